What follows belongs to an exercise in optimizing a design on an open flow for small area, a short achievable clock period and few clock cycles; a production flow would make more cautious choices.
Function was checked by simulation only, so behaviour that the tests miss may differ from the original.
Runs are listed by start time; runs that overlapped did not see each other's results, and the first one shown may already differ from the original design.
Not every run is shown, and edits may drop behaviour that the tests do not exercise.

File: flow/config.mk
export PLATFORM = sky130hd
export DESIGN_NAME = zipcore
export DESIGN_NICKNAME = zipcore
export VERILOG_FILES = /design/flow/design.v
export SDC_FILE = /design/flow/constraint.sdc
export NUM_CORES = 4
export LEC_CHECK = 0
export CAP_MARGIN = 20
export CORE_MARGIN = 2
export CORE_UTILIZATION = 40
export SLEW_MARGIN = 20
File: flow/constraint.sdc
create_clock -name core_clock -period 12.0 [get_ports {i_clk}]
set_input_delay 2.4000 -clock core_clock [delete_from_list [all_inputs] [get_ports {i_clk}]]
set_output_delay 2.4000 -clock core_clock [all_outputs]
set_load 0.01 [all_outputs]
File: flow/design.v
`default_nettype	none
module	wbdblpriarb(i_clk, i_rst,
	i_a_cyc_a,i_a_cyc_b,i_a_stb_a,i_a_stb_b,i_a_we,i_a_adr, i_a_dat, i_a_sel, o_a_ack, o_a_stall, o_a_err,
	i_b_cyc_a,i_b_cyc_b,i_b_stb_a,i_b_stb_b,i_b_we,i_b_adr, i_b_dat, i_b_sel, o_b_ack, o_b_stall, o_b_err,
	o_cyc_a, o_cyc_b, o_stb_a, o_stb_b, o_we, o_adr, o_dat, o_sel,
		i_ack, i_stall, i_err);
	parameter			DW=32, AW=32;
	input	wire			i_clk, i_rst;
	input	wire			i_a_cyc_a, i_a_cyc_b, i_a_stb_a, i_a_stb_b, i_a_we;
	input	wire	[(AW-1):0]	i_a_adr;
	input	wire	[(DW-1):0]	i_a_dat;
	input	wire	[(DW/8-1):0]	i_a_sel;
	output	wire			o_a_ack, o_a_stall, o_a_err;
	input	wire			i_b_cyc_a, i_b_cyc_b, i_b_stb_a, i_b_stb_b, i_b_we;
	input	wire	[(AW-1):0]	i_b_adr;
	input	wire	[(DW-1):0]	i_b_dat;
	input	wire	[(DW/8-1):0]	i_b_sel;
	output	wire			o_b_ack, o_b_stall, o_b_err;
	output	wire			o_cyc_a,o_cyc_b, o_stb_a, o_stb_b, o_we;
	output	wire	[(AW-1):0]	o_adr;
	output	wire	[(DW-1):0]	o_dat;
	output	wire	[(DW/8-1):0]	o_sel;
	input	wire			i_ack, i_stall, i_err;
	reg	r_a_owner;
	assign o_cyc_a = ((r_a_owner) ? i_a_cyc_a : i_b_cyc_a);
	assign o_cyc_b = ((r_a_owner) ? i_a_cyc_b : i_b_cyc_b);
	always @(posedge i_clk)
		if (i_rst)
			r_a_owner <= 1'b1;
		else if ((!o_cyc_a)&&(!o_cyc_b))
			r_a_owner <= ((i_b_stb_a)||(i_b_stb_b))? 1'b0:1'b1;
	assign o_we    = (r_a_owner) ? i_a_we    : i_b_we;
	assign o_stb_a = (r_a_owner) ? i_a_stb_a : i_b_stb_a;
	assign o_stb_b = (r_a_owner) ? i_a_stb_b : i_b_stb_b;
	assign o_adr   = (r_a_owner) ? i_a_adr   : i_b_adr;
	assign o_dat   = (r_a_owner) ? i_a_dat   : i_b_dat;
	assign o_sel   = (r_a_owner) ? i_a_sel   : i_b_sel;
	assign	o_a_ack   = ( r_a_owner) ? i_ack   : 1'b0;
	assign	o_b_ack   = (!r_a_owner) ? i_ack   : 1'b0;
	assign	o_a_stall = ( r_a_owner) ? i_stall : 1'b1;
	assign	o_b_stall = (!r_a_owner) ? i_stall : 1'b1;
	assign	o_a_err = ( r_a_owner) ? i_err : 1'b0;
	assign	o_b_err = (!r_a_owner) ? i_err : 1'b0;
endmodule
`default_nettype	none
module	dblfetch(i_clk, i_reset, i_new_pc, i_clear_cache,
			i_stall_n, i_pc, o_insn, o_pc, o_valid,
		o_wb_cyc, o_wb_stb, o_wb_we, o_wb_addr, o_wb_data,
			i_wb_ack, i_wb_stall, i_wb_err, i_wb_data,
		o_illegal);
	parameter		ADDRESS_WIDTH=32, AUX_WIDTH = 1;
	parameter	[0:0]	F_OPT_CLK2FFLOGIC=1'b0;
	localparam		AW=ADDRESS_WIDTH, DW = 32;
	input	wire			i_clk, i_reset, i_new_pc, i_clear_cache,
						i_stall_n;
	input	wire	[(AW-1):0]	i_pc;
	output	reg	[(DW-1):0]	o_insn;
	output	reg	[(AW-1):0]	o_pc;
	output	wire			o_valid;
	output	reg			o_wb_cyc, o_wb_stb;
	output	wire			o_wb_we;
	output	reg	[(AW-1):0]	o_wb_addr;
	output	wire	[(DW-1):0]	o_wb_data;
	input	wire			i_wb_ack, i_wb_stall, i_wb_err;
	input	wire	[(DW-1):0]	i_wb_data;
	output	reg		o_illegal;
	assign	o_wb_we = 1'b0;
	assign	o_wb_data = 32'h0000;
	reg	last_ack, last_stb, invalid_bus_cycle;
	reg	[(DW-1):0]	cache	[0:1];
	reg			cache_read_addr, cache_write_addr;
	reg	[1:0]		cache_valid;
	always @(posedge i_clk)
		if ((i_reset)||((o_wb_cyc)&&(i_wb_err)))
		begin
			o_wb_cyc <= 1'b0;
			o_wb_stb <= 1'b0;
		end else if (o_wb_cyc)
		begin
			if ((o_wb_stb)&&(!i_wb_stall))
				o_wb_stb <= (!last_stb);
			if (((i_wb_ack)&&(last_ack))
				||((i_new_pc)||(i_clear_cache)))
			begin
				o_wb_cyc <= 1'b0;
				o_wb_stb <= 1'b0;
			end
		end else if ((invalid_bus_cycle)||(i_new_pc)
			||((o_valid)&&(i_stall_n)&&(cache_read_addr)))
		begin
			o_wb_cyc <= 1'b1;
			o_wb_stb <= 1'b1;
		end
	always @(posedge i_clk)
		if (o_wb_stb)
		begin
			if (!i_wb_stall)
				last_stb <= 1'b1;
		end else
			last_stb <= 1'b0;
	always @(posedge i_clk)
		if (!o_wb_cyc)
			last_ack <= 1'b0;
		else if (i_wb_ack)
			last_ack <= 1'b1;
	always @(posedge i_clk)
		if (i_reset)
			invalid_bus_cycle <= 1'b0;
		else if ((i_new_pc)||(i_clear_cache))
			invalid_bus_cycle <= 1'b1;
		else if (!o_wb_cyc)
			invalid_bus_cycle <= 1'b0;
	always @(posedge i_clk)
		if (i_new_pc)
			o_wb_addr <= i_pc;
		else if (o_wb_stb)
		begin
			if ((!i_wb_stall)&&(!invalid_bus_cycle))
				o_wb_addr <= o_wb_addr + 1'b1;
		end
	always @(posedge i_clk)
		if (!o_wb_cyc)
			cache_write_addr <= 1'b0;
		else if ((o_wb_cyc)&&(i_wb_ack))
			cache_write_addr <= cache_write_addr + 1'b1;
	always @(posedge i_clk)
		if (i_reset)
		begin
			cache[0] <= 32'h0;
			cache[1] <= 32'h0;
		end else if ((o_wb_cyc)&&(i_wb_ack))
			cache[cache_write_addr] <= i_wb_data;
	always @(posedge i_clk)
		if ((i_new_pc)||(invalid_bus_cycle)
				||((o_valid)&&(cache_read_addr)&&(i_stall_n)))
			cache_read_addr <= 1'b0;
		else if ((o_valid)&&(i_stall_n))
			cache_read_addr <= 1'b1;
	always @(posedge i_clk)
		if ((i_reset)||(i_new_pc)||(invalid_bus_cycle))
			cache_valid <= 2'b00;
		else begin
			if ((o_valid)&&(i_stall_n))
				cache_valid[cache_read_addr] <= 1'b0;
			if ((o_wb_cyc)&&(i_wb_ack))
				cache_valid[cache_write_addr] <= 1'b1;
		end
	always @(posedge i_clk)
		if (i_reset)
			o_insn <= 32'h0;
		else if (((i_stall_n)||(!o_valid))&&(o_wb_cyc)&&(i_wb_ack))
			o_insn <= i_wb_data;
		else if (!o_valid)
			o_insn <= cache[cache_read_addr];
		else if (i_stall_n)
			o_insn <= cache[cache_read_addr^1];
	always @(posedge i_clk)
		if (i_new_pc)
			o_pc <= i_pc;
		else if ((o_valid)&&(i_stall_n))
			o_pc <= o_pc + 1'b1;
	assign	o_valid = cache_valid[cache_read_addr];
	always @(posedge i_clk)
		if ((o_wb_cyc)&&(i_wb_err))
			o_illegal <= 1'b1;
		else if ((!o_wb_cyc)&&((i_new_pc)||(invalid_bus_cycle)))
			o_illegal <= 1'b0;
endmodule
`default_nettype	none
module	memops(i_clk, i_reset, i_stb, i_lock,
		i_op, i_addr, i_data, i_oreg,
			o_busy, o_valid, o_err, o_wreg, o_result,
		o_wb_cyc_gbl, o_wb_cyc_lcl,
			o_wb_stb_gbl, o_wb_stb_lcl,
			o_wb_we, o_wb_addr, o_wb_data, o_wb_sel,
		i_wb_ack, i_wb_stall, i_wb_err, i_wb_data);
	parameter	ADDRESS_WIDTH=30;
	parameter [0:0]	IMPLEMENT_LOCK=1'b1,
			WITH_LOCAL_BUS=1'b1,
			OPT_ALIGNMENT_ERR=1'b0,
			OPT_ZERO_ON_IDLE=1'b0;
	parameter [0:0]	F_OPT_CLK2FFLOGIC = 1'b0;
	localparam	AW=ADDRESS_WIDTH;
	input	wire		i_clk, i_reset;
	input	wire		i_stb, i_lock;
	input	wire	[2:0]	i_op;
	input	wire	[31:0]	i_addr;
	input	wire	[31:0]	i_data;
	input	wire	[4:0]	i_oreg;
	output	wire		o_busy;
	output	reg		o_valid;
	output	reg		o_err;
	output	reg	[4:0]	o_wreg;
	output	reg	[31:0]	o_result;
	output	wire		o_wb_cyc_gbl;
	output	reg		o_wb_stb_gbl;
	output	wire		o_wb_cyc_lcl;
	output	reg		o_wb_stb_lcl;
	output	reg		o_wb_we;
	output	reg	[(AW-1):0]	o_wb_addr;
	output	reg	[31:0]	o_wb_data;
	output	reg	[3:0]	o_wb_sel;
	input	wire		i_wb_ack, i_wb_stall, i_wb_err;
	input	wire	[31:0]	i_wb_data;
	reg	misaligned;
	generate if (OPT_ALIGNMENT_ERR)
	begin : GENERATE_ALIGNMENT_ERR
		always @(*)
		casez({ i_op[2:1], i_addr[1:0] })
		4'b01?1: misaligned <= 1'b1;  
		4'b0110: misaligned <= 1'b1;  
		4'b10?1: misaligned <= 1'b1;  
		default: misaligned <= 1'b0;
		endcase
	end else begin : NO_ALIGNMENT_ERR
		always @(*) misaligned = (i_op[0])&&(!i_op[0]);
	end
	endgenerate
	reg	r_wb_cyc_gbl, r_wb_cyc_lcl;
	wire	gbl_stb, lcl_stb;
	assign	lcl_stb = (i_stb)&&(WITH_LOCAL_BUS!=0)&&(i_addr[31:24]==8'hff)
				&&(!misaligned);
	assign	gbl_stb = (i_stb)&&((WITH_LOCAL_BUS==0)||(i_addr[31:24]!=8'hff))
				&&(!misaligned);
	always @(posedge i_clk)
		if (i_reset)
		begin
			r_wb_cyc_gbl <= 1'b0;
			r_wb_cyc_lcl <= 1'b0;
		end else if ((r_wb_cyc_gbl)||(r_wb_cyc_lcl))
		begin
			if ((i_wb_ack)||(i_wb_err))
			begin
				r_wb_cyc_gbl <= 1'b0;
				r_wb_cyc_lcl <= 1'b0;
			end
		end else if (i_stb)  
		begin  
			r_wb_cyc_lcl <= lcl_stb;
			r_wb_cyc_gbl <= gbl_stb;
		end
	always @(posedge i_clk)
		if ((i_reset)||((i_wb_err)&&(r_wb_cyc_gbl)))
			o_wb_stb_gbl <= 1'b0;
		else if (o_wb_cyc_gbl)
			o_wb_stb_gbl <= (o_wb_stb_gbl)&&(i_wb_stall);
		else
			o_wb_stb_gbl <= gbl_stb;
	always @(posedge i_clk)
		if ((i_reset)||((i_wb_err)&&(r_wb_cyc_lcl)))
			o_wb_stb_lcl <= 1'b0;
		else if (o_wb_cyc_lcl)
			o_wb_stb_lcl <= (o_wb_stb_lcl)&&(i_wb_stall);
		else
			o_wb_stb_lcl  <= lcl_stb;
	reg	[3:0]	r_op;
	always @(posedge i_clk)
	if (i_stb)
	begin
		o_wb_we   <= i_op[0];
		if (OPT_ZERO_ON_IDLE)
		begin
			casez({ i_op[2:1], i_addr[1:0] })
			4'b100?: o_wb_data <= { i_data[15:0], 16'h00 };
			4'b101?: o_wb_data <= { 16'h00, i_data[15:0] };
			4'b1100: o_wb_data <= {         i_data[7:0], 24'h00 };
			4'b1101: o_wb_data <= {  8'h00, i_data[7:0], 16'h00 };
			4'b1110: o_wb_data <= { 16'h00, i_data[7:0],  8'h00 };
			4'b1111: o_wb_data <= { 24'h00, i_data[7:0] };
			default: o_wb_data <= i_data;
			endcase
		end else
			casez({ i_op[2:1], i_addr[1:0] })
			4'b10??: o_wb_data <= { (2){ i_data[15:0] } };
			4'b11??: o_wb_data <= { (4){ i_data[7:0] } };
			default: o_wb_data <= i_data;
			endcase
		o_wb_addr <= i_addr[(AW+1):2];
		casez({ i_op[2:1], i_addr[1:0] })
		4'b01??: o_wb_sel <= 4'b1111;
		4'b100?: o_wb_sel <= 4'b1100;
		4'b101?: o_wb_sel <= 4'b0011;
		4'b1100: o_wb_sel <= 4'b1000;
		4'b1101: o_wb_sel <= 4'b0100;
		4'b1110: o_wb_sel <= 4'b0010;
		4'b1111: o_wb_sel <= 4'b0001;
		default: o_wb_sel <= 4'b1111;
		endcase
		r_op <= { i_op[2:1] , i_addr[1:0] };
	end else if ((OPT_ZERO_ON_IDLE)&&(!o_wb_cyc_gbl)&&(!o_wb_cyc_lcl))
	begin
		o_wb_we   <= 1'b0;
		o_wb_addr <= 0;
		o_wb_data <= 32'h0;
		o_wb_sel  <= 4'h0;
	end
	always @(posedge i_clk)
		o_valid <= (!i_reset)&&((o_wb_cyc_gbl)||(o_wb_cyc_lcl))
				&&(i_wb_ack)&&(!o_wb_we);
	always @(posedge i_clk)
		if (i_reset)
			o_err <= 1'b0;
		else if ((o_wb_cyc_gbl)||(o_wb_cyc_lcl))
			o_err <= i_wb_err;
		else
			o_err <= ((i_stb)&&(misaligned));
	assign	o_busy = (r_wb_cyc_gbl)||(r_wb_cyc_lcl);
	always @(posedge i_clk)
		if (i_stb)
			o_wreg    <= i_oreg;
	always @(posedge i_clk)
	if ((OPT_ZERO_ON_IDLE)&&(!i_wb_ack))
		o_result <= 32'h0;
	else begin
		casez(r_op)
		4'b01??: o_result <= i_wb_data;
		4'b100?: o_result <= { 16'h00, i_wb_data[31:16] };
		4'b101?: o_result <= { 16'h00, i_wb_data[15: 0] };
		4'b1100: o_result <= { 24'h00, i_wb_data[31:24] };
		4'b1101: o_result <= { 24'h00, i_wb_data[23:16] };
		4'b1110: o_result <= { 24'h00, i_wb_data[15: 8] };
		4'b1111: o_result <= { 24'h00, i_wb_data[ 7: 0] };
		default: o_result <= i_wb_data;
		endcase
	end
	generate
	if (IMPLEMENT_LOCK != 0)
	begin
		reg	lock_gbl, lock_lcl;
		always @(posedge i_clk)
		begin
			if ((i_reset)||((i_wb_err)&&
					((r_wb_cyc_gbl)||(r_wb_cyc_lcl))))
			begin
				lock_gbl <= 1'b0;
				lock_lcl <= 1'b0;
			end else begin
				lock_gbl <= (i_lock)&&((r_wb_cyc_gbl)||(lock_gbl));
				lock_lcl <= (i_lock)&&((r_wb_cyc_lcl)||(lock_lcl));
			end
		end
		assign	o_wb_cyc_gbl = (r_wb_cyc_gbl)||(lock_gbl);
		assign	o_wb_cyc_lcl = (r_wb_cyc_lcl)||(lock_lcl);
	end else begin
		assign	o_wb_cyc_gbl = (r_wb_cyc_gbl);
		assign	o_wb_cyc_lcl = (r_wb_cyc_lcl);
	end endgenerate
	/*verilator lint_off UNUSED*/
	wire	unused;
	assign	unused = i_lock;
	/*verilator lint_on UNUSED*/
endmodule
`default_nettype	none
module	idecode(i_clk, i_rst, i_ce, i_stalled,
		i_instruction, i_gie, i_pc, i_pf_valid,
			i_illegal,
		o_valid,
		o_phase, o_illegal,
		o_pc, o_gie,
		o_dcdR, o_dcdA, o_dcdB, o_I, o_zI,
		o_cond, o_wF,
		o_op, o_ALU, o_M, o_DV, o_FP, o_break, o_lock,
		o_wR, o_rA, o_rB,
		o_early_branch, o_early_branch_stb, o_branch_pc, o_ljmp,
		o_pipe,
		o_sim, o_sim_immv
		);
	parameter	ADDRESS_WIDTH=24, IMPLEMENT_MPY=1, EARLY_BRANCHING=1,
			IMPLEMENT_DIVIDE=1, IMPLEMENT_FPU=0, AW = ADDRESS_WIDTH;
	input	wire		i_clk, i_rst, i_ce, i_stalled;
	input	wire [31:0]	i_instruction;
	input	wire		i_gie;
	input	wire [(AW-1):0]	i_pc;
	input	wire		i_pf_valid, i_illegal;
	output	wire		o_valid, o_phase;
	output	reg		o_illegal;
	output	reg	[AW:0]	o_pc;
	output	reg		o_gie;
	output	reg	[6:0]	o_dcdR, o_dcdA, o_dcdB;
	output	wire	[31:0]	o_I;
	output	reg		o_zI;
	output	reg	[3:0]	o_cond;
	output	reg		o_wF;
	output	reg	[3:0]	o_op;
	output	reg		o_ALU, o_M, o_DV, o_FP, o_break;
	output	wire		o_lock;
	output	reg		o_wR, o_rA, o_rB;
	output	wire		o_early_branch, o_early_branch_stb;
	output	wire	[(AW-1):0]	o_branch_pc;
	output	wire		o_ljmp;
	output	wire		o_pipe;
	output	reg		o_sim		;
	output	reg	[22:0]	o_sim_immv	;
	wire	[4:0]	w_op;
	wire		w_ldi, w_mov, w_cmptst, w_ldilo, w_ALU, w_brev,
			w_noop, w_lock;
	wire	[4:0]	w_dcdR, w_dcdB, w_dcdA;
	wire		w_dcdR_pc, w_dcdR_cc;
	wire		w_dcdA_pc, w_dcdA_cc;
	wire		w_dcdB_pc, w_dcdB_cc;
	wire	[3:0]	w_cond;
	wire		w_wF, w_mem, w_sto, w_div, w_fpu;
	wire		w_wR, w_rA, w_rB, w_wR_n;
	wire		w_ljmp, w_ljmp_dly, w_cis_ljmp;
	wire	[31:0]	iword;
	reg	[15:0]	r_nxt_half;
	assign	iword = (o_phase)
			? { r_nxt_half[15:0], i_instruction[15:0] }
			: i_instruction;
	generate
	if (EARLY_BRANCHING != 0)
	begin
		reg	r_pre_ljmp;
		always @(posedge i_clk)
		if ((i_rst)||(o_early_branch))
			r_pre_ljmp <= 1'b0;
		else if ((i_ce)&&(i_pf_valid))
			r_pre_ljmp <= (!o_phase)&&(i_instruction[31])
				&&(i_instruction[14:0] == 15'h7cf8);
		else if (i_ce)
			r_pre_ljmp <= 1'b0;
		assign	w_cis_ljmp = r_pre_ljmp;
		assign	w_ljmp = (iword == 32'h7c87c000);
	end else begin
		assign	w_cis_ljmp = 1'b0;
		assign	w_ljmp = 1'b0;
	end
	endgenerate
	reg	[4:0]	w_cis_op;
	always @(*)
		if (!iword[31])
			w_cis_op = w_op;
		else case(iword[26:24])
		3'h0: w_cis_op = 5'h00;
		3'h1: w_cis_op = 5'h01;
		3'h2: w_cis_op = 5'h02;
		3'h3: w_cis_op = 5'h10;
		3'h4: w_cis_op = 5'h12;
		3'h5: w_cis_op = 5'h13;
		3'h6: w_cis_op = 5'h18;
		3'h7: w_cis_op = 5'h0d;
		endcase
	assign	w_op= iword[26:22];
	assign	w_mov    = (w_cis_op      == 5'h0d);
	assign	w_ldi    = (w_cis_op[4:1] == 4'hc);
	assign	w_brev   = (w_cis_op      == 5'h8);
	assign	w_cmptst = (w_cis_op[4:1] == 4'h8);
	assign	w_ldilo  = (w_cis_op[4:0] == 5'h9);
	assign	w_ALU    = (!w_cis_op[4])  
				&&(w_cis_op[3:1] != 3'h7);  
	assign	w_dcdR = { ((!iword[31])&&(w_mov)&&(~i_gie))?iword[18]:i_gie,
				iword[30:27] };
	assign	w_lock   = (!iword[31])&&(w_op[4:0]==5'h1d)&&(
				((IMPLEMENT_FPU>0)&&(w_dcdR[3:1]==3'h7))
				||(IMPLEMENT_FPU==0));
	assign	w_noop   = (!iword[31])&&(w_op[4:0] == 5'h1f)&&(
			((IMPLEMENT_FPU>0)&&(w_dcdR[3:1] == 3'h7))
			||(IMPLEMENT_FPU==0));
	assign w_dcdB[4] = ((!iword[31])&&(w_mov)&&(~i_gie))?iword[13]:i_gie;
	assign w_dcdB[3:0]= (iword[31])
				? (((!iword[23])&&(iword[26:25]==2'b10))
					? 4'hd : iword[22:19])
				: iword[17:14];
	assign	w_dcdA = w_dcdR;	 
	assign	w_dcdR_pc = (w_dcdR == {i_gie, 4'hf});
	assign	w_dcdR_cc = (w_dcdR == {i_gie, 4'he});
	assign	w_dcdA_pc = w_dcdR_pc;
	assign	w_dcdA_cc = w_dcdR_cc;
	assign	w_dcdB_pc = (w_rB)&&(w_dcdB[3:0] == 4'hf);
	assign	w_dcdB_cc = (w_rB)&&(w_dcdB[3:0] == 4'he);
	assign	w_cond = ((w_ldi)||(iword[31])) ? 4'h8 :
			{ (iword[21:19]==3'h0), iword[21:19] };
	assign	w_mem    = (w_cis_op[4:3] == 2'b10)&&(w_cis_op[2:1] !=2'b00);
	assign	w_sto     = (w_mem)&&( w_cis_op[0]);
	assign	w_div     = (!iword[31])&&(w_op[4:1] == 4'h7);
	assign	w_fpu   = (!iword[31])&&(w_op[4:3] == 2'b11)
				&&(w_dcdR[3:1] != 3'h7)&&(w_op[2:1] != 2'b00);
	assign	w_rA =  
			((w_fpu)&&(w_cis_op[4:1] != 4'hf))
			||(w_div)
			||((w_ALU)&&(!w_brev)&&(!w_mov))
			||(w_sto)
			||(w_cmptst);
	assign	w_rB     = (w_mov)
				||((!iword[31])&&(iword[18])&&(!w_ldi))
				||(( iword[31])&&(iword[23])&&(!w_ldi))
				||(( iword[31])&&(w_mem));
	assign	w_wR_n   = (w_sto)
				||((!iword[31])&&(w_cis_op[4:3]==2'b11)
					&&(w_cis_op[2:1]!=2'b00)
					&&(w_dcdR[3:1]==3'h7))
				||(w_cmptst);
	assign	w_wR     = ~w_wR_n;
	assign	w_wF     = (w_cmptst)
			||((w_cond[3])&&((w_fpu)||(w_div)
				||((w_ALU)&&(!w_mov)&&(!w_ldilo)&&(!w_brev)
					&&(w_dcdR[3:1] != 3'h7))));
	reg	[22:0]	r_I;
	wire	[22:0]	w_I, w_fullI;
	wire		w_Iz;
	assign	w_fullI = (w_ldi) ? { iword[22:0] }  
			:((w_mov) ?{ {(23-13){iword[12]}}, iword[12:0] }
			:((~iword[18]) ? { {(23-18){iword[17]}}, iword[17:0] }
			: { {(23-14){iword[13]}}, iword[13:0] }
			));
	wire	[7:0]	w_halfbits;
	assign	w_halfbits = iword[23:16];
	wire	[7:0]	w_halfI;
	assign	w_halfI = (iword[26:24]==3'h6) ? w_halfbits[7:0]
			:(w_halfbits[7])?
				{ {(6){w_halfbits[2]}}, w_halfbits[1:0]}
				:{ w_halfbits[6], w_halfbits[6:0] };
	assign	w_I  = (iword[31])?{{(23-8){w_halfI[7]}}, w_halfI }:w_fullI;
	assign	w_Iz = (w_I == 0);
	reg	r_phase;
	always @(posedge i_clk)
		if ((i_rst)  
			||(o_early_branch)||(w_ljmp_dly))
			r_phase <= 1'b0;
		else if ((i_ce)&&(i_pf_valid))
			r_phase <= (o_phase)? 1'b0
				: ((i_instruction[31])&&(i_pf_valid));
		else if (i_ce)
			r_phase <= 1'b0;
	assign	o_phase = r_phase;
	always @(posedge i_clk)
		if (i_rst)
			o_illegal <= 1'b0;
		else if (i_ce)
		begin
			o_illegal <= (i_illegal);
			if ((IMPLEMENT_MPY==0)&&((w_cis_op[4:1]==4'h5)||(w_cis_op[4:0]==5'h0c)))
				o_illegal <= 1'b1;
			if ((IMPLEMENT_DIVIDE==0)&&(w_div))
				o_illegal <= 1'b1;
			else if ((IMPLEMENT_DIVIDE!=0)&&(w_div)&&(w_dcdR[3:1]==3'h7))
				o_illegal <= 1'b1;
			if ((IMPLEMENT_FPU==0)&&(w_fpu))
				o_illegal <= 1'b1;
			if ((w_cis_op[4:3]==2'b11)&&(w_cis_op[2:1]!=2'b00)
				&&(w_dcdR[3:1]==3'h7)
				&&(
					(w_cis_op[2:0] != 3'h4)	 
					&&(w_cis_op[2:0] != 3'h7)))	 
				o_illegal <= 1'b1;
		end
	always @(posedge i_clk)
		if (i_ce)
		begin
			if (!o_phase)
				o_gie<= i_gie;
			if (iword[31])
			begin
				if (o_phase)
					o_pc <= o_pc + 1'b1;
				else if (i_pf_valid)
					o_pc <= { i_pc, 1'b1 };
			end else begin
				o_pc <= { i_pc + 1'b1, 1'b0 };
			end
			o_cond <= w_cond;
			o_wF <= w_wF;
			o_op <= ((w_ldi)||(w_noop))? 4'hd : w_cis_op[3:0];
			o_dcdR <= { w_dcdR_cc, w_dcdR_pc, w_dcdR};
			o_dcdA <= { w_dcdA_cc, w_dcdA_pc, w_dcdA};
			o_dcdB <= { w_dcdB_cc, w_dcdB_pc, w_dcdB};
			o_wR  <= w_wR;
			o_rA  <= w_rA;
			o_rB  <= w_rB;
			r_I    <= w_I;
			o_zI   <= w_Iz;
			o_ALU  <=  (w_ALU)||(w_ldi)||(w_cmptst)||(w_noop);
			o_M    <=  w_mem;
			o_DV   <=  w_div;
			o_FP   <=  w_fpu;
			o_break <= (!iword[31])&&(w_op[4:0]==5'h1c)&&(
				((IMPLEMENT_FPU>0)&&(w_dcdR[3:1]==3'h7))
				||(IMPLEMENT_FPU==0));
			r_nxt_half <= { iword[31], iword[14:0] };
			o_sim <= 1'b0;
			o_sim_immv <= iword[22:0];
		end
	assign	o_lock = 1'b0;
	generate
	if (EARLY_BRANCHING!=0)
	begin
		reg			r_early_branch,
					r_early_branch_stb,
					r_ljmp;
		reg	[(AW-1):0]	r_branch_pc;
		always @(posedge i_clk)
			if (i_rst)
				r_ljmp <= 1'b0;
			else if ((i_ce)&&(o_phase))
				r_ljmp <= w_cis_ljmp;
			else if ((i_ce)&&(i_pf_valid))
				r_ljmp <= (w_ljmp);
		assign	o_ljmp = r_ljmp;
		always @(posedge i_clk)
		if (i_rst)
		begin
			r_early_branch     <= 1'b0;
			r_early_branch_stb <= 1'b0;
		end else if ((i_ce)&&(i_pf_valid))
		begin
			if (r_ljmp)
			begin
				r_early_branch     <= 1'b1;
				r_early_branch_stb <= 1'b1;
			end else if ((!iword[31])&&(iword[30:27]==4'hf)
					&&(w_cond[3]))
			begin
				if ((w_op[4:0]==5'h02)&&(!iword[18]))
				begin
					r_early_branch     <= 1'b1;
					r_early_branch_stb  <= 1'b1;
				end else begin
					r_early_branch     <= 1'b0;
					r_early_branch_stb  <= 1'b0;
				end
			end else begin
				r_early_branch <= 1'b0;
				r_early_branch_stb <= 1'b0;
			end
		end else if (i_ce)
		begin
			r_early_branch     <= 1'b0;
			r_early_branch_stb <= 1'b0;
		end else
			r_early_branch_stb <= 1'b0;
		always @(posedge i_clk)
			if (i_ce)
			begin
				if (r_ljmp)
					r_branch_pc <= iword[(AW+1):2];
				else  
				r_branch_pc <= i_pc
					+ {{(AW-15){iword[17]}},iword[16:2]}
					+ {{(AW-1){1'b0}},1'b1};
			end
		assign	w_ljmp_dly         = r_ljmp;
		assign	o_early_branch     = r_early_branch;
		assign	o_early_branch_stb = r_early_branch_stb;
		assign	o_branch_pc        = r_branch_pc;
	end else begin
		assign	w_ljmp_dly         = 1'b0;
		assign	o_early_branch     = 1'b0;
		assign	o_early_branch_stb = 1'b0;
		assign	o_branch_pc = {(AW){1'b0}};
		assign	o_ljmp = 1'b0;
	end endgenerate
	reg	r_valid;
	assign o_pipe = 1'b0;
	always @(posedge i_clk)
		if (i_rst)
			r_valid <= 1'b0;
		else if (i_ce)
			r_valid <= ((i_pf_valid)||(o_phase)||(i_illegal))
					&&(!o_ljmp)&&(!o_early_branch);
		else if (!i_stalled)
			r_valid <= 1'b0;
	assign	o_valid = r_valid;
	assign	o_I = { {(32-22){r_I[22]}}, r_I[21:0] };
	/*verilator lint_off UNUSED*/
	wire	[3:0] possibly_unused;
	assign	possibly_unused = { w_lock, w_ljmp, w_ljmp_dly, w_cis_ljmp };
	/*verilator lint_on UNUSED*/
endmodule
`default_nettype	none
module	div(i_clk, i_rst, i_wr, i_signed, i_numerator, i_denominator,
		o_busy, o_valid, o_err, o_quotient, o_flags);
	parameter		BW=32, LGBW = 5;
	input	wire		i_clk, i_rst;
	input	wire		i_wr, i_signed;
	input	wire [(BW-1):0]	i_numerator, i_denominator;
	output	reg		o_busy, o_valid, o_err;
	output	reg [(BW-1):0]	o_quotient;
	output	wire	[3:0]	o_flags;
	reg			r_busy;
	reg	[(2*BW-2):0]	r_divisor;
	reg	[(BW-1):0]	r_dividend;
	wire	[(BW):0]	diff;  
	assign	diff = r_dividend - r_divisor[(BW-1):0];
	reg		r_sign, pre_sign, r_z, r_c, last_bit;
	reg	[(LGBW-1):0]	r_bit;
	reg	zero_divisor;
	always @(posedge i_clk)
		if (i_rst)
			r_busy <= 1'b0;
		else if (i_wr)
			r_busy <= 1'b1;
		else if ((last_bit)||(zero_divisor))
			r_busy <= 1'b0;
	always @(posedge i_clk)
		if (i_rst)
			o_busy <= 1'b0;
		else if (i_wr)
			o_busy <= 1'b1;
		else if (((last_bit)&&(!r_sign))||(zero_divisor))
			o_busy <= 1'b0;
		else if (!r_busy)
			o_busy <= 1'b0;
	always @(posedge i_clk)
		if (i_rst)
			zero_divisor <= 1'b0;
		else if (i_wr)
			zero_divisor <= (i_denominator == 0);
		else if (!r_busy)
			zero_divisor <= 1'b0;
	always @(posedge i_clk)
		if (i_rst)
			o_valid <= 1'b0;
		else if (r_busy)
		begin
			if ((last_bit)||(zero_divisor))
				o_valid <= (zero_divisor)||(!r_sign);
		end else if (r_sign)
		begin
			o_valid <= (!zero_divisor);  
		end else
			o_valid <= 1'b0;
	always @(posedge i_clk)
		if((i_rst)||(o_valid))
			o_err <= 1'b0;
		else if (((r_busy)||(r_sign))&&(zero_divisor))
			o_err <= 1'b1;
		else
			o_err <= 1'b0;
	always @(posedge i_clk)
		if ((r_busy)&&(!pre_sign))
			r_bit <= r_bit + {(LGBW){1'b1}};
		else
			r_bit <= {(LGBW){1'b1}};
	always @(posedge i_clk)
		if (r_busy)
			last_bit <= (r_bit == {{(LGBW-1){1'b0}},1'b1});
		else
			last_bit <= 1'b0;
	always @(posedge i_clk)
		if (i_wr)
			pre_sign <= i_signed;
		else
			pre_sign <= 1'b0;
	always @(posedge i_clk)
		if((r_busy)&&(r_divisor[(2*BW-2):(BW)] == 0)&&(!diff[BW]))
			r_z <= 1'b0;
		else if ((!r_busy)&&(!r_sign))
			r_z <= 1'b1;
	always @(posedge i_clk)
		if (pre_sign)
		begin
			if (r_dividend[BW-1])
				r_dividend <= -r_dividend;
		end else if((r_busy)&&(r_divisor[(2*BW-2):(BW)]==0)&&(!diff[BW]))
			r_dividend <= diff[(BW-1):0];
		else if (!r_busy)
			r_dividend <=  i_numerator;
	always @(posedge i_clk)
		if (pre_sign)
		begin
			if (r_divisor[(2*BW-2)])
				r_divisor[(2*BW-2):(BW-1)]
					<= -r_divisor[(2*BW-2):(BW-1)];
		end else if (r_busy)
			r_divisor <= { 1'b0, r_divisor[(2*BW-2):1] };
		else
			r_divisor <= {  i_denominator, {(BW-1){1'b0}} };
	always @(posedge i_clk)
		if (pre_sign)
			r_sign <= ((r_divisor[(2*BW-2)])^(r_dividend[(BW-1)]));
		else if (r_busy)
			r_sign <= (r_sign)&&(!zero_divisor);
		else
			r_sign <= 1'b0;
	always @(posedge i_clk)
		if (r_busy)
		begin
			o_quotient <= { o_quotient[(BW-2):0], 1'b0 };
			if ((r_divisor[(2*BW-2):(BW)] == 0)&&(!diff[BW]))
			begin
				o_quotient[0] <= 1'b1;
			end
		end else if (r_sign)
			o_quotient <= -o_quotient;
		else
			o_quotient <= 0;
	always @(posedge i_clk)
		r_c <= (r_busy)&&((diff == 0)||(r_dividend == 0));
	wire	w_n;
	assign w_n = o_quotient[(BW-1)];
	assign o_flags = { 1'b0, w_n, r_c, r_z };
endmodule
`default_nettype	none
module	cpuops(i_clk,i_rst, i_ce, i_op, i_a, i_b, o_c, o_f, o_valid,
			o_busy);
	parameter	IMPLEMENT_MPY = 4;
	input	wire	i_clk, i_rst, i_ce;
	input	wire	[3:0]	i_op;
	input	wire	[31:0]	i_a, i_b;
	output	reg	[31:0]	o_c;
	output	wire	[3:0]	o_f;
	output	reg		o_valid;
	output	wire		o_busy;
	wire	[32:0]		w_lsr_result, w_asr_result, w_lsl_result;
	wire	signed	[32:0]	w_pre_asr_input, w_pre_asr_shifted;
	assign	w_pre_asr_input = { i_a, 1'b0 };
	assign	w_pre_asr_shifted = w_pre_asr_input >>> i_b[4:0];
	assign	w_asr_result = (|i_b[31:5])? {(33){i_a[31]}}
				: w_pre_asr_shifted; 
	assign	w_lsr_result = ((|i_b[31:6])||(i_b[5]&&(i_b[4:0]!=0)))? 33'h00
				:((i_b[5])?{32'h0,i_a[31]}
				: ( { i_a, 1'b0 } >> (i_b[4:0]) )); 
	assign	w_lsl_result = ((|i_b[31:6])||(i_b[5]&&(i_b[4:0]!=0)))? 33'h00
				:((i_b[5])?{i_a[0], 32'h0}
				: ({1'b0, i_a } << i_b[4:0]));	 
	wire	[31:0]	w_brev_result;
	genvar	k;
	generate
	for(k=0; k<32; k=k+1)
	begin : bit_reversal_cpuop
		assign w_brev_result[k] = i_b[31-k];
	end endgenerate
	wire	z, n, v;
	reg	c, pre_sign, set_ovfl, keep_sgn_on_ovfl;
	always @(posedge i_clk)
		if (i_ce)  
			set_ovfl<=(((i_op==4'h0)&&(i_a[31] != i_b[31])) 
				||((i_op==4'h2)&&(i_a[31] == i_b[31]))  
				||(i_op == 4'h6)  
				||(i_op == 4'h5));  
	always @(posedge i_clk)
		if (i_ce)  
			keep_sgn_on_ovfl<=
				(((i_op==4'h0)&&(i_a[31] != i_b[31])) 
				||((i_op==4'h2)&&(i_a[31] == i_b[31])));  
	wire	[63:0]	mpy_result;  
	reg	mpyhi;		 
	wire	mpybusy;	 
	wire	mpydone;	 
	wire	this_is_a_multiply_op;
	assign	this_is_a_multiply_op = (i_ce)&&((i_op[3:1]==3'h5)||(i_op[3:0]==4'hc));
	generate
	if (IMPLEMENT_MPY == 0)
	begin  
		assign	mpy_result = 64'h00;
		assign	mpybusy    = 1'b0;
		assign	mpydone    = 1'b1;
		always @(*) mpyhi = 1'b0;  
	end else if (IMPLEMENT_MPY == 1)
	begin  
		wire	signed	[63:0]	w_mpy_a_input, w_mpy_b_input;
		assign	w_mpy_a_input = {{(32){(i_a[31])&(i_op[0])}},i_a[31:0]};
		assign	w_mpy_b_input = {{(32){(i_b[31])&(i_op[0])}},i_b[31:0]};
		assign	mpy_result = w_mpy_a_input * w_mpy_b_input;
		assign	mpybusy = 1'b0;
		assign	mpydone = 1'b0;
		always @(*) mpyhi = 1'b0;  
	end else if (IMPLEMENT_MPY == 2)
	begin  
		reg	signed	[63:0]	r_mpy_a_input, r_mpy_b_input;
		always @(posedge i_clk)
		begin
			r_mpy_a_input <={{(32){(i_a[31])&(i_op[0])}},i_a[31:0]};
			r_mpy_b_input <={{(32){(i_b[31])&(i_op[0])}},i_b[31:0]};
		end
		assign	mpy_result = r_mpy_a_input * r_mpy_b_input;
		assign	mpybusy = 1'b0;
		reg	mpypipe;
		always @(posedge i_clk)
			if (i_rst)
				mpypipe <= 1'b0;
			else
				mpypipe <= (this_is_a_multiply_op);
		assign	mpydone = mpypipe;  
		always @(posedge i_clk)
			if (this_is_a_multiply_op)
				mpyhi  = i_op[1];
	end else if (IMPLEMENT_MPY == 3)
	begin  
		reg	signed	[63:0]	r_smpy_result;
		reg		[63:0]	r_umpy_result;
		reg	signed	[31:0]	r_mpy_a_input, r_mpy_b_input;
		reg		[1:0]	mpypipe;
		reg		[1:0]	r_sgn;
		always @(posedge i_clk)
			if (i_rst)
				mpypipe <= 2'b0;
			else
			mpypipe <= { mpypipe[0], this_is_a_multiply_op };
		always @(posedge i_clk)
		begin
			r_mpy_a_input <= i_a[31:0];
			r_mpy_b_input <= i_b[31:0];
			r_sgn <= { r_sgn[0], i_op[0] };
		end
		wire		[31:0]	u_mpy_a_input, u_mpy_b_input;
		assign	u_mpy_a_input = r_mpy_a_input;
		assign	u_mpy_b_input = r_mpy_b_input;
		always @(posedge i_clk)
			r_smpy_result <= r_mpy_a_input * r_mpy_b_input;
		always @(posedge i_clk)
			r_umpy_result <= u_mpy_a_input * u_mpy_b_input;
		always @(posedge i_clk)
			if (this_is_a_multiply_op)
				mpyhi  <= i_op[1];
		assign	mpybusy = mpypipe[0];
		assign	mpy_result = (r_sgn[1])?r_smpy_result:r_umpy_result;
		assign	mpydone = mpypipe[1];
	end else  
	begin  
		reg	[63:0]	r_mpy_result;
		reg	[31:0]	r_mpy_a_input, r_mpy_b_input;
		reg		r_mpy_signed;
		reg	[2:0]	mpypipe;
		always @(posedge i_clk)
		begin
			if (i_rst)
				mpypipe <= 3'h0;
			else begin
				mpypipe[0] <= this_is_a_multiply_op;
				mpypipe[1] <= mpypipe[0];
				mpypipe[2] <= mpypipe[1];
			end
			if (i_op[0])  
			begin
				r_mpy_a_input <= {(~i_a[31]),i_a[30:0]};
				r_mpy_b_input <= {(~i_b[31]),i_b[30:0]};
			end else begin
				r_mpy_a_input <= i_a[31:0];
				r_mpy_b_input <= i_b[31:0];
			end
			r_mpy_signed  <= i_op[0];
			if (this_is_a_multiply_op)
				mpyhi  <= i_op[1];
		end
		assign	mpybusy = |mpypipe[1:0];
		assign	mpydone = mpypipe[2];
		reg	[31:0]	pp_f, pp_l;  
		reg	[32:0]	pp_oi;  
		reg	[32:0]	pp_s;
		always @(posedge i_clk)
		begin
			pp_f<=r_mpy_a_input[31:16]*r_mpy_b_input[31:16];
			pp_oi<=r_mpy_a_input[31:16]*r_mpy_b_input[15: 0]
				+ r_mpy_a_input[15: 0]*r_mpy_b_input[31:16];
			pp_l<=r_mpy_a_input[15: 0]*r_mpy_b_input[15: 0];
			if (r_mpy_signed)
				pp_s <= 32'h8000_0000-(
				  	r_mpy_a_input[31:0]
					+ r_mpy_b_input[31:0]);
			else
				pp_s <= 33'h0;
		end
		always @(posedge i_clk)
		begin
			r_mpy_result[15:0] <= pp_l[15:0];
			r_mpy_result[63:16] <=
			  	{ 32'h00, pp_l[31:16] }
				+ { 15'h00, pp_oi }
				+ { pp_s, 15'h00 }
				+ { pp_f, 16'h00 };
		end
		assign	mpy_result = r_mpy_result;
	end
	endgenerate  
	always @(posedge i_clk)
	if (i_ce)
	begin
		pre_sign <= (i_a[31]);
		c <= 1'b0;
		casez(i_op)
		4'b0000:{c,o_c } <= {1'b0,i_a}-{1'b0,i_b}; 
		4'b0001:   o_c   <= i_a & i_b;		 
		4'b0010:{c,o_c } <= i_a + i_b;		 
		4'b0011:   o_c   <= i_a | i_b;		 
		4'b0100:   o_c   <= i_a ^ i_b;		 
		4'b0101:{o_c,c } <= w_lsr_result[32:0];	 
		4'b0110:{c,o_c } <= w_lsl_result[32:0];  
		4'b0111:{o_c,c } <= w_asr_result[32:0];	 
		4'b1000:   o_c   <= w_brev_result;	 
		4'b1001:   o_c   <= { i_a[31:16], i_b[15:0] };  
		4'b1010:   o_c   <= mpy_result[63:32];	 
		4'b1011:   o_c   <= mpy_result[63:32];	 
		4'b1100:   o_c   <= mpy_result[31:0];	 
		default:   o_c   <= i_b;		 
		endcase
	end else  
		o_c <= (mpyhi)?mpy_result[63:32]:mpy_result[31:0];
	reg	r_busy;
	always @(posedge i_clk)
		if (i_rst)
			r_busy <= 1'b0;
		else
			r_busy <= ((IMPLEMENT_MPY > 1)
					&&(this_is_a_multiply_op))||mpybusy;
	assign	o_busy = (r_busy);  
	assign	z = (o_c == 32'h0000);
	assign	n = (o_c[31]);
	assign	v = (set_ovfl)&&(pre_sign != o_c[31]);
	wire	vx = (keep_sgn_on_ovfl)&&(pre_sign != o_c[31]);
	assign	o_f = { v, n^vx, c, z };
	always @(posedge i_clk)
		if (i_rst)
			o_valid <= 1'b0;
		else if (IMPLEMENT_MPY <= 1)
			o_valid <= (i_ce);
		else
			o_valid <=((i_ce)&&(!this_is_a_multiply_op))||(mpydone);
endmodule
`default_nettype	none
module	zipcpu(i_clk, i_rst, i_interrupt,
		i_halt, i_clear_pf_cache, i_dbg_reg, i_dbg_we, i_dbg_data,
			o_dbg_stall, o_dbg_reg, o_dbg_cc,
			o_break,
		o_wb_gbl_cyc, o_wb_gbl_stb,
			o_wb_lcl_cyc, o_wb_lcl_stb,
			o_wb_we, o_wb_addr, o_wb_data, o_wb_sel,
			i_wb_ack, i_wb_stall, i_wb_data,
			i_wb_err,
		o_op_stall, o_pf_stall, o_i_count
		);
	parameter [31:0] RESET_ADDRESS=32'h0100000;
	parameter	ADDRESS_WIDTH=30,
			LGICACHE=8;
	parameter	IMPLEMENT_MPY = 4;
	parameter	IMPLEMENT_DIVIDE = 1;
	parameter	IMPLEMENT_FPU = 0,
			IMPLEMENT_LOCK=1;
	parameter	EARLY_BRANCHING = 0;
	parameter	WITH_LOCAL_BUS = 1;
	localparam	AW=ADDRESS_WIDTH;
	localparam	[(AW-1):0]	RESET_BUS_ADDRESS = RESET_ADDRESS[(AW+1):2];
	input	wire		i_clk, i_rst, i_interrupt;
	input	wire		i_halt, i_clear_pf_cache;
	input	wire	[4:0]	i_dbg_reg;
	input	wire		i_dbg_we;
	input	wire	[31:0]	i_dbg_data;
	output	wire		o_dbg_stall;
	output	reg	[31:0]	o_dbg_reg;
	output	reg	[3:0]	o_dbg_cc;
	output	wire		o_break;
	output	wire		o_wb_gbl_cyc, o_wb_gbl_stb;
	output	wire		o_wb_lcl_cyc, o_wb_lcl_stb, o_wb_we;
	output	wire	[(AW-1):0]	o_wb_addr;
	output	wire	[31:0]	o_wb_data;
	output	wire	[3:0]	o_wb_sel;
	input	wire		i_wb_ack, i_wb_stall;
	input	wire	[31:0]	i_wb_data;
	input	wire		i_wb_err;
	output	wire		o_op_stall;
	output	wire		o_pf_stall;
	output	wire		o_i_count;
	(* ram_style = "distributed" *)
	reg	[31:0]	regset [0:31];
	reg	[3:0]	flags, iflags;
	wire	[14:0]	w_uflags, w_iflags;
	reg		break_en, step, sleep, r_halted;
	wire		break_pending, trap, gie, ubreak;
	wire		w_clear_icache, ill_err_u;
	reg		ill_err_i;
	reg		ibus_err_flag;
	wire		ubus_err_flag;
	wire		idiv_err_flag, udiv_err_flag;
	wire		ifpu_err_flag, ufpu_err_flag;
	wire		ihalt_phase, uhalt_phase;
	wire		master_ce;
	reg	[(AW+1):0]	pf_pc;
	reg	new_pc;
	wire	clear_pipeline;
	assign	clear_pipeline = new_pc;
	wire		dcd_stalled;
	wire		pf_cyc, pf_stb, pf_we, pf_ack, pf_stall, pf_err;
	wire	[(AW-1):0]	pf_addr;
	wire	[31:0]		pf_data;
	wire	[31:0]		pf_instruction;
	wire	[(AW-1):0]	pf_instruction_pc;
	wire	pf_valid, pf_gie, pf_illegal;
	reg		op_valid ,
			op_valid_mem, op_valid_alu;
	reg		op_valid_div, op_valid_fpu;
	wire		op_stall, dcd_ce, dcd_phase;
	wire	[3:0]	dcd_opn;
	wire	[4:0]	dcd_A, dcd_B, dcd_R;
	wire		dcd_Acc, dcd_Bcc, dcd_Apc, dcd_Bpc, dcd_Rcc, dcd_Rpc;
	wire	[3:0]	dcd_F;
	wire		dcd_wR, dcd_rA, dcd_rB,
				dcd_ALU, dcd_M, dcd_DIV, dcd_FP,
				dcd_wF, dcd_gie, dcd_break, dcd_lock,
				dcd_pipe, dcd_ljmp;
	wire		dcd_valid;
	wire	[AW:0]	dcd_pc ;
	wire	[31:0]	dcd_I;
	wire		dcd_zI;	 
	wire	dcd_A_stall, dcd_B_stall, dcd_F_stall;
	wire	dcd_illegal;
	wire			dcd_early_branch, dcd_early_branch_stb;
	wire	[(AW-1):0]	dcd_branch_pc;
	wire		dcd_sim;
	wire	[22:0]	dcd_sim_immv;
	reg	[4:0]	alu_reg;
	wire	[3:0]	op_opn;
	wire	[4:0]	op_R;
	reg	[31:0]	r_op_Av, r_op_Bv;
	reg	[(AW-1):0]	op_pc;
	wire	[31:0]	w_op_Av, w_op_Bv;
	wire	[31:0]	op_Av, op_Bv;
	reg		op_wR, op_wF;
	wire		op_gie, op_Rcc;
	wire	[3:0]	op_Fl;
	reg	[6:0]	r_op_F;
	wire	[7:0]	op_F;
	wire		op_ce, op_phase, op_pipe, op_change_data_ce;
	reg	op_illegal;
	wire	op_break;
	wire	op_lock;
	wire	[(AW-1):0]	alu_pc;
	reg		r_alu_pc_valid, mem_pc_valid;
	wire		alu_pc_valid;
	wire		alu_phase;
	wire		alu_ce , alu_stall;
	wire	[31:0]	alu_result;
	wire	[3:0]	alu_flags;
	wire		alu_valid, alu_busy;
	wire		set_cond;
	reg		alu_wR, alu_wF;
	wire		alu_gie, alu_illegal;
	wire	mem_ce, mem_stalled;
	wire	mem_pipe_stalled;
	wire	mem_valid, mem_ack, mem_stall, mem_err, bus_err,
		mem_cyc_gbl, mem_cyc_lcl, mem_stb_gbl, mem_stb_lcl, mem_we;
	wire	[4:0]		mem_wreg;
	wire			mem_busy, mem_rdbusy;
	wire	[(AW-1):0]	mem_addr;
	wire	[31:0]		mem_data, mem_result;
	wire	[3:0]		mem_sel;
	wire	div_ce, div_error, div_busy, div_valid;
	wire	[31:0]	div_result;
	wire	[3:0]	div_flags;
	wire		fpu_ce, fpu_error, fpu_busy, fpu_valid;
	wire	[31:0]	fpu_result;
	wire	[3:0]	fpu_flags;
	assign	div_ce = (master_ce)&&(!clear_pipeline)&&(op_valid_div)
				&&(!mem_rdbusy)&&(!div_busy)&&(!fpu_busy)
				&&(set_cond);
	assign	fpu_ce = (master_ce)&&(!clear_pipeline)&&(op_valid_fpu)
				&&(!mem_rdbusy)&&(!div_busy)&&(!fpu_busy)
				&&(set_cond);
	wire	adf_ce_unconditional;
	wire		wr_reg_ce, wr_flags_ce, wr_write_pc, wr_write_cc,
			wr_write_scc, wr_write_ucc;
	wire	[4:0]	wr_reg_id;
	wire	[31:0]	wr_gpreg_vl, wr_spreg_vl;
	wire	w_switch_to_interrupt, w_release_from_interrupt;
	reg	[(AW+1):0]	ipc;
	wire	[(AW+1):0]	upc;
	assign	master_ce = ((!i_halt)||(alu_phase))&&(!o_break)&&(!sleep);
	assign		dcd_stalled = (dcd_valid)&&(op_stall);
	wire	prelock_stall;
	assign	op_stall = (alu_busy)||(div_busy)||(fpu_busy)||(wr_reg_ce)
			||(mem_busy)||(op_valid)||(wr_flags_ce);
	assign	op_ce = ((dcd_valid)||(dcd_illegal)||(dcd_early_branch))&&(!op_stall);
	assign	op_change_data_ce = (!op_stall);
	assign	alu_stall = (op_valid_alu)&&((!master_ce)||(op_break));
	assign	alu_ce = (master_ce)&&(op_valid_alu)&&(!alu_stall)&&(!clear_pipeline);
	assign	mem_ce = (master_ce)&&(op_valid_mem)&&(!mem_stalled)
			&&(!clear_pipeline);
	assign	mem_stalled = (op_valid_mem)&&(!master_ce);
	assign	adf_ce_unconditional = (master_ce)&&(!clear_pipeline)&&(op_valid)
				&&(!op_valid_mem)&&(!mem_rdbusy)
				&&((!op_valid_alu)||(!alu_stall))&&(!op_break)
				&&(!div_busy)&&(!fpu_busy)&&(!clear_pipeline);
	wire	pf_stalled;
	assign	pf_stalled = (dcd_stalled)||(dcd_phase);
	wire	pf_new_pc;
	assign	pf_new_pc = (new_pc)||((dcd_early_branch_stb)&&(!clear_pipeline));
	wire	[(AW-1):0]	pf_request_address;
	assign	pf_request_address = ((dcd_early_branch)&&(!clear_pipeline))
				? dcd_branch_pc:pf_pc[(AW+1):2];
	assign	pf_gie = gie;
	dblfetch #(ADDRESS_WIDTH)
		pf(i_clk, i_rst, pf_new_pc, w_clear_icache,
				(!pf_stalled),
				pf_request_address,
				pf_instruction, pf_instruction_pc,
					pf_valid,
				pf_cyc, pf_stb, pf_we, pf_addr, pf_data,
					pf_ack, pf_stall, pf_err, i_wb_data,
				pf_illegal);
	assign		dcd_ce = (!dcd_valid)||(!dcd_stalled);
	idecode #(AW, IMPLEMENT_MPY, EARLY_BRANCHING, IMPLEMENT_DIVIDE,
			IMPLEMENT_FPU)
		instruction_decoder(i_clk, 
			(clear_pipeline)||(w_clear_icache),
			dcd_ce,
			dcd_stalled, pf_instruction, pf_gie,
			pf_instruction_pc, pf_valid, pf_illegal, 
			dcd_valid, dcd_phase,
			dcd_illegal, dcd_pc, dcd_gie,
			{ dcd_Rcc, dcd_Rpc, dcd_R },
			{ dcd_Acc, dcd_Apc, dcd_A },
			{ dcd_Bcc, dcd_Bpc, dcd_B },
			dcd_I, dcd_zI, dcd_F, dcd_wF, dcd_opn,
			dcd_ALU, dcd_M, dcd_DIV, dcd_FP, dcd_break, dcd_lock,
			dcd_wR,dcd_rA, dcd_rB,
			dcd_early_branch, dcd_early_branch_stb,
			dcd_branch_pc, dcd_ljmp,
			dcd_pipe,
			dcd_sim, dcd_sim_immv);
	assign	op_pipe = 1'b0;
	assign	w_op_Av = regset[dcd_A];
	assign	w_op_Bv = regset[dcd_B];
	wire	[8:0]	w_cpu_info;
	assign	w_cpu_info = {
	1'b1,
	(IMPLEMENT_MPY    >0)? 1'b1:1'b0,
	(IMPLEMENT_DIVIDE >0)? 1'b1:1'b0,
	(IMPLEMENT_FPU    >0)? 1'b1:1'b0,
	1'b0,
	1'b0,
	1'b0,
	1'b0,
	1'b1
	};
	wire	[31:0]	w_pcA_v;
	assign	w_pcA_v[(AW+1):0] = { (dcd_A[4] == dcd_gie)
				? { dcd_pc[AW:1], 2'b00 }
				: { upc[(AW+1):2], uhalt_phase, 1'b0 } };
	generate
	if (AW < 30)
		assign	w_pcA_v[31:(AW+2)] = 0;
	endgenerate
	always @(posedge i_clk)
		if (op_ce)
		begin
			if (dcd_Apc)
				r_op_Av <= w_pcA_v;
			else if (dcd_Acc)
				r_op_Av <= { w_cpu_info, w_op_Av[22:16], 1'b0, (dcd_A[4])?w_uflags:w_iflags };
			else
				r_op_Av <= w_op_Av;
		end
	wire	[31:0]	w_op_BnI, w_pcB_v;
	assign	w_pcB_v[(AW+1):0] = { (dcd_B[4] == dcd_gie)
					? { dcd_pc[AW:1], 2'b00 }
					: { upc[(AW+1):2], uhalt_phase, 1'b0 } };
	generate
	if (AW < 30)
		assign	w_pcB_v[31:(AW+2)] = 0;
	endgenerate
	assign	w_op_BnI = (!dcd_rB) ? 32'h00
		: ((dcd_Bcc) ? { w_cpu_info, w_op_Bv[22:16],  
			1'b0, (dcd_B[4])?w_uflags:w_iflags}
		: w_op_Bv);
	always @(posedge i_clk)
		if(op_ce)
		begin
			if ((dcd_Bpc)&&(dcd_rB))
				r_op_Bv <= w_pcB_v + { dcd_I[29:0], 2'b00 };
			else
				r_op_Bv <= w_op_BnI + dcd_I;
		end
	always @(posedge i_clk)
		if (op_ce)  
		begin  
			case(dcd_F[2:0])
			3'h0:	r_op_F <= 7'h00;	 
			3'h1:	r_op_F <= 7'h11;	 
			3'h2:	r_op_F <= 7'h44;	 
			3'h3:	r_op_F <= 7'h22;	 
			3'h4:	r_op_F <= 7'h08;	 
			3'h5:	r_op_F <= 7'h10;	 
			3'h6:	r_op_F <= 7'h40;	 
			3'h7:	r_op_F <= 7'h20;	 
			endcase
		end  
	assign	op_F = { r_op_F[3], r_op_F[6:0] };
	wire	w_op_valid;
	assign	w_op_valid = (!clear_pipeline)&&(dcd_valid)&&(!dcd_ljmp)&&(!dcd_early_branch);
	always @(posedge i_clk)
		if (clear_pipeline)
		begin
			op_valid     <= 1'b0;
			op_valid_alu <= 1'b0;
			op_valid_mem <= 1'b0;
			op_valid_div <= 1'b0;
			op_valid_fpu <= 1'b0;
		end else if (op_ce)
		begin
			op_valid<= (w_op_valid)||(dcd_illegal)&&(dcd_valid)||(dcd_early_branch);
			op_valid_alu <= (w_op_valid)&&((dcd_ALU)||(dcd_illegal)
					||(dcd_early_branch));
			op_valid_mem <= (dcd_M)&&(!dcd_illegal)&&(w_op_valid);
			op_valid_div <= (dcd_DIV)&&(!dcd_illegal)&&(w_op_valid);
			op_valid_fpu <= (dcd_FP)&&(!dcd_illegal)&&(w_op_valid);
		end else if ((adf_ce_unconditional)||(mem_ce))
		begin
			op_valid     <= 1'b0;
			op_valid_alu <= 1'b0;
			op_valid_mem <= 1'b0;
			op_valid_div <= 1'b0;
			op_valid_fpu <= 1'b0;
		end
	reg	r_op_break;
	always @(posedge i_clk)
		if ((i_rst)||(clear_pipeline))	r_op_break <= 1'b0;
		else if (op_ce)
			r_op_break <= (dcd_break);
		else if (!op_valid)
			r_op_break <= 1'b0;
	assign	op_break = r_op_break;
	assign op_lock       = 1'b0;
	always @(posedge i_clk)
		if (clear_pipeline)
			op_illegal <= 1'b0;
		else if(op_ce)
			op_illegal <= (dcd_valid)&&((dcd_illegal)||(dcd_lock));
		else if(alu_ce)
			op_illegal <= 1'b0;
	always @(posedge i_clk)
		if (op_ce)
		begin
			op_wF <= (dcd_wF)&&((!dcd_Rcc)||(!dcd_wR))
				&&(!dcd_early_branch)&&(!dcd_illegal);
			op_wR <= (dcd_wR)&&(!dcd_early_branch)&&(!dcd_illegal);
		end
	reg	[3:0]	r_op_opn;
	reg	[4:0]	r_op_R;
	reg		r_op_Rcc;
	reg		r_op_gie;
	always @(posedge i_clk)
		if (op_change_data_ce)
		begin
			r_op_opn    <= (dcd_early_branch) ? 4'hf : dcd_opn;
			r_op_R    <= dcd_R;
			r_op_Rcc <= (dcd_Rcc)&&(dcd_wR)&&(dcd_R[4]==dcd_gie);
			r_op_gie <= dcd_gie;
			op_pc  <= (dcd_early_branch)?dcd_branch_pc:dcd_pc[AW:1];
		end
	assign	op_opn = r_op_opn;
	assign	op_R = r_op_R;
	assign	op_gie = r_op_gie;
	assign	op_Rcc = r_op_Rcc;
	assign	op_Fl = (op_gie)?(w_uflags[3:0]):(w_iflags[3:0]);
	reg	r_op_phase;
	always @(posedge i_clk)
		if (clear_pipeline)
			r_op_phase <= 1'b0;
		else if (op_change_data_ce)
			r_op_phase <= (dcd_phase)&&((!dcd_wR)||(!dcd_Rpc));
	assign	op_phase = r_op_phase;
	assign	op_Av = r_op_Av;
	assign	dcd_A_stall = 1'b0;
	assign	op_Bv = r_op_Bv;
	assign	dcd_B_stall = 1'b0;
	assign	dcd_F_stall = 1'b0;
	cpuops	#(IMPLEMENT_MPY) doalu(i_clk, (clear_pipeline),
			alu_ce, op_opn, op_Av, op_Bv,
			alu_result, alu_flags, alu_valid, alu_busy);
	generate
	if (IMPLEMENT_DIVIDE != 0)
	begin
		div thedivide(i_clk, (clear_pipeline), div_ce, op_opn[0],
			op_Av, op_Bv, div_busy, div_valid, div_error, div_result,
			div_flags);
	end else begin
		assign	div_error = 1'b0;  
		assign	div_busy  = 1'b0;
		assign	div_valid = 1'b0;
		assign	div_result= 32'h00;
		assign	div_flags = 4'h0;
	end endgenerate
	generate
	if (IMPLEMENT_FPU != 0)
	begin
		assign	fpu_error = 1'b0;  
		assign	fpu_busy  = 1'b0;
		assign	fpu_valid = 1'b0;
		assign	fpu_result= 32'h00;
		assign	fpu_flags = 4'h0;
	end else begin
		assign	fpu_error = 1'b0;
		assign	fpu_busy  = 1'b0;
		assign	fpu_valid = 1'b0;
		assign	fpu_result= 32'h00;
		assign	fpu_flags = 4'h0;
	end endgenerate
	assign	set_cond = ((op_F[7:4]&op_Fl[3:0])==op_F[3:0]);
	always @(posedge i_clk)
		if (i_rst)
		begin
			alu_wR   <= 1'b0;
			alu_wF   <= 1'b0;
		end else if (alu_ce)
		begin
			alu_wR  <= (op_wR)&&(set_cond);
			alu_wF  <= (op_wF)&&(set_cond);
		end else if (!alu_busy) begin
			alu_wR <= (i_halt)&&(i_dbg_we);
			alu_wF <= 1'b0;
		end
	reg	r_alu_phase;
	always @(posedge i_clk)
		if (i_rst)
			r_alu_phase <= 1'b0;
		else if ((adf_ce_unconditional)||(mem_ce))
			r_alu_phase <= op_phase;
	assign	alu_phase = r_alu_phase;
	always @(posedge i_clk)
		if ((i_halt)&&(i_dbg_we))
			alu_reg <= i_dbg_reg;
		else
			alu_reg <= op_R;
	reg		dbgv;
	always @(posedge i_clk)
		dbgv <= (!i_rst)&&(i_halt)&&(i_dbg_we)&&(r_halted);
	reg	[31:0]	dbg_val;
	always @(posedge i_clk)
		dbg_val <= i_dbg_data;
	assign	alu_gie = op_gie;
	assign	alu_pc = op_pc;
	reg	r_alu_illegal;
	always @(posedge i_clk)
		if (clear_pipeline)
			r_alu_illegal <= 1'b0;
		else if (alu_ce)
			r_alu_illegal <= op_illegal;
		else
			r_alu_illegal <= 1'b0;
	assign	alu_illegal = (r_alu_illegal);
	always @(posedge i_clk)
		if (clear_pipeline)
			r_alu_pc_valid <= 1'b0;
		else if ((adf_ce_unconditional)&&(!op_phase))
			r_alu_pc_valid <= 1'b1;
		else if (((!alu_busy)&&(!div_busy)&&(!fpu_busy))||(clear_pipeline))
			r_alu_pc_valid <= 1'b0;
	assign	alu_pc_valid = (r_alu_pc_valid)&&((!alu_busy)&&(!div_busy)&&(!fpu_busy));
	always @(posedge i_clk)
		if (i_rst)
			mem_pc_valid <= 1'b0;
		else
			mem_pc_valid <= (mem_ce);
	wire	bus_lock;
	assign	prelock_stall = 1'b0;
	assign	bus_lock = 1'b0;
	memops	#(AW,IMPLEMENT_LOCK,WITH_LOCAL_BUS) domem(i_clk, i_rst,
			(mem_ce)&&(set_cond), bus_lock,
				(op_opn[2:0]), op_Bv, op_Av, op_R,
				mem_busy,
				mem_valid, bus_err, mem_wreg, mem_result,
			mem_cyc_gbl, mem_cyc_lcl,
				mem_stb_gbl, mem_stb_lcl,
				mem_we, mem_addr, mem_data, mem_sel,
				mem_ack, mem_stall, mem_err, i_wb_data);
	assign	mem_pipe_stalled = 1'b0;
	assign	mem_rdbusy = ((mem_busy)&&(!mem_we));
	wbdblpriarb	#(32,AW) pformem(i_clk, i_rst,
		mem_cyc_gbl, mem_cyc_lcl, mem_stb_gbl, mem_stb_lcl,
			mem_we, mem_addr, mem_data, mem_sel,
			mem_ack, mem_stall, mem_err,
		pf_cyc,1'b0,pf_stb, 1'b0, pf_we, pf_addr, mem_data, mem_sel,
			pf_ack, pf_stall, pf_err,
		o_wb_gbl_cyc, o_wb_lcl_cyc, o_wb_gbl_stb, o_wb_lcl_stb,
			o_wb_we, o_wb_addr, o_wb_data, o_wb_sel,
			i_wb_ack, i_wb_stall, i_wb_err);
	assign	wr_reg_ce = (dbgv)||(mem_valid)
				||((!clear_pipeline)&&(!alu_illegal)
					&&(((alu_wR)&&(alu_valid))
						||(div_valid)||(fpu_valid)));
	assign	wr_reg_id = (alu_wR|div_valid|fpu_valid)?alu_reg:mem_wreg;
	assign	wr_write_cc = (wr_reg_id[3:0] == 4'he);
	assign	wr_write_scc = (wr_reg_id[4:0] == {1'b0, 4'he});
	assign	wr_write_ucc = (wr_reg_id[4:0] == {1'b1, 4'he});
	assign	wr_write_pc = (wr_reg_id[3:0] == 4'hf);
	assign	wr_gpreg_vl = ((mem_valid) ? mem_result
				:((div_valid|fpu_valid))
					? ((div_valid) ? div_result:fpu_result)
				:((dbgv) ? dbg_val : alu_result));
	assign	wr_spreg_vl = ((mem_valid) ? mem_result
				:((dbgv) ? dbg_val : alu_result));
	always @(posedge i_clk)
		if (wr_reg_ce)
			regset[wr_reg_id] <= wr_gpreg_vl;
	assign	wr_flags_ce = ((alu_wF)||(div_valid)||(fpu_valid))&&(!clear_pipeline)&&(!alu_illegal);
	assign	w_uflags = { 1'b0, uhalt_phase, ufpu_err_flag,
			udiv_err_flag, ubus_err_flag, trap, ill_err_u,
			ubreak, step, 1'b1, sleep,
			((wr_flags_ce)&&(alu_gie))?alu_flags:flags };
	assign	w_iflags = { 1'b0, ihalt_phase, ifpu_err_flag,
			idiv_err_flag, ibus_err_flag, trap, ill_err_i,
			break_en, 1'b0, 1'b0, sleep,
			((wr_flags_ce)&&(!alu_gie))?alu_flags:iflags };
	always @(posedge i_clk)
		if ((wr_reg_ce)&&(wr_write_ucc))
			flags <= wr_gpreg_vl[3:0];
		else if ((wr_flags_ce)&&(alu_gie))
			flags <= (div_valid)?div_flags:((fpu_valid)?fpu_flags
				: alu_flags);
	always @(posedge i_clk)
		if ((wr_reg_ce)&&(wr_write_scc))
			iflags <= wr_gpreg_vl[3:0];
		else if ((wr_flags_ce)&&(!alu_gie))
			iflags <= (div_valid)?div_flags:((fpu_valid)?fpu_flags
				: alu_flags);
	always @(posedge i_clk)
		if ((i_rst)||(i_halt))
			break_en <= 1'b0;
		else if ((wr_reg_ce)&&(wr_write_scc))
			break_en <= wr_spreg_vl[7];
	assign	break_pending = op_break;
	assign	o_break = ((break_en)||(!op_gie))&&(break_pending)
				&&(!clear_pipeline)
			||((!alu_gie)&&(bus_err))
			||((!alu_gie)&&(div_error))
			||((!alu_gie)&&(fpu_error))
			||((!alu_gie)&&(alu_illegal)&&(!clear_pipeline));
	always @(posedge i_clk)
		if ((i_rst)||(w_switch_to_interrupt))
			sleep <= 1'b0;
		else if ((wr_reg_ce)&&(wr_write_cc)&&(!alu_gie))
			sleep <= (wr_spreg_vl[4])
				&&((!i_interrupt)||(!wr_spreg_vl[5]));
		else if ((wr_reg_ce)&&(wr_write_cc)&&(wr_spreg_vl[5]))
			sleep <= wr_spreg_vl[4];
	always @(posedge i_clk)
		if (i_rst)
			step <= 1'b0;
		else if ((wr_reg_ce)&&(!alu_gie)&&(wr_write_ucc))
			step <= wr_spreg_vl[6];
	assign	w_switch_to_interrupt = (gie)&&(
			((i_interrupt)&&(!alu_phase)&&(!bus_lock))
			||(((alu_pc_valid)||(mem_pc_valid))&&(step)&&(!alu_phase)&&(!bus_lock))
			||((master_ce)&&(break_pending)&&(!break_en))
			||((alu_illegal)&&(!clear_pipeline))
			||(div_error)
			||(fpu_error)
			||(bus_err)
			||((wr_reg_ce)&&(!wr_spreg_vl[5])
				&&(wr_reg_id[4])&&(wr_write_cc))
			);
	assign	w_release_from_interrupt = (!gie)&&(!i_interrupt)
			&&(((wr_reg_ce)&&(wr_spreg_vl[5])
				&&(wr_write_scc))
			);
	reg	r_gie;
	always @(posedge i_clk)
		if (i_rst)
			r_gie <= 1'b0;
		else if (w_switch_to_interrupt)
			r_gie <= 1'b0;
		else if (w_release_from_interrupt)
			r_gie <= 1'b1;
	assign	gie = r_gie;
	reg	r_trap;
	always @(posedge i_clk)
		if ((i_rst)||(w_release_from_interrupt))
			r_trap <= 1'b0;
		else if ((alu_gie)&&(wr_reg_ce)&&(!wr_spreg_vl[5])
				&&(wr_write_ucc))  
			r_trap <= 1'b1;
		else if ((wr_reg_ce)&&(wr_write_ucc)&&(!alu_gie))
			r_trap <= (r_trap)&&(wr_spreg_vl[9]);
	reg	r_ubreak;
	always @(posedge i_clk)
		if ((i_rst)||(w_release_from_interrupt))
			r_ubreak <= 1'b0;
		else if ((op_gie)&&(break_pending)&&(w_switch_to_interrupt))
			r_ubreak <= 1'b1;
		else if (((!alu_gie)||(dbgv))&&(wr_reg_ce)&&(wr_write_ucc))
			r_ubreak <= (ubreak)&&(wr_spreg_vl[7]);
	assign	trap = r_trap;
	assign	ubreak = r_ubreak;
	always @(posedge i_clk)
		if (i_rst)
			ill_err_i <= 1'b0;
		else if ((dbgv)&&(wr_write_scc))
			ill_err_i <= (ill_err_i)&&(wr_spreg_vl[8]);
		else if ((alu_illegal)&&(!alu_gie)&&(!clear_pipeline))
			ill_err_i <= 1'b1;
	reg	r_ill_err_u;
	always @(posedge i_clk)
		if ((i_rst)||(w_release_from_interrupt))
			r_ill_err_u <= 1'b0;
		else if (((!alu_gie)||(dbgv))&&(wr_reg_ce)&&(wr_write_ucc))
			r_ill_err_u <=((ill_err_u)&&(wr_spreg_vl[8]));
		else if ((alu_illegal)&&(alu_gie)&&(!clear_pipeline))
			r_ill_err_u <= 1'b1;
	assign	ill_err_u = r_ill_err_u;
	always @(posedge i_clk)
		if (i_rst)
			ibus_err_flag <= 1'b0;
		else if ((dbgv)&&(wr_write_scc))
			ibus_err_flag <= (ibus_err_flag)&&(wr_spreg_vl[10]);
		else if ((bus_err)&&(!alu_gie))
			ibus_err_flag <= 1'b1;
	reg	r_ubus_err_flag;
	always @(posedge i_clk)
		if ((i_rst)||(w_release_from_interrupt))
			r_ubus_err_flag <= 1'b0;
		else if (((!alu_gie)||(dbgv))&&(wr_reg_ce)&&(wr_write_ucc))
			r_ubus_err_flag <= (ubus_err_flag)&&(wr_spreg_vl[10]);
		else if ((bus_err)&&(alu_gie))
			r_ubus_err_flag <= 1'b1;
	assign	ubus_err_flag = r_ubus_err_flag;
	generate
	if (IMPLEMENT_DIVIDE != 0)
	begin
		reg	r_idiv_err_flag, r_udiv_err_flag;
		always @(posedge i_clk)
			if (i_rst)
				r_idiv_err_flag <= 1'b0;
			else if ((dbgv)&&(wr_write_scc))
				r_idiv_err_flag <= (r_idiv_err_flag)&&(wr_spreg_vl[11]);
			else if ((div_error)&&(!alu_gie))
				r_idiv_err_flag <= 1'b1;
		assign	idiv_err_flag = r_idiv_err_flag;
		always @(posedge i_clk)
			if ((i_rst)||(w_release_from_interrupt))
				r_udiv_err_flag <= 1'b0;
			else if (((!alu_gie)||(dbgv))&&(wr_reg_ce)
					&&(wr_write_ucc))
				r_udiv_err_flag <= (r_udiv_err_flag)&&(wr_spreg_vl[11]);
			else if ((div_error)&&(alu_gie))
				r_udiv_err_flag <= 1'b1;
		assign	udiv_err_flag = r_udiv_err_flag;
	end else begin
		assign	idiv_err_flag = 1'b0;
		assign	udiv_err_flag = 1'b0;
	end endgenerate
	generate
	if (IMPLEMENT_FPU !=0)
	begin
		reg		r_ifpu_err_flag, r_ufpu_err_flag;
		always @(posedge i_clk)
			if (i_rst)
				r_ifpu_err_flag <= 1'b0;
			else if ((dbgv)&&(wr_write_scc))
				r_ifpu_err_flag <= (r_ifpu_err_flag)&&(wr_spreg_vl[12]);
			else if ((fpu_error)&&(fpu_valid)&&(!alu_gie))
				r_ifpu_err_flag <= 1'b1;
		always @(posedge i_clk)
			if ((i_rst)&&(w_release_from_interrupt))
				r_ufpu_err_flag <= 1'b0;
			else if (((!alu_gie)||(dbgv))&&(wr_reg_ce)
					&&(wr_write_ucc))
				r_ufpu_err_flag <= (r_ufpu_err_flag)&&(wr_spreg_vl[12]);
			else if ((fpu_error)&&(alu_gie)&&(fpu_valid))
				r_ufpu_err_flag <= 1'b1;
		assign	ifpu_err_flag = r_ifpu_err_flag;
		assign	ufpu_err_flag = r_ufpu_err_flag;
	end else begin
		assign	ifpu_err_flag = 1'b0;
		assign	ufpu_err_flag = 1'b0;
	end endgenerate
	reg		r_ihalt_phase;
	always @(posedge i_clk)
		if (i_rst)
			r_ihalt_phase <= 1'b0;
		else if ((!alu_gie)&&(alu_pc_valid)&&(!clear_pipeline))
			r_ihalt_phase <= alu_phase;
	assign	ihalt_phase = r_ihalt_phase;
	reg		r_uhalt_phase;
	always @(posedge i_clk)
		if ((i_rst)||(w_release_from_interrupt))
			r_uhalt_phase <= 1'b0;
		else if ((alu_gie)&&(alu_pc_valid))
			r_uhalt_phase <= alu_phase;
		else if ((!alu_gie)&&(wr_reg_ce)&&(wr_write_ucc))
			r_uhalt_phase <= wr_spreg_vl[13];
	assign	uhalt_phase = r_uhalt_phase;
	reg	[(AW+1):0]	r_upc;
	always @(posedge i_clk)
		if ((wr_reg_ce)&&(wr_reg_id[4])&&(wr_write_pc))
			r_upc <= { wr_spreg_vl[(AW+1):2], 2'b00 };
		else if ((alu_gie)&&
				(((alu_pc_valid)&&(!clear_pipeline)&&(!alu_illegal))
				||(mem_pc_valid)))
			r_upc <= { alu_pc, 2'b00 };
	assign	upc = r_upc;
	always @(posedge i_clk)
		if (i_rst)
			ipc <= { RESET_BUS_ADDRESS, 2'b00 };
		else if ((wr_reg_ce)&&(!wr_reg_id[4])&&(wr_write_pc))
			ipc <= { wr_spreg_vl[(AW+1):2], 2'b00 };
		else if ((!alu_gie)&&(!alu_phase)&&
				(((alu_pc_valid)&&(!clear_pipeline)&&(!alu_illegal))
				||(mem_pc_valid)))
			ipc <= { alu_pc, 2'b00 };
	always @(posedge i_clk)
		if (i_rst)
			pf_pc <= { RESET_BUS_ADDRESS, 2'b00 };
		else if ((w_switch_to_interrupt)||((!gie)&&(w_clear_icache)))
			pf_pc <= { ipc[(AW+1):2], 2'b00 };
		else if ((w_release_from_interrupt)||((gie)&&(w_clear_icache)))
			pf_pc <= { upc[(AW+1):2], 2'b00 };
		else if ((wr_reg_ce)&&(wr_reg_id[4] == gie)&&(wr_write_pc))
			pf_pc <= { wr_spreg_vl[(AW+1):2], 2'b00 };
		else if ((dcd_early_branch)&&(!clear_pipeline))
			pf_pc <= { dcd_branch_pc + 1'b1, 2'b00 };
		else if ((new_pc)||((!pf_stalled)&&(pf_valid)))
			pf_pc <= { pf_pc[(AW+1):2] + {{(AW-1){1'b0}},1'b1}, 2'b00 };
	reg	r_clear_icache;
	always @(posedge i_clk)
		if ((i_rst)||(i_clear_pf_cache))
			r_clear_icache <= 1'b1;
		else if ((wr_reg_ce)&&(wr_write_scc))
			r_clear_icache <=  wr_spreg_vl[14];
		else
			r_clear_icache <= 1'b0;
	assign	w_clear_icache = r_clear_icache;
	always @(posedge i_clk)
		if ((i_rst)||(w_clear_icache))
			new_pc <= 1'b1;
		else if (w_switch_to_interrupt)
			new_pc <= 1'b1;
		else if (w_release_from_interrupt)
			new_pc <= 1'b1;
		else if ((wr_reg_ce)&&(wr_reg_id[4] == gie)&&(wr_write_pc))
			new_pc <= 1'b1;
		else
			new_pc <= 1'b0;
	wire	[31:0]	w_debug_pc;
	assign	w_debug_pc[(AW+1):0] = { (i_dbg_reg[4])
				? { upc[(AW+1):2], uhalt_phase, 1'b0 }
				: { ipc[(AW+1):2], ihalt_phase, 1'b0 } };
	generate
	if (AW<30)
		assign	w_debug_pc[31:(AW+2)] = 0;
	endgenerate
	always @(posedge i_clk)
	begin
		o_dbg_reg <= regset[i_dbg_reg];
		if (i_dbg_reg[3:0] == 4'hf)
			o_dbg_reg <= w_debug_pc;
		else if (i_dbg_reg[3:0] == 4'he)
		begin
			o_dbg_reg[14:0] <= (i_dbg_reg[4])?w_uflags:w_iflags;
			o_dbg_reg[15] <= 1'b0;
			o_dbg_reg[31:23] <= w_cpu_info;
			o_dbg_reg[5] <= gie;
		end
	end
	always @(posedge i_clk)
		o_dbg_cc <= { o_break, bus_err, gie, sleep };
	always @(posedge i_clk)
		r_halted <= (i_halt)&&((op_valid)||(i_rst));
	assign	o_dbg_stall = !r_halted;
	assign	o_op_stall = (master_ce)&&(op_stall);
	assign	o_pf_stall = (master_ce)&&(!pf_valid);
	assign	o_i_count  = (alu_pc_valid)&&(!clear_pipeline);
	/*verilator lint_off UNUSED*/
	wire	[56:0]	unused;
	assign	unused = { pf_new_pc,
		fpu_ce, pf_data, wr_spreg_vl[1:0],
		ipc[1:0], upc[1:0], pf_pc[1:0],
		dcd_rA, dcd_pipe, dcd_zI,
		dcd_A_stall, dcd_B_stall, dcd_F_stall,
		op_Rcc, op_pipe, op_lock, mem_pipe_stalled, prelock_stall,
		dcd_F };
	generate if (AW+2 < 32)
	begin
		wire	[31:(AW+2)] generic_ignore;
		assign generic_ignore = wr_spreg_vl[31:(AW+2)];
	end endgenerate
	/*verilator lint_on UNUSED*/
endmodule
`default_nettype	none
module	zipbones(i_clk, i_rst,
		o_wb_cyc, o_wb_stb, o_wb_we, o_wb_addr, o_wb_data, o_wb_sel,
			i_wb_ack, i_wb_stall, i_wb_data, i_wb_err,
		i_ext_int,
		o_ext_int,
		i_dbg_cyc, i_dbg_stb, i_dbg_we, i_dbg_addr, i_dbg_data,
			o_dbg_ack, o_dbg_stall, o_dbg_data
		);
	parameter	RESET_ADDRESS=32'h0100000, ADDRESS_WIDTH=30,
			LGICACHE=8;
	parameter [0:0]	START_HALTED=0;
	parameter	EXTERNAL_INTERRUPTS=1,
			IMPLEMENT_MPY = 4;
	parameter [0:0]
			IMPLEMENT_DIVIDE=1,
			IMPLEMENT_FPU=0,
			IMPLEMENT_LOCK=1;
	localparam	 
			PHYSICAL_ADDRESS_WIDTH=ADDRESS_WIDTH,
			PAW=ADDRESS_WIDTH,
			VIRTUAL_ADDRESS_WIDTH=PAW,
			LGTLBSZ = 6,
			VAW=VIRTUAL_ADDRESS_WIDTH;
	localparam	AW=ADDRESS_WIDTH;
	input	wire	i_clk, i_rst;
	output	wire		o_wb_cyc, o_wb_stb, o_wb_we;
	output	wire	[(PAW-1):0]	o_wb_addr;
	output	wire	[31:0]	o_wb_data;
	output	wire	[3:0]	o_wb_sel;
	input	wire		i_wb_ack, i_wb_stall;
	input	wire	[31:0]	i_wb_data;
	input	wire		i_wb_err;
	input	wire		i_ext_int;
	output	wire		o_ext_int;
	input	wire		i_dbg_cyc, i_dbg_stb, i_dbg_we, i_dbg_addr;
	input	wire	[31:0]	i_dbg_data;
	output	wire		o_dbg_ack;
	output	wire		o_dbg_stall;
	output	wire	[31:0]	o_dbg_data;
	wire		dbg_cyc, dbg_stb, dbg_we, dbg_addr, dbg_stall;
	wire	[31:0]	dbg_idata, dbg_odata;
	reg		dbg_ack;
	assign	dbg_cyc     = i_dbg_cyc;
	assign	dbg_stb     = i_dbg_stb;
	assign	dbg_we      = i_dbg_we;
	assign	dbg_addr    = i_dbg_addr;
	assign	dbg_idata   = i_dbg_data;
	assign	o_dbg_ack   = dbg_ack;
	assign	o_dbg_stall = dbg_stall;
	assign	o_dbg_data  = dbg_odata;
	wire		cpu_break, dbg_cmd_write;
	reg		cmd_reset, cmd_halt, cmd_step, cmd_clear_pf_cache;
	reg	[4:0]	cmd_addr;
	wire	[3:0]	cpu_dbg_cc;
	assign	dbg_cmd_write = (dbg_stb)&&(dbg_we)&&(!dbg_addr);
	always @(posedge i_clk)
		cmd_reset <= (i_rst)||((dbg_cmd_write)&&(dbg_idata[6]));
	always @(posedge i_clk)
		if ((i_rst)||(cmd_reset))
			cmd_halt <= START_HALTED;
		else if (dbg_cmd_write)
			cmd_halt <= ((dbg_idata[10])&&(!dbg_idata[8]));
		else if ((cmd_step)||(cpu_break))
			cmd_halt  <= 1'b1;
	always @(posedge i_clk)
		cmd_clear_pf_cache <= (i_rst)||((dbg_cmd_write)&&(dbg_idata[11]));
	always @(posedge i_clk)
		cmd_step <= (!i_rst)&&(dbg_cmd_write)&&(dbg_idata[8]);
	always @(posedge i_clk)
		if (i_rst)
			cmd_addr <= 5'h0;
		else if (dbg_cmd_write)
			cmd_addr <= dbg_idata[4:0];
	wire	cpu_reset;
	assign	cpu_reset = (cmd_reset);
	wire	cpu_halt, cpu_dbg_stall;
	assign	cpu_halt = (cmd_halt);
	wire	[31:0]	cmd_data;
	assign	cmd_data = { 7'h00, 8'h00, i_ext_int,
			cpu_dbg_cc,
			1'b0, cmd_halt, (!cpu_dbg_stall), 1'b0,
			i_ext_int, cpu_reset, 1'b0, cmd_addr };
	wire		cpu_lcl_cyc, cpu_lcl_stb, 
			cpu_dbg_we,
			cpu_op_stall, cpu_pf_stall, cpu_i_count;
	wire	[31:0]	cpu_dbg_data;
	assign cpu_dbg_we = ((dbg_stb)&&(dbg_we)&&(dbg_addr));
	zipcpu	#(.RESET_ADDRESS(RESET_ADDRESS),
			.ADDRESS_WIDTH(ADDRESS_WIDTH),
			.LGICACHE(LGICACHE),
			.WITH_LOCAL_BUS(0))
		thecpu(i_clk, cpu_reset, i_ext_int,
			cpu_halt, cmd_clear_pf_cache, cmd_addr[4:0], cpu_dbg_we,
				dbg_idata, cpu_dbg_stall, cpu_dbg_data,
				cpu_dbg_cc, cpu_break,
			o_wb_cyc, o_wb_stb,
				cpu_lcl_cyc, cpu_lcl_stb,
				o_wb_we, o_wb_addr, o_wb_data, o_wb_sel,
				i_wb_ack, i_wb_stall, i_wb_data,
				(i_wb_err)||(cpu_lcl_cyc),
			cpu_op_stall, cpu_pf_stall, cpu_i_count
			);
	assign	dbg_odata = (!dbg_addr)?cmd_data :cpu_dbg_data;
	always @(posedge i_clk)
		dbg_ack <= (dbg_stb)&&(!o_dbg_stall);
	assign	dbg_stall= (cpu_dbg_stall)&&(dbg_addr);
	assign	o_ext_int = (cmd_halt) && (!i_wb_stall);
	/*verilator lint_off UNUSED*/
	wire	[4:0] unused;
	assign	unused = { dbg_cyc, cpu_lcl_stb, cpu_op_stall, cpu_pf_stall, cpu_i_count };
	/*verilator lint_on UNUSED*/
endmodule
`default_nettype	none
module	zipcore(i_clk, i_reset,
		o_wb_cyc, o_wb_stb, o_wb_we, o_wb_addr, o_wb_data, o_wb_sel,
		i_wb_ack, i_wb_stall, i_wb_data, i_wb_err);
	input	wire		i_clk, i_reset;
	output	wire		o_wb_cyc, o_wb_stb, o_wb_we;
	output	wire	[29:0]	o_wb_addr;
	output	wire	[31:0]	o_wb_data;
	output	wire	[3:0]	o_wb_sel;
	input	wire		i_wb_ack, i_wb_stall;
	input	wire	[31:0]	i_wb_data;
	input	wire		i_wb_err;
	wire		dbg_ack, dbg_stall, ext_int;
	wire	[31:0]	dbg_data;
	zipbones #(.RESET_ADDRESS(32'h0100000), .ADDRESS_WIDTH(30),
			.LGICACHE(6))
		swic(i_clk, i_reset,
			o_wb_cyc, o_wb_stb, o_wb_we, o_wb_addr, o_wb_data,
				o_wb_sel, i_wb_ack, i_wb_stall, i_wb_data,
				i_wb_err,
			1'b0, ext_int,
			1'b0, 1'b0, 1'b0, 1'b0, 32'h00,
				dbg_ack, dbg_stall, dbg_data);
	wire	[34:0]	unused;
	assign	unused = { dbg_ack, dbg_stall, ext_int, dbg_data };
endmodule
File: flow/run.sh
#!/bin/bash
# synth_recipe.tcl (not shown) runs the flow's synth.tcl, then flattens the netlist and writes it again
# the make line also repeats each setting of config.mk as NAME=value (left out here)
make -C /OpenROAD-flow-scripts/flow DESIGN_CONFIG=/design/flow/config.mk WORK_HOME=/design/flow/orfs CLKGATE_MAP_FILE= SYNTH_SCRIPT=/design/flow/synth_recipe.tcl finish
==> impl_metrics.py, run 1 <==
metrics = {
    "status": {
        "status": "no timing/DRC/antenna violations",
    },
    "floorplanning": {
        "die_x_um": 609,
        "ios": 106,
        "coreArea_um2": 365000,
        "start_util_pct": 40.1,
        "dieHeight_um": 609,
        "die_area_um2": 371000,
        "std_cell_rows": 222,
    },
    "cts": {
        "cts_hold_buf": 0,
        "clkTransAtPathRegs_ns": 0.06,
        "clk_root_buffer_cell": "clkbuf_16",
        "cts-resized-gates": 0,
        "htree_levels": 4,
        "cts_buffers": 234,
        "clk_latency_ns": 1.00,
        "clockBufferDepth": 4,
        "cts_tree": "done",
        "postCtsSetupBuffers": 0,
        "cts_sinks": 2106,
    },
    "synthesis": {
        "synth_area_leaders": "edfxtp_1 32%, fa_1 11%, mux4_2 11%",
        "syn_inst": 13200,
        "ys_warn_count": 8,
        "synth_ff_type": "edfxtp_1",
        "synthesis.nets": 14800,
        "yosys.cell_types.count": 94,
        "yosysTopAreaCell": "edfxtp_1",
        "synth_top_area_share_pct": 32.3,
        "synth-seq-area-share_pct": 39.6,
        "synth.avg_cell_area_um2": 11.1,
        "ys_seq_elements": 2106,
        "synth-edff-count": 1573,
        "synth-async-reset-ratio_pct": 0,
        "netlist_area_um2": 146000,
    },
    "finish": {
        "top_regs": "swic.thecpu.regset (1024), swic.thecpu.pf.cache (64), swic.thecpu.genblk3.thedivide.r_divisor (63)",
        "layout.nets": 14700,
        "seqCellArea_um2": 58000,
        "area_delta_synth_final_pct": 10.2,
        "layout_common_cells": "1573 x edfxtp_1, 1342 x inv_1, 1228 x nand2_1",
        "largest_register": "swic.thecpu.regset",
        "layout-drive-gt1-share_pct": 12.7,
        "fin_util_pct": 44.2,
        "n_fill_cell": 34000,
        "final_common_cell": "edfxtp_1",
        "multiInputGateArea_um2": 80900,
        "largest_reg_flops": 1024,
        "final_cell_area_um2": 161000,
    },
    "sta": {
        "finalHoldViolCount": 0,
        "slew_headroom_pct": 16.7,
        "max_clock_freq_ghz": 0.112,
        "finClkSkew_ns": 0.109,
        "setup_tns_ns": 0,
        "fin_crit_sh_pct": 74.5,
        "worst_pin_slew_ns": 1.24,
        "period_needed_ns": 8.94,
        "setup_violations": 0,
        "rsz0062_at_grt": "false",
        "finalMaxSlewViolations": 0,
    },
    "detailed_routing": {
        "drt_pass1_iterations": 10,
        "viasPerCell": 6.02,
        "top_layer": "met5",
        "drt-met1-wl_um": 211000,
        "wl_met3_um": 55800,
        "wl_per_cell_um": 29.7,
        "vias": 109000,
        "drc_errors": 0,
        "wl_met2_um": 235000,
        "drt_iter0_drc": 14200,
        "final_antenna_net_count": 0,
        "routed_wl_um": 538000,
    },
    "critical_path": {
        "start_kind": "register",
        "cp_slowest_stage_delay_ns": 0.63,
        "slowest_stage": "inv_1",
        "worstPathMaxFanout": 18,
        "cpMostUsedCell": "inv_1",
        "arrival_ns": 9.79,
        "cp.required_ns": 12.84,
        "cp-end-kind": "register",
        "crit_type": "register to register",
    },
    "global_routing": {
        "grt_antenna_before_repair": 43,
        "grt_pass1_wl_um": 768000,
        "grt_max_degree": 144,
        "grt_remaining_overflow": 0,
        "grt_pass1_vias": 106000,
        "track_usage_pct": 28.5,
    },
    "place": {
        "post_dp_cell_area_um2": 154000,
        "place_congestion": 1.02,
        "dp_hpwl_um": 380000,
        "port-buffer-count": 105,
    },
    "run": {
        "drv_cap": 0,
    },
    "min_path": {
        "min_path_type": "register to register",
    },
}
## cell usage after synthesis, types with 56 or more instances
library cell  count
edfxtp_1       1573
inv_1          1348
nand2_1        1230
nor2_1         1173
fa_1            803
ha_1            801
mux4_2          686
a21oi_1         650
clkbuf_1        579
dfxtp_1         533
o21ai_0         495
mux2i_1         325
xnor2_1         305
a211oi_1        197
xor2_1          181
and2_1          174
nand3_1         161
a21o_1          144
o22ai_1         138
nor3_1          135
buf_1           124
nor2b_1         122
mux2_2          121
a31oi_1          79
o211ai_1         72
nand2b_1         68
a221oi_1         63
and3_1           62
nand4_1          59
nor4_1           58
o21a_1           56
## metrics by stage
stage | worst slack (ns) | std cells | hold WS, ns
after floorplan | 4.38 | 13200 | 0.310
after global placement | 3.25 | 17700 | 0.313
after detailed placement | 3.20 | 17700 | 0.312
after CTS | 3.18 | 18100 | 0.319
after global routing | 2.55 | 18100 | 0.329
final | 3.06 | 18100 | 0.325
## area by class of cell
| class | count | share of cell area, % |
|---|---|---|
| inverters | 1370 | 3.19 |
| clock inverters | 114 | 0.745 |
| repair buffers | 434 | 2.22 |
| clock buffers | 315 | 3.98 |
| diodes | 20 | 0.0310 |
| multi-input cells | 8942 | 50.2 |
| well taps | 4816 | 3.74 |
| flip-flops and latches | 2106 | 35.9 |
## critical path: cells and delay by family (launching register included)
family	cells	cell delay [ns]
flops	1	0.29
buf+inv	8	1.21
xor+xnor	2	0.29
simple gates	4	0.50
fa+ha+maj	8	3.67
compound gates	13	2.86
## logic make-up after synthesis
group | after synthesis | synth area share [%]
and+or+nand+nor | 3419 | 10.4
AOI/OAI and AO/OA | 2301 | 10.0
buffers and inverters | 2127 | 5.52
DFF | 2106 | 39.6
adders and majority gates | 1604 | 17.8
muxes | 1132 | 13.7
xor gates and xnor gates | 486 | 2.91
## metal layers
metal | global-route usage (%) | vias to the layer above
li1 | - | 46800
met5 | 0 | -
met1 | 37.9 | 55100
met3 | 6.54 | 1224
met2 | 43.0 | 5880
met4 | 15.9 | 32
## final timing paths
path              cells after the start             startpoint                      to  slack [ns]
setup / recovery                     35               register                register        3.06
hold / removal                        0  swic.thecpu.r_op_R[0]  swic.thecpu.alu_reg[0]        0.33
setup reg to reg                     35               register                register        3.06
hold reg to reg                       0  swic.thecpu.r_op_R[0]  swic.thecpu.alu_reg[0]        0.33
Testbench counts, summed over its fixed seeds: cycles 82,505.
Power of run 1 is not shown: the default activity estimate is doubtful for this run.
==> run 2: changes to the inputs <==
--- a/flow/design.v
+++ b/flow/design.v
@@ -393,2 +393,3 @@
 	output	reg	[22:0]	o_sim_immv	;
+	reg	r_lock;
 	wire	[4:0]	w_op;
@@ -543,2 +544,3 @@
 					(w_cis_op[2:0] != 3'h4)	 
+					&&(w_cis_op[2:0] != 3'h5)	 
 					&&(w_cis_op[2:0] != 3'h7)))	 
@@ -578,2 +580,3 @@
 				||(IMPLEMENT_FPU==0));
+			r_lock  <= w_lock;
 			r_nxt_half <= { iword[31], iword[14:0] };
@@ -582,3 +585,3 @@
 		end
-	assign	o_lock = 1'b0;
+	assign	o_lock = r_lock;
 	generate
@@ -739,3 +742,5 @@
 	always @(posedge i_clk)
-		if (i_wr)
+		if (i_rst)
+			pre_sign <= 1'b0;
+		else if (i_wr)
 			pre_sign <= i_signed;
@@ -768,3 +773,5 @@
 	always @(posedge i_clk)
-		if (pre_sign)
+		if (i_rst)
+			r_sign <= 1'b0;
+		else if (pre_sign)
 			r_sign <= ((r_divisor[(2*BW-2)])^(r_dividend[(BW-1)]));
@@ -1142,3 +1149,3 @@
 	assign	div_ce = (master_ce)&&(!clear_pipeline)&&(op_valid_div)
-				&&(!mem_rdbusy)&&(!div_busy)&&(!fpu_busy)
+				&&(!mem_rdbusy)&&(!div_busy)&&(!fpu_busy)&&(!alu_busy)
 				&&(set_cond);
@@ -1158,11 +1165,42 @@
 	wire	prelock_stall;
-	assign	op_stall = (alu_busy)||(div_busy)||(fpu_busy)||(wr_reg_ce)
-			||(mem_busy)||(op_valid)||(wr_flags_ce);
+	reg	cc_invalid_for_dcd;
+	always @(posedge i_clk)
+		cc_invalid_for_dcd <= (wr_flags_ce)
+			||(wr_reg_ce)&&(wr_reg_id[3:0] == 4'he)
+			||(op_valid)&&((op_wF)||((op_wR)&&(op_R[3:0] == 4'he)))
+			||((alu_wF)||((alu_wR)&&(alu_reg[3:0] == 4'he)))
+			||(mem_busy)||(div_busy)||(fpu_busy);
+	wire	seq_stall, seq_only;
+	assign	seq_stall = (alu_busy)||(div_busy)||(fpu_busy)
+			||(wr_reg_ce)||(mem_busy)||(op_valid)||(wr_flags_ce);
+	assign	seq_only = ((step)&&(gie))
+			||((dcd_valid)&&((dcd_rA)&&((dcd_Acc)||((dcd_Apc)&&(dcd_A[4] != dcd_gie)))))
+			||((dcd_valid)&&((dcd_rB)&&((dcd_Bcc)||((dcd_Bpc)&&(dcd_B[4] != dcd_gie)))));
+	assign	op_stall = ((seq_only)&&(seq_stall))
+		||(op_valid)&&(  
+			(alu_stall)
+			||(((op_valid_div)||(op_valid_fpu))
+				&&(!adf_ce_unconditional))
+			||(mem_stalled)  
+			||(op_Rcc)
+			)
+			||(dcd_valid)&&(
+				(dcd_A_stall)
+				||(dcd_B_stall)
+				||(dcd_F_stall)
+			);
 	assign	op_ce = ((dcd_valid)||(dcd_illegal)||(dcd_early_branch))&&(!op_stall);
 	assign	op_change_data_ce = (!op_stall);
-	assign	alu_stall = (op_valid_alu)&&((!master_ce)||(op_break));
-	assign	alu_ce = (master_ce)&&(op_valid_alu)&&(!alu_stall)&&(!clear_pipeline);
+	assign	alu_stall = (((!master_ce)||(mem_rdbusy)||(alu_busy))&&(op_valid_alu))  
+			||(prelock_stall)
+			||((op_valid)&&(op_break))
+			||(wr_reg_ce)&&(wr_write_cc)
+			||(div_busy)||(fpu_busy);
+	assign	alu_ce = (master_ce)&&(op_valid_alu)&&(!alu_stall)
+				&&(!clear_pipeline);
 	assign	mem_ce = (master_ce)&&(op_valid_mem)&&(!mem_stalled)
 			&&(!clear_pipeline);
-	assign	mem_stalled = (op_valid_mem)&&(!master_ce);
+	assign	mem_stalled = (mem_busy)||(alu_busy)||(div_busy)||(fpu_busy)||((op_valid_mem)&&(
+				(!master_ce)
+				||((wr_reg_ce)&&(wr_reg_id[4] == op_gie)&&((wr_write_pc)||(wr_write_cc)))));
 	assign	adf_ce_unconditional = (master_ce)&&(!clear_pipeline)&&(op_valid)
@@ -1170,3 +1208,3 @@
 				&&((!op_valid_alu)||(!alu_stall))&&(!op_break)
-				&&(!div_busy)&&(!fpu_busy)&&(!clear_pipeline);
+				&&(!div_busy)&&(!fpu_busy)&&(!alu_busy)&&(!clear_pipeline);
 	wire	pf_stalled;
@@ -1212,13 +1250,3 @@
 	wire	[8:0]	w_cpu_info;
-	assign	w_cpu_info = {
-	1'b1,
-	(IMPLEMENT_MPY    >0)? 1'b1:1'b0,
-	(IMPLEMENT_DIVIDE >0)? 1'b1:1'b0,
-	(IMPLEMENT_FPU    >0)? 1'b1:1'b0,
-	1'b0,
-	1'b0,
-	1'b0,
-	1'b0,
-	1'b1
-	};
+	assign	w_cpu_info = 9'h1c1;  
 	wire	[31:0]	w_pcA_v;
@@ -1231,2 +1259,4 @@
 	endgenerate
+	reg	[4:0]	op_Aid, op_Bid;
+	reg		op_rA, op_rB;
 	always @(posedge i_clk)
@@ -1234,2 +1264,13 @@
 		begin
+			op_Aid <= dcd_A;
+			op_Bid <= dcd_B;
+			op_rA <= dcd_rA;
+			op_rB <= dcd_rB;
+		end
+	always @(posedge i_clk)
+		if (op_ce)
+		begin
+			if ((wr_reg_ce)&&(wr_reg_id == dcd_A))
+				r_op_Av <= wr_gpreg_vl;
+			else
 			if (dcd_Apc)
@@ -1240,2 +1281,6 @@
 				r_op_Av <= w_op_Av;
+		end else
+		begin
+			if ((wr_reg_ce)&&(wr_reg_id == op_Aid)&&(op_rA))
+				r_op_Av <= wr_gpreg_vl;
 		end
@@ -1250,2 +1295,3 @@
 	assign	w_op_BnI = (!dcd_rB) ? 32'h00
+		: ((wr_reg_ce)&&(wr_reg_id == dcd_B)) ? wr_gpreg_vl
 		: ((dcd_Bcc) ? { w_cpu_info, w_op_Bv[22:16],  
@@ -1254,9 +1300,8 @@
 	always @(posedge i_clk)
-		if(op_ce)
-		begin
-			if ((dcd_Bpc)&&(dcd_rB))
-				r_op_Bv <= w_pcB_v + { dcd_I[29:0], 2'b00 };
-			else
-				r_op_Bv <= w_op_BnI + dcd_I;
-		end
+		if ((op_ce)&&(dcd_Bpc)&&(dcd_rB))
+			r_op_Bv <= w_pcB_v + { dcd_I[29:0], 2'b00 };
+		else if (op_ce)
+			r_op_Bv <= w_op_BnI + dcd_I;
+		else if ((wr_reg_ce)&&(op_Bid == wr_reg_id)&&(op_rB))
+			r_op_Bv <= wr_gpreg_vl;
 	always @(posedge i_clk)
@@ -1310,3 +1355,15 @@
 	assign	op_break = r_op_break;
-	assign op_lock       = 1'b0;
+	generate
+	if (IMPLEMENT_LOCK != 0)
+	begin
+		reg	r_op_lock;
+		always @(posedge i_clk)
+			if (clear_pipeline)
+				r_op_lock <= 1'b0;
+			else if (op_ce)
+				r_op_lock <= (dcd_valid)&&(dcd_lock)&&(!clear_pipeline);
+		assign	op_lock = r_op_lock;
+	end else begin
+		assign	op_lock = 1'b0;
+	end endgenerate
 	always @(posedge i_clk)
@@ -1315,3 +1372,3 @@
 		else if(op_ce)
-			op_illegal <= (dcd_valid)&&((dcd_illegal)||(dcd_lock));
+			op_illegal <= (dcd_valid)&&((dcd_illegal)||((dcd_lock)&&(IMPLEMENT_LOCK == 0)));
 		else if(alu_ce)
@@ -1350,7 +1407,27 @@
 	assign	op_phase = r_op_phase;
-	assign	op_Av = r_op_Av;
-	assign	dcd_A_stall = 1'b0;
-	assign	op_Bv = r_op_Bv;
-	assign	dcd_B_stall = 1'b0;
-	assign	dcd_F_stall = 1'b0;
+	assign	op_Av = ((wr_reg_ce)&&(wr_reg_id == op_Aid))  
+			?  wr_gpreg_vl : r_op_Av;
+	assign	dcd_A_stall = (dcd_rA)  
+				&&((op_valid)||(mem_rdbusy)
+					||(div_busy)||(fpu_busy))
+				&&(((op_wF)||(cc_invalid_for_dcd))&&(dcd_Acc))
+			||((dcd_rA)&&(dcd_Acc)&&(cc_invalid_for_dcd));
+	assign	op_Bv = ((wr_reg_ce)&&(wr_reg_id == op_Bid)&&(op_rB))
+			? wr_gpreg_vl: r_op_Bv;
+	assign	dcd_B_stall = (dcd_rB)  
+				&&((op_valid)||(mem_rdbusy)
+					||(div_busy)||(fpu_busy)||(alu_busy))
+				&&(
+				((!dcd_zI)&&(
+					((op_R == dcd_B)&&(op_wR))
+					||((mem_rdbusy)&&(!dcd_pipe))
+					))
+				||(((op_wF)||(cc_invalid_for_dcd))&&(dcd_Bcc))
+				)
+			||((dcd_rB)&&(dcd_Bcc)&&(cc_invalid_for_dcd))
+			||((dcd_rB)&&(!dcd_zI)&&((div_busy)||(alu_busy)||(fpu_busy)||(mem_rdbusy)));
+	assign	dcd_F_stall = ((!dcd_F[3])
+					||((dcd_rA)&&(dcd_Acc))
+					||((dcd_rB)&&(dcd_Bcc)))
+					&&(op_valid)&&(op_Rcc);
 	cpuops	#(IMPLEMENT_MPY) doalu(i_clk, (clear_pipeline),
@@ -1388,3 +1465,3 @@
 	always @(posedge i_clk)
-		if (i_rst)
+		if ((i_rst)||(clear_pipeline))
 		begin
@@ -1408,6 +1485,6 @@
 	always @(posedge i_clk)
-		if ((i_halt)&&(i_dbg_we))
-			alu_reg <= i_dbg_reg;
-		else
+		if (adf_ce_unconditional)
 			alu_reg <= op_R;
+		else if ((i_halt)&&(i_dbg_we))
+			alu_reg <= i_dbg_reg;
 	reg		dbgv;
@@ -1418,4 +1495,14 @@
 		dbg_val <= i_dbg_data;
-	assign	alu_gie = op_gie;
-	assign	alu_pc = op_pc;
+	reg	r_alu_gie;
+	always @(posedge i_clk)
+		if ((adf_ce_unconditional)||(mem_ce))
+			r_alu_gie  <= op_gie;
+	assign	alu_gie = r_alu_gie;
+	reg	[(AW-1):0]	r_alu_pc;
+	always @(posedge i_clk)
+		if ((adf_ce_unconditional)
+			||((master_ce)&&(op_valid_mem)&&(!clear_pipeline)
+				&&(!mem_stalled)))
+			r_alu_pc  <= op_pc;
+	assign	alu_pc = r_alu_pc;
 	reg	r_alu_illegal;
@@ -1443,4 +1530,38 @@
 	wire	bus_lock;
-	assign	prelock_stall = 1'b0;
-	assign	bus_lock = 1'b0;
+	generate
+	if (IMPLEMENT_LOCK != 0)
+	begin
+		reg	r_prelock_stall;
+		always @(posedge i_clk)
+			if (clear_pipeline)
+				r_prelock_stall <= 1'b0;
+			else if ((op_valid)&&(op_lock)&&(op_ce))
+				r_prelock_stall <= 1'b1;
+			else if ((op_valid)&&(dcd_valid)&&(pf_valid))
+				r_prelock_stall <= 1'b0;
+		assign	prelock_stall = r_prelock_stall;
+		reg	r_prelock_primed;
+		always @(posedge i_clk)
+			if (clear_pipeline)
+				r_prelock_primed <= 1'b0;
+			else if (r_prelock_stall)
+				r_prelock_primed <= 1'b1;
+			else if ((adf_ce_unconditional)||(mem_ce))
+				r_prelock_primed <= 1'b0;
+		reg	[1:0]	r_bus_lock;
+		always @(posedge i_clk)
+			if (clear_pipeline)
+				r_bus_lock <= 2'b00;
+			else if ((op_valid)&&((adf_ce_unconditional)||(mem_ce)))
+			begin
+				if (r_prelock_primed)
+					r_bus_lock <= 2'b10;
+				else if (r_bus_lock != 2'h0)
+					r_bus_lock <= r_bus_lock + 2'b11;
+			end
+		assign	bus_lock = |r_bus_lock;
+	end else begin
+		assign	prelock_stall = 1'b0;
+		assign	bus_lock = 1'b0;
+	end endgenerate
 	memops	#(AW,IMPLEMENT_LOCK,WITH_LOCAL_BUS) domem(i_clk, i_rst,
@@ -1487,3 +1608,3 @@
 			ubreak, step, 1'b1, sleep,
-			((wr_flags_ce)&&(alu_gie))?alu_flags:flags };
+			((wr_flags_ce)&&(alu_gie))?((div_valid)?div_flags:alu_flags):flags };
 	assign	w_iflags = { 1'b0, ihalt_phase, ifpu_err_flag,
@@ -1491,3 +1612,3 @@
 			break_en, 1'b0, 1'b0, sleep,
-			((wr_flags_ce)&&(!alu_gie))?alu_flags:iflags };
+			((wr_flags_ce)&&(!alu_gie))?((div_valid)?div_flags:alu_flags):iflags };
 	always @(posedge i_clk)
@@ -1509,3 +1630,11 @@
 			break_en <= wr_spreg_vl[7];
-	assign	break_pending = op_break;
+	reg	r_break_pending;
+	always @(posedge i_clk)
+		if ((clear_pipeline)||(!op_valid))
+			r_break_pending <= 1'b0;
+		else if (op_break)
+			r_break_pending <= (!alu_busy)&&(!div_busy)&&(!fpu_busy)&&(!mem_busy)&&(!wr_reg_ce);
+		else
+			r_break_pending <= 1'b0;
+	assign	break_pending = r_break_pending;
 	assign	o_break = ((break_en)||(!op_gie))&&(break_pending)
@@ -1745,3 +1874,7 @@
 	always @(posedge i_clk)
-		r_halted <= (i_halt)&&((op_valid)||(i_rst));
+		r_halted <= (i_halt)&&(
+			(!pf_cyc)&&(!mem_busy)&&(!alu_busy)
+				&&(!div_busy)&&(!fpu_busy)
+			&&((op_valid)||(i_rst)||(dcd_illegal))
+			&&((dcd_valid)||(i_rst)||(pf_illegal)));
 	assign	o_dbg_stall = !r_halted;
==> impl_metrics.py, run 2 <==
metrics = {
    "status": {
        "status": "no timing/DRC/antenna violations",
    },
    "global_routing": {
        "grt_pass1_wl_um": 794000,
        "grt_antenna_before_repair": 86,
        "grt_max_degree": 112,
        "track_usage_pct": 28.8,
        "grt_pass1_vias": 109000,
        "grt_remaining_overflow": 0,
    },
    "place": {
        "dp_hpwl_um": 401000,
        "place_congestion": 1.03,
        "post_dp_cell_area_um2": 158000,
        "port-buffer-count": 105,
        "pre_cts_ws_ns": 2.79,
    },
    "detailed_routing": {
        "drt_iter0_drc": 15400,
        "routed_wl_um": 558000,
        "vias": 113000,
        "drc_errors": 0,
        "wl_per_cell_um": 29.6,
        "viasPerCell": 6.00,
        "final_antenna_net_count": 0,
        "drt_pass1_iterations": 9,
    },
    "finish": {
        "seqCellArea_um2": 59600,
        "multiInputGateArea_um2": 82900,
        "top_regs": "swic.thecpu.regset (1024), swic.thecpu.pf.cache (64), swic.thecpu.genblk4.thedivide.r_divisor (63)",
        "layout-drive-gt1-share_pct": 13.0,
        "largest_register": "swic.thecpu.regset",
        "final_common_cell": "edfxtp_1",
        "final_cell_area_um2": 166000,
        "layout.nets": 15200,
        "layout_common_cells": "1619 x edfxtp_1, 1372 x nand2_1, 1334 x inv_1",
        "largest_reg_flops": 1024,
        "area_delta_synth_final_pct": 10.9,
        "n_fill_cell": 34500,
    },
    "floorplanning": {
        "start_util_pct": 40.2,
        "dieHeight_um": 616,
        "coreArea_um2": 372000,
        "die_area_um2": 379000,
        "std_cell_rows": 224,
        "die_x_um": 616,
        "ios": 106,
    },
    "cts": {
        "clk_latency_ns": 1.00,
        "cts_buffers": 240,
        "cts_tree": "done",
        "clockBufferDepth": 4,
        "cts-resized-gates": 0,
        "clkTransAtPathRegs_ns": 0.06,
        "cts_hold_buf": 0,
        "cts_sinks": 2165,
        "htree_levels": 4,
        "postCtsSetupBuffers": 0,
        "clk_root_buffer_cell": "clkbuf_16",
    },
    "synthesis": {
        "ys_warn_count": 8,
        "netlist_area_um2": 150000,
        "synth-async-reset-ratio_pct": 0,
        "synth_top_area_share_pct": 32.5,
        "ys_seq_elements": 2165,
        "synth_ff_type": "edfxtp_1",
        "synth_area_leaders": "edfxtp_1 32%, fa_1 11%, mux4_2 9.7%",
        "syn_inst": 13600,
        "synth.avg_cell_area_um2": 11.0,
        "synthesis.nets": 15300,
        "yosys.cell_count.top_type": "edfxtp_1",
        "synth-seq-area-share_pct": 39.8,
        "yosys.cell_types.count": 94,
        "yosysTopAreaCell": "edfxtp_1",
        "synth-edff-count": 1619,
        "netlist_top_cells_count": "1619 x edfxtp_1, 1375 x nand2_1, 1338 x inv_1",
    },
    "sta": {
        "period_needed_ns": 9.42,
        "slew_headroom_pct": 15.3,
        "fin_crit_sh_pct": 78.5,
        "setup_tns_ns": 0,
        "finalMaxSlewViolations": 0,
        "setup_violations": 0,
        "finalHoldViolCount": 0,
        "finClkSkew_ns": 0.113,
        "fin_ws_ns": 2.58,
        "worst_pin_slew_ns": 1.26,
        "rsz0062_at_grt": "false",
        "max_clock_freq_ghz": 0.106,
    },
    "critical_path": {
        "cp_slowest_stage_delay_ns": 0.78,
        "cp-end-kind": "register",
        "crit_buf_inv": 3,
        "worstPathMaxFanout": 17,
        "crit_type": "register to register",
        "cpMostUsedCell": "o21ai_0",
        "start_kind": "register",
        "arrival_ns": 10.27,
        "cp.required_ns": 12.85,
        "critPathTopFamily": "adder cells",
        "slowest_stage": "dfxtp_1",
    },
    "run": {
        "drv_cap": 0,
    },
    "min_path": {
        "min_path_type": "register to register",
    },
}
## run 2: changes by cell type after synthesis, moves of 41 or more
cell      previous run  this run
mux2_2             121       177
nand2_1           1230      1375
mux2i_1            325       402
edfxtp_1          1573      1619
mux4_2             686       645
o21ai_0            495       564
## run 2: logic make-up (layout without fill, tap and decap cells)
logic type / after synthesis / after routing / share of synthesized area, %
adder cells (fa/ha/maj): 1606 / 1606 / 17.4
other: 0 / 65 / 0
flip-flops: 2165 / 2165 / 39.8
AO/OA/AOI/OAI: 2364 / 2364 / 10.0
multiplexers: 1227 / 1227 / 13.8
XOR/XNOR: 504 / 504 / 2.95
AND/OR/NAND/NOR: 3626 / 3626 / 10.7
buffers and inverters: 2120 / 2296 / 5.40
## run 2: path summary, 6_finish.rpt
path,cells after the start,end,slack (ns),start
setup / recovery,33,register,2.58,register
hold / removal,0,register,0.32,register
setup reg to reg,33,register,2.58,register
hold reg to reg,0,register,0.32,register
## run 2: layout make-up
| type | instances | area share [%] |
|---|---|---|
| multi-input combinational | 9327 | 49.9 |
| sequential | 2165 | 35.9 |
| clock buffer | 298 | 3.92 |
| tap | 4972 | 3.75 |
| inverter | 1369 | 3.10 |
| timing repair buffer | 478 | 2.34 |
| clock inverter | 151 | 0.974 |
| antenna | 65 | 0.0980 |
## run 2: metrics by stage
step | instances | hold slack (ns) | util [%]
global route | 18800 | 0.324 | 44.5
CTS | 18800 | 0.325 | 44.5
detailed placement | 18300 | 0.314 | 42.3
finish | 18800 | 0.323 | 44.6
floorplan | 13600 | 0.310 | -
global placement | 18300 | 0.315 | 42.3
## run 2: worst register-to-register path, delay by kind of cell, from the launching register on
| kind | cells | cell delay [ns] |
|---|---|---|
| adder cells (fa/ha/maj) | 8 | 3.17 |
| AO/OA/AOI/OAI | 16 | 2.94 |
| buffers and inverters | 3 | 0.87 |
| XOR/XNOR | 2 | 0.27 |
| flip-flops | 1 | 0.78 |
| AND/OR/NAND/NOR | 4 | 1.29 |
## run 2: metal layers
metal | track usage (%) | wire length, um
met5 | 0.808 | 326
met4 | 14.3 | 31500
met3 | 8.65 | 67600
met2 | 41.9 | 236000
met1 | 39.0 | 223000
Testbench counts for the RTL of run 2, summed over its fixed seeds: cycles 64,960.
Power of run 2 is not shown: the default activity estimate is doubtful for this run.

separate check: timing with driven ports:
No port has a modelled driver above. Below, the same layouts with a new extraction and two added sets of constraints. Step 1: set_driving_cell puts a clkbuf_16 on i_clk and a buf_2 on each other input, an assumption about the parent block. Step 2 moves the port delays by t, midway between the first and last clock arrival at a register: inputs arrive t later, outputs are due t later. That takes back most of the time a late clock gives input paths. a / b / c = no drivers / after step 1 / after step 2; a / b = the first two.
run	shift t [ns]	setup slack, ns	latest minus earliest clock arrival (ns)	slew at the worst register clock pin (ns)	worst data-port slew with drivers (ns)
run 1	1.046	3.059 / 3.059 / 3.059	0.113 / 0.113	0.08 / 0.08	0.28
run 2	1.038	2.581 / 2.581 / 2.581	0.117 / 0.117	0.07 / 0.07	0.27
After both steps every run listed still meets setup and hold.
